Background: an optimization exercise with open tools, aiming at a short achievable clock period and few clock cycles. Do not read the settings as production practice.
RTL that was checked went through simulation tests only; none was proved equivalent to the original.
Order is by start time. A run may have started before the one above it ended, and the first run may already hold edits.
Not every run is shown, and edits may drop behaviour that the tests do not exercise.
Only the layout flow was run in runs 2 to 4 and 6; the RTL was not checked for function there.
Power is estimated from default activity; no workload was simulated.

--- flow/run.sh ---
#!/bin/bash
# synth_recipe.tcl (not shown) runs the flow's synth.tcl, then flattens the netlist and writes it again
# the make line also repeats each setting of config.mk as NAME=value (left out here)
make -C /OpenROAD-flow-scripts/flow DESIGN_CONFIG=/design/flow/config.mk WORK_HOME=/design/flow/orfs CLKGATE_MAP_FILE= SYNTH_SCRIPT=/design/flow/synth_recipe.tcl finish
--- flow/design.v ---
`timescale 1ns/1ps
module mux2 #(parameter WIDTH = 32) (
  input logic sel,
  input logic [WIDTH-1:0] in0,
  input logic [WIDTH-1:0] in1,
  output logic [WIDTH-1:0] out
);
  assign out = (sel == 1'b0) ? in0 : in1;
endmodule 
`timescale 1ns/1ps
module mux3 #(parameter WIDTH = 32) (
  input logic [1:0] sel,
  input logic [WIDTH-1:0] in0,
  input logic [WIDTH-1:0] in1,
  input logic [WIDTH-1:0] in2,
  output logic [WIDTH-1:0] out
);
  assign out = (sel == 2'b00) ? in0 :
               (sel == 2'b01) ? in1 : in2;
endmodule
`timescale 1ns/1ps
module alu (
  input  logic [3:0]  alu_op,
  input  logic [31:0] num1,
  input  logic [31:0] num2,
  input  logic        store_op,  
  output logic [31:0] result,
  output logic        zero
);
  always_comb begin
    if (store_op) begin
      result = num1 + num2;  
    end else begin
      case (alu_op)
        4'b0000: result = num1 + num2;                                           
        4'b0001: result = num1 - num2;                                           
        4'b0010: result = num1 << num2[4:0];                                     
        4'b0011: result = $signed(num1) < $signed(num2) ? 32'h1 : 32'h0;         
        4'b0100: result = num1 ^ num2;                                           
        4'b0101: result = num1 >> num2[4:0];                                     
        4'b0110: result = $signed(num1) >>> num2[4:0];                           
        4'b0111: result = num1 | num2;                                           
        4'b1000: result = num1 & num2;                                           
        4'b1001: result = (num1 < num2) ? 32'h1 : 32'h0;                         
        default: result = 32'h0;
      endcase
    end
  end
  assign zero = (result == 32'h0) ? 1'b1 : 1'b0;
endmodule
module branch_unit (  
  input  logic [31:0] val1,
  input  logic [31:0] val2,
  input  logic [2:0]  funct3,
  output logic        branch_taken
);
  always_comb begin
    case (funct3)
      3'b000: branch_taken = (val1 == val2);                    
      3'b001: branch_taken = (val1 != val2);                    
      3'b100: branch_taken = ($signed(val1) < $signed(val2));   
      3'b101: branch_taken = ($signed(val1) >= $signed(val2));  
      3'b110: branch_taken = (val1 < val2);                     
      3'b111: branch_taken = (val1 >= val2);                    
      default: branch_taken = 1'b0;
    endcase
  end
endmodule
`timescale 1ns/1ps
module controller (
  input logic [6:0] opcode,
  input logic [2:0] funct3,
  input logic [6:0] funct7,
  output logic       branch,
  output logic       mem_read,
  output logic       mem_write,
  output logic       reg_write,
  output logic [2:0] alu_src,     
  output logic [1:0] result_src,  
  output logic       jal,
  output logic       jalr,
  output logic [3:0] alu_op       
);
  always_comb begin
    case (opcode)
      7'b0110011: begin  
        branch     = 1'b0;
        mem_read   = 1'b0;
        alu_src    = 3'b000;
        mem_write  = 1'b0;
        result_src = 2'b00;
        reg_write  = 1'b1;
        jal        = 1'b0;
        jalr       = 1'b0;
      end
      7'b0010011: begin  
        branch     = 1'b0;
        mem_read   = 1'b0;
        alu_src    = 3'b001;
        mem_write  = 1'b0;
        result_src = 2'b00;
        reg_write  = 1'b1;
        jal        = 1'b0;
        jalr       = 1'b0;
      end
      7'b0000011: begin  
        branch     = 1'b0;
        mem_read   = 1'b1;
        alu_src    = 3'b001;
        mem_write  = 1'b0;
        result_src = 2'b01;
        reg_write  = 1'b1;
        jal        = 1'b0;
        jalr       = 1'b0;
      end
      7'b0100011: begin  
        branch     = 1'b0;
        mem_read   = 1'b0;
        alu_src    = 1'b1;
        mem_write  = 1'b1;
        result_src = 2'b00;
        reg_write  = 1'b0;
        jal        = 1'b0;
        jalr       = 1'b0;
      end
      7'b1100011: begin  
        branch     = 1'b1;
        mem_read   = 1'b0;
        alu_src    = 1'b0;
        mem_write  = 1'b0;
        result_src = 1'b0;
        reg_write  = 1'b0;
        jal        = 1'b0;
        jalr       = 1'b0;
      end
      7'b0110111: begin  
        branch     = 1'b0;
        mem_read   = 1'b0;
        alu_src    = 3'b101; 
        mem_write  = 1'b0;
        result_src = 2'b00; 
        reg_write  = 1'b1;
        jal        = 1'b0;
        jalr       = 1'b0;
      end
      7'b0010111: begin  
        branch     = 1'b0;
        mem_read   = 1'b0;
        alu_src    = 3'b011; 
        mem_write  = 1'b0;
        result_src = 2'b00; 
        reg_write  = 1'b1;
        jal        = 1'b0;
        jalr       = 1'b0;
      end
      7'b1101111: begin  
        branch     = 1'b0;
        mem_read   = 1'b0;
        alu_src    = 3'b000;
        mem_write  = 1'b0;
        result_src = 2'b10;
        reg_write  = 1'b1;
        jal        = 1'b1;
        jalr       = 1'b0;
      end
      7'b1100111: begin  
        branch     = 1'b0;
        mem_read   = 1'b0;
        alu_src    = 3'b001;
        mem_write  = 1'b0;
        result_src = 2'b10;
        reg_write  = 1'b1;
        jal        = 1'b0;
        jalr       = 1'b1;
      end
      default: begin
        branch     = 1'b0;
        mem_read   = 1'b0;
        alu_src    = 3'b000;
        mem_write  = 1'b0;
        result_src = 2'b00;
        reg_write  = 1'b0;
        jal        = 1'b0;
        jalr       = 1'b0;
      end
    endcase
  end
  always_comb begin
    alu_op = 4'b0000;  
    case (opcode)
      7'b0110011: begin  
        case ({funct7, funct3})
          10'b0000000_000: alu_op = 4'b0000;  
          10'b0100000_000: alu_op = 4'b0001;  
          10'b0000000_001: alu_op = 4'b0010;  
          10'b0000000_010: alu_op = 4'b0011;  
          10'b0000000_011: alu_op = 4'b1001;  
          10'b0000000_100: alu_op = 4'b0100;  
          10'b0000000_101: alu_op = 4'b0101;  
          10'b0100000_101: alu_op = 4'b0110;  
          10'b0000000_110: alu_op = 4'b0111;  
          10'b0000000_111: alu_op = 4'b1000;  
          default:         alu_op = 4'b0000;
        endcase
      end
      7'b0010011: begin  
        case (funct3)
          3'b000: alu_op = 4'b0000;                                    
          3'b010: alu_op = 4'b0011;                                    
          3'b011: alu_op = 4'b1001;                                    
          3'b100: alu_op = 4'b0100;                                    
          3'b110: alu_op = 4'b0111;                                    
          3'b111: alu_op = 4'b1000;                                    
          3'b001: alu_op = 4'b0010;                                    
          3'b101: alu_op = (funct7[5]) ? 4'b0110 : 4'b0101;            
          default: alu_op = 4'b0000;
        endcase
      end
      default: alu_op = 4'b0000;  
    endcase
  end
endmodule
`timescale 1ns/1ps
module instruction_decoder (
  input logic [31:0] instruction,
  output logic [6:0] opcode,
  output logic [4:0] rd,
  output logic [2:0] funct3,
  output logic [4:0] rs1,
  output logic [4:0] rs2,
  output logic [6:0] funct7
);
  assign opcode = instruction[6:0];
  assign rd     = instruction[11:7];
  assign funct3 = instruction[14:12];
  assign rs1    = instruction[19:15];
  assign rs2    = instruction[24:20];
  assign funct7 = instruction[31:25];
endmodule
`timescale 1ns/1ps
module program_counter (
  input  logic        clk,
  input  logic        reset,
  input  logic [31:0] pc_in,
  output logic [31:0] pc_out
);
  always_ff @(posedge clk) begin
    if (reset) pc_out <= 32'h00000000;
    else pc_out <= pc_in;
  end
endmodule
`timescale 1ns/1ps
module register_file (
  input logic         clk,
  input logic         reset,
  input logic         reg_write,
  input logic [4:0]   rs1,
  input logic [4:0]   rs2,
  input logic [4:0]   rd,
  input logic [31:0]  write_data,
  output logic [31:0] read_data1,
  output logic [31:0] read_data2
);
  logic [31:0] registers [31:0];
  assign read_data1 = registers[rs1];
  assign read_data2 = registers[rs2];
  always_ff @(posedge clk) begin
    if (reset) begin
      for (int i = 0; i < 32; i++) registers[i] <= 32'h0;
    end else if (reg_write && rd != 5'd0) begin
      registers[rd] <= write_data;
    end
  end
endmodule
`timescale 1ns/1ps
module sign_extender (
  input  logic [31:0] instruction,
  output logic [31:0] imm_ex
);
  always_comb begin
    case (instruction[6:0])
      7'b0010011,  
      7'b0000011,  
      7'b1100111:  
        imm_ex = {{20{instruction[31]}}, instruction[31:20]};
      7'b0100011:  
        imm_ex = {{20{instruction[31]}}, instruction[31:25], instruction[11:7]};
      7'b1100011:  
        imm_ex = {{19{instruction[31]}}, instruction[31], instruction[7], instruction[30:25], instruction[11:8], 1'b0};
      7'b0110111,  
      7'b0010111:  
        imm_ex = {instruction[31:12], 12'b0};
      7'b1101111:  
        imm_ex = {{11{instruction[31]}}, instruction[31], instruction[19:12], instruction[20], instruction[30:21], 1'b0};
      default:
        imm_ex = 32'h0;
    endcase
  end
endmodule
`timescale 1ns/1ps
module load_store_unit (
  input  logic        mem_write,
  input  logic        mem_read,
  input  logic [2:0]  width,
  input  logic [31:0] address,
  input  logic [31:0] write_data,
  input  logic [31:0] bus_rdata,
  output logic [31:0] bus_addr,
  output logic [31:0] bus_wdata,
  output logic [3:0]  bus_wstrb,
  output logic [31:0] read_data
);
  logic [7:0]  rd_byte;
  logic [15:0] rd_half;
  assign bus_addr = address;
  always_comb begin
    bus_wstrb = 4'b0000;
    bus_wdata = write_data;
    if (mem_write) begin
      case (width[1:0])
        2'b00: begin  
          bus_wstrb = 4'b0001 << address[1:0];
          bus_wdata = {4{write_data[7:0]}};
        end
        2'b01: begin  
          bus_wstrb = address[1] ? 4'b1100 : 4'b0011;
          bus_wdata = {2{write_data[15:0]}};
        end
        default: begin  
          bus_wstrb = 4'b1111;
          bus_wdata = write_data;
        end
      endcase
    end
  end
  always_comb begin
    case (address[1:0])
      2'b00:   rd_byte = bus_rdata[7:0];
      2'b01:   rd_byte = bus_rdata[15:8];
      2'b10:   rd_byte = bus_rdata[23:16];
      default: rd_byte = bus_rdata[31:24];
    endcase
  end
  assign rd_half = address[1] ? bus_rdata[31:16] : bus_rdata[15:0];
  always_comb begin
    if (!mem_read) read_data = 32'h00000000;
    else begin
      case (width)
        3'b000:  read_data = {{24{rd_byte[7]}}, rd_byte};   
        3'b001:  read_data = {{16{rd_half[15]}}, rd_half};  
        3'b100:  read_data = {24'h0, rd_byte};              
        3'b101:  read_data = {16'h0, rd_half};              
        default: read_data = bus_rdata;                     
      endcase
    end
  end
endmodule
`timescale 1ns/1ps
module cpu (
  input  logic        clk,
  input  logic        reset,
  output logic [31:0] imem_addr,
  input  logic [31:0] imem_rdata,
  output logic [31:0] dmem_addr,
  output logic [31:0] dmem_wdata,
  output logic [3:0]  dmem_wstrb,
  input  logic [31:0] dmem_rdata
);
  logic [31:0] instruction_a,
               instruction_out,
               read_data1,
               read_data2,
               num1,
               num2,
               data_memory_read_data,
               alu_result,
               write_data,
               imm_ex,
               pc_next,
               pc_plus4;
  logic        branch, 
               mem_read, 
               mem_write,
               reg_write,
               branch_taken,
               jal,
               jalr,
               link;
  logic [2:0]  alu_src;
  logic [1:0]  result_src;
  logic [3:0]  alu_op;
  logic [6:0]  opcode;
  logic [4:0]  rd, rs1, rs2;
  logic [2:0]  funct3;
  logic [6:0]  funct7;
  assign pc_plus4 = instruction_a + 4;
  assign pc_next  = (jal) ? (instruction_a + imm_ex) :                     
                    (jalr) ? ((read_data1 + imm_ex) & ~32'b1) :            
                    (branch && branch_taken) ? (instruction_a + imm_ex) :  
                     pc_plus4;                                             
   program_counter program_counter(
    .clk(clk),
    .reset(reset),
    .pc_in(pc_next),
    .pc_out(instruction_a)
  );
  assign imem_addr       = instruction_a;
  assign instruction_out = imem_rdata;
  instruction_decoder instruction_decoder(
    .instruction(instruction_out),
    .opcode(opcode),
    .rd(rd),
    .funct3(funct3),
    .rs1(rs1),
    .rs2(rs2),
    .funct7(funct7)
  );
  register_file register_file(
    .clk(clk),
    .reset(reset),
    .reg_write(reg_write),
    .rs1(rs1),
    .rs2(rs2),
    .rd(rd),
    .write_data(write_data),
    .read_data1(read_data1),
    .read_data2(read_data2)
  );
  controller controller(
    .opcode(opcode),
    .funct3(funct3),
    .funct7(funct7),
    .branch(branch),
    .mem_read(mem_read),
    .alu_src(alu_src),
    .mem_write(mem_write),
    .result_src(result_src),
    .jal(jal),
    .jalr(jalr),
    .reg_write(reg_write),
    .alu_op(alu_op)
  );
  alu alu(
    .alu_op(alu_op),
    .num1(num1),
    .num2(num2),
    .store_op(mem_write),
    .result(alu_result),
    .zero()
  );
  branch_unit branch_unit(
    .val1(read_data1),
    .val2(read_data2),
    .funct3(funct3),
    .branch_taken(branch_taken)
  );
  sign_extender sign_extender(
    .instruction(instruction_out),
    .imm_ex(imm_ex)
  );
  mux3 src1_mux(  
    .sel(alu_src[2:1]),
    .in0(read_data1),
    .in1(instruction_a), 
    .in2(32'b0), 
    .out(num1)
  );
  mux2 src2_mux(  
    .sel(alu_src[0]),
    .in0(read_data2),
    .in1(imm_ex),
    .out(num2)
  );
  load_store_unit load_store_unit(  
    .mem_write(mem_write),
    .mem_read(mem_read),
    .width(funct3),
    .address(alu_result),
    .write_data(read_data2),
    .bus_rdata(dmem_rdata),
    .bus_addr(dmem_addr),
    .bus_wdata(dmem_wdata),
    .bus_wstrb(dmem_wstrb),
    .read_data(data_memory_read_data)
  );
  mux3 data_mux(  
    .sel(result_src),
    .in0(alu_result),
    .in1(data_memory_read_data),
    .in2(pc_plus4),  
    .out(write_data)
  );
endmodule
--- flow/constraint.sdc ---
create_clock -name core_clock -period 12.0 [get_ports {clk}]
set_input_delay 2.4000 -clock core_clock [delete_from_list [all_inputs] [get_ports {clk}]]
set_output_delay 2.4000 -clock core_clock [all_outputs]
set_load 0.01 [all_outputs]
--- flow/config.mk ---
export PLATFORM = sky130hd
export DESIGN_NAME = cpu
export DESIGN_NICKNAME = cpu
export VERILOG_FILES = /design/flow/design.v
export SDC_FILE = /design/flow/constraint.sdc
export NUM_CORES = 4
export LEC_CHECK = 0
export CAP_MARGIN = 20
export CORE_MARGIN = 2
export CORE_UTILIZATION = 40
export SETUP_SLACK_MARGIN = 0.5
export SLEW_MARGIN = 20
==> out/summary.md, run 1 <==
The run finished with no timing, DRC or antenna violations. Fraction of final layout cells sized beyond drive strength 1: 0.171. The type of the setup path with the least slack was in -> out.

edfxtp_1 takes more of the synthesized area than any other cell. Clock-pin slew was measured on the worst setup and hold paths at 0.05 ns. From bottom edge to top edge, the die measures 421 um. The count of buffers added on input and output ports is 165.

Met2 layer usage reported by global route: 0.515. The hold violation count in the final report was 0. The HPWL after detailed placement is 208000 um. After synthesis, the netlist uses 94 different library cells. The dominant cell by count in the synthesized netlist is nor2_1. The total setup violations reported at the end of the flow is 0. The initialized floorplan defines 153 standard-cell rows. The first global-routing pass estimated 425000 um of wire. The via density per instance works out to 6.64. The worst register-to-register path begins at register_file.registers[0][0]. VDD sags by at most 0.117 mV. In this run, the number of DRC markers left after iteration 0 of detailed routing was 8754. The most instantiated flip-flop cell in the synthesis netlist is edfxtp_1.

The post-layout utilization of the core is 0.458. The Yosys step of the flow raised 7 warnings. The reg-to-reg setup timing slack was 4.01 ns; the pin count of the biggest net entering global routing was 103.

The logs give 0.450 for the sequential area share after synthesis and 31400 um^2 for the total area of sequential cells. The tools report the quantity of hold-fixing buffers added after cts as 0. The async set-or-reset flop fraction in the synthesized netlist is 0. The worst register-to-register path ends at register_file.registers[28][14].

Sorting the synthesized cells by area gives the leading types as edfxtp_1, mux4_2, mux2i_1. The logs give 0.0713 for the met3 demand-to-capacity share in global routing and 6371 for the post-synthesis instance total. After detailed routing, the number of remaining DRC violations is 0. The run gives 1.07 as the final weighted congestion in routability-driven placement.

The remaining max-slew budget at the tightest pin is 0.181. For the deepest level of the CTS H-tree, the log shows 3. The worst hold path begins at program_counter.pc_out[0]. Counting every sink on the clock net gives 1056.

TritonCTS built the clock tree. Based on the critical path, the design can be clocked at up to 0.0879 GHz. For the count of antenna-violating nets left after detailed routing, the log shows 0. The number of nets in the layout is 6765, and the cell depth of the worst min-delay path is 2. The cell area that synthesis handed to floorplanning was 69700 um^2. Share of the clock period used by the worst path after layout: 0.948. Max-cap violations in this run came to 0. The class of the most critical hold timing path was reg -> reg.

The end of the worst hold path was program_counter.pc_out[0]. The largest fanout on the critical path was 13; the met1 layer usage reported by global route was 0.413. After synthesis, the most frequently instantiated cells are nor2_1, edfxtp_1, mux2i_1. The final layout contains routed wiring with a total length of 303000 um. After detailed routing, the average wire length per cell comes to 34.0 um.

From left edge to right edge, the die measures 421 um. For the worst setup path, the data required time is 9.60 ns. Setup repair after global routing could not meet its margin everywhere. In this run the standard cell core region covers 173000 um^2. At the later pin of the worst-skew pair, clock insertion delay measures 0.75 ns.

The shortest period the worst path allows was 11.38 ns; the via total after detailed routing was 59200. The run gives 178000 um^2 as the area of the die. Clock tree synthesis inserted a total of 112 buffers. The layout-stage area growth over the synthesis result was 14.1%. The number of cells on the worst reg-to-reg path is 24.

For the via count of the first global-routing pass, the log shows 56800. A synthesized cell averages 10.9 um^2. The starting utilization of the core area is 0.402. The area share of the leading cell type in the synthesized netlist was 0.441; the fill cell total of the finished layout was 16100. The maximum clock path buffer count was 3; the number of flops mapped to enable cells by yosys was 1024. The actual slew at the worst max-slew pin is 1.22 ns, and the total global-route track usage is 0.330. The logs give 0 ns for the setup TNS after final layout and 36200 um^2 for the area of combinational cells with multiple inputs.

The worst setup path is captured at an output port. STA classifies the critical path startpoint as an input pin. Pin placement for this block handled 166 I/O pins.

The tools report the sum of overflow across all layers after global routing as 0. The peak-usage layer in the global routing report is met2. For the detailed-router iteration count before antenna repair, the log shows 6. The worst setup skew after layout was 0.0536 ns; the arrival time reported for the critical path endpoint was 8.98 ns. The synthesized design contains 1056 register bits. The run gives 0 as the number of max-slew violations in the final report. For this design the static power due to leakage is 30.6 nW.

Dividing total power by cell area gives a power density of 150 nW/um^2. The library cell used as clock root buffer is clkbuf_16. The number of antenna violations at the first check in global routing came out at 9.
[stage by stage]
step           power (mW)  setup WS, ns  instances  cell area, um^2  hold WS, ns
2_1_floorplan        6.60         0.518       6402            69800        0.509
3_3_place_gp         8.35        -0.613       8704            75600        0.576
3_5_place_dp         8.36        -0.583       8704            75600        0.567
4_1_cts              11.8         0.489       8912            79300        0.576
5_1_grt              12.2         0.485       8919            79500        0.606
6_report             11.9         0.623       8921            79500        0.591
[power breakdown]
part / leakage (nW) / internal (mW) / switching (mW)
clock network: 1.70 / 1.93 / 1.51
registers: 10.8 / 4.17 / 0.0766
logic: 18.0 / 1.39 / 2.85
total: 30.6 / 7.48 / 4.43
[critical path: stages]
cell	delay [ns]
clkdlybuf4s50_1	0.67
buf_4	0.31
or2_4	0.39
a21oi_1	0.10
nor4_1	0.37
buf_4	0.24
a22oi_1	0.11
buf_4	0.21
fa_1	0.43
nor2b_1	0.18
o31a_1	0.19
o221ai_1	0.18
and3b_1	0.25
nor4b_2	0.42
o21ai_0	0.27
a21oi_2	0.27
a21oi_1	0.12
buf_4	0.16
o41ai_4	0.42
buf_4	0.30
a31o_2	0.21
a21oi_1	0.09
nor2_1	0.12
clkdlybuf4s50_1	0.55
[registers in the layout, indices dropped and copies added (netlist names)]
name / count
register_file.registers: 1024
program_counter.pc_out: 32
[routing by layer]
layer	vias to the layer above	routed length [um]
met3	874	34700
met1	29800	109000
met5	-	31
met4	4	23300
met2	4155	136000
li1	24400	-
[area by class of cell]
cell class                 count  area share
multi-input combinational   4638       0.455
sequential                  1056       0.395
timing repair buffer         553      0.0621
tap                         2325      0.0366
clock buffer                 138      0.0365
clock inverter                65     0.00778
inverter                     143     0.00678
antenna                        3   0.0000944
[cells by family (layout without fill, tap and decap cells)]
family / after synthesis / after routing / share of synthesized area
DFF: 1056 / 1056 / 0.450
xor gates and xnor gates: 97 / 97 / 0.0122
buffers and inverters: 710 / 899 / 0.0430
muxes: 989 / 989 / 0.205
and+or+nand+nor: 1968 / 1970 / 0.122
other: 1 / 35 / 0.0000538
adders and majority gates: 195 / 195 / 0.0354
AOI/OAI and AO/OA: 1355 / 1355 / 0.132
[timing repair]
action                                  4_1_cts  5_1_grt
resized for setup                            30       31
buffers inserted                              2        2
cloned                                        3        2
endpoints found under the setup margin       14        9
pin swaps                                     2        3
[worst max path at each step]
stage	startpoint	end
2_1_floorplan	imem_rdata[20]	dmem_wstrb[2]
6_report	imem_rdata[18]	dmem_wstrb[0]
4_1_cts	imem_rdata[20]	dmem_wstrb[0]
3_3_place_gp	imem_rdata[19]	dmem_wstrb[0]
5_1_grt	imem_rdata[18]	dmem_wstrb[0]
3_5_place_dp	imem_rdata[19]	dmem_wstrb[0]
[placed cells by master (no fill, tap or decap), types with 150 or more instances in the layout]
master           synthesis  final
edfxtp_1              1024   1024
a21oi_1                362    355
mux2i_1                616    612
buf_4                   39    362
clkdlybuf4s50_1          0    151
a22oi_1                264    264
ha_1                   191    191
mux4_2                 346    346
o21ai_0                152    150
nor2_1                1251   1244
nand2_1                267    237
Testbench counts, summed over its fixed seeds: cycles 51,712.
==> run 2: changes to the inputs <==
--- a/flow/design.v
+++ b/flow/design.v
@@ -366,128 +366,225 @@
   output logic [3:0]  dmem_wstrb,
   input  logic [31:0] dmem_rdata
 );
-  logic [31:0] instruction_a,
-               instruction_out,
-               read_data1,
-               read_data2,
-               num1,
-               num2,
-               data_memory_read_data,
-               alu_result,
-               write_data,
-               imm_ex,
-               pc_next,
-               pc_plus4;
-  logic        branch, 
-               mem_read, 
-               mem_write,
-               reg_write,
-               branch_taken,
-               jal,
-               jalr,
-               link;
-  logic [2:0]  alu_src;
-  logic [1:0]  result_src;
-  logic [3:0]  alu_op;
-  logic [6:0]  opcode;
-  logic [4:0]  rd, rs1, rs2;
-  logic [2:0]  funct3;
-  logic [6:0]  funct7;
-  assign pc_plus4 = instruction_a + 4;
-  assign pc_next  = (jal) ? (instruction_a + imm_ex) :                     
-                    (jalr) ? ((read_data1 + imm_ex) & ~32'b1) :            
-                    (branch && branch_taken) ? (instruction_a + imm_ex) :  
-                     pc_plus4;                                             
-   program_counter program_counter(
-    .clk(clk),
-    .reset(reset),
-    .pc_in(pc_next),
-    .pc_out(instruction_a)
-  );
-  assign imem_addr       = instruction_a;
-  assign instruction_out = imem_rdata;
-  instruction_decoder instruction_decoder(
-    .instruction(instruction_out),
-    .opcode(opcode),
-    .rd(rd),
-    .funct3(funct3),
-    .rs1(rs1),
-    .rs2(rs2),
-    .funct7(funct7)
-  );
-  register_file register_file(
-    .clk(clk),
-    .reset(reset),
-    .reg_write(reg_write),
-    .rs1(rs1),
-    .rs2(rs2),
-    .rd(rd),
-    .write_data(write_data),
-    .read_data1(read_data1),
-    .read_data2(read_data2)
-  );
-  controller controller(
-    .opcode(opcode),
-    .funct3(funct3),
-    .funct7(funct7),
-    .branch(branch),
-    .mem_read(mem_read),
-    .alu_src(alu_src),
-    .mem_write(mem_write),
-    .result_src(result_src),
-    .jal(jal),
-    .jalr(jalr),
-    .reg_write(reg_write),
-    .alu_op(alu_op)
-  );
-  alu alu(
-    .alu_op(alu_op),
-    .num1(num1),
-    .num2(num2),
-    .store_op(mem_write),
-    .result(alu_result),
-    .zero()
-  );
-  branch_unit branch_unit(
-    .val1(read_data1),
-    .val2(read_data2),
-    .funct3(funct3),
-    .branch_taken(branch_taken)
-  );
-  sign_extender sign_extender(
-    .instruction(instruction_out),
-    .imm_ex(imm_ex)
-  );
-  mux3 src1_mux(  
-    .sel(alu_src[2:1]),
-    .in0(read_data1),
-    .in1(instruction_a), 
-    .in2(32'b0), 
-    .out(num1)
-  );
-  mux2 src2_mux(  
-    .sel(alu_src[0]),
-    .in0(read_data2),
-    .in1(imm_ex),
-    .out(num2)
-  );
-  load_store_unit load_store_unit(  
-    .mem_write(mem_write),
-    .mem_read(mem_read),
-    .width(funct3),
-    .address(alu_result),
-    .write_data(read_data2),
-    .bus_rdata(dmem_rdata),
-    .bus_addr(dmem_addr),
-    .bus_wdata(dmem_wdata),
-    .bus_wstrb(dmem_wstrb),
-    .read_data(data_memory_read_data)
-  );
-  mux3 data_mux(  
-    .sel(result_src),
-    .in0(alu_result),
-    .in1(data_memory_read_data),
-    .in2(pc_plus4),  
-    .out(write_data)
-  );
+  logic [31:0] pc_f;
+  logic        v_d;
+  logic [31:0] ir_d, pc_d;
+  logic        v_e, wr_e, ld_e, st_e, br_e, jalr_e, link_e;
+  logic [4:0]  rd_e;
+  logic [2:0]  f3_e;
+  logic [31:0] a_e, b_e, r2_e, imm_e, tgt_e, lnk_e;
+  logic        op_add_e, op_sub_e, op_sll_e, op_slt_e, op_sltu_e, op_xor_e,
+               op_srl_e, op_sra_e, op_or_e, op_and_e;
+  logic        v_m, wr_m, ld_m;
+  logic [4:0]  rd_m;
+  logic [2:0]  f3_m;
+  logic [31:0] res_m, addr_m, wdata_m;
+  logic [3:0]  wstrb_m;
+  logic        v_w, wr_w, ld_w;
+  logic [4:0]  rd_w;
+  logic [2:0]  f3_w;
+  logic [1:0]  lo_w;
+  logic [31:0] res_w, rdata_w;
+  logic [31:0] rf [1:31];
+  logic [7:0]  w_byte;
+  logic [15:0] w_half;
+  logic [31:0] ld_val_w, wb_val;
+  always_comb begin
+    case (lo_w)
+      2'b00:   w_byte = rdata_w[7:0];
+      2'b01:   w_byte = rdata_w[15:8];
+      2'b10:   w_byte = rdata_w[23:16];
+      default: w_byte = rdata_w[31:24];
+    endcase
+    w_half = lo_w[1] ? rdata_w[31:16] : rdata_w[15:0];
+    case (f3_w)
+      3'b000:  ld_val_w = {{24{w_byte[7]}}, w_byte};
+      3'b001:  ld_val_w = {{16{w_half[15]}}, w_half};
+      3'b100:  ld_val_w = {24'h0, w_byte};
+      3'b101:  ld_val_w = {16'h0, w_half};
+      default: ld_val_w = rdata_w;
+    endcase
+  end
+  assign wb_val = ld_w ? ld_val_w : res_w;
+  always_ff @(posedge clk) begin
+    if (reset) begin
+      for (int i = 1; i < 32; i++) rf[i] <= 32'h0;
+    end else if (v_w && wr_w) begin
+      rf[rd_w] <= wb_val;
+    end
+  end
+  logic [31:0] bx_e, sum_e, sll_e, srl_e, sra_e, alu_e, agu_e;
+  logic        c_e, slt_e, sltu_e, eq_e, lt_e, ltu_e, taken_e, redir_e;
+  logic [31:0] redir_pc_e;
+  assign bx_e = b_e ^ {32{op_sub_e | op_slt_e | op_sltu_e}};
+  assign {c_e, sum_e} = {1'b0, a_e} + {1'b0, bx_e} + {32'h0, (op_sub_e | op_slt_e | op_sltu_e)};
+  assign slt_e  = (a_e[31] ^ b_e[31]) ? a_e[31] : sum_e[31];
+  assign sltu_e = ~c_e;
+  assign sll_e  = a_e << b_e[4:0];
+  assign srl_e  = a_e >> b_e[4:0];
+  assign sra_e  = $signed(a_e) >>> b_e[4:0];
+  assign alu_e = ({32{op_add_e | op_sub_e}} & sum_e)
+               | ({32{op_slt_e}}  & {31'h0, slt_e})
+               | ({32{op_sltu_e}} & {31'h0, sltu_e})
+               | ({32{op_xor_e}}  & (a_e ^ b_e))
+               | ({32{op_or_e}}   & (a_e | b_e))
+               | ({32{op_and_e}}  & (a_e & b_e))
+               | ({32{op_sll_e}}  & sll_e)
+               | ({32{op_srl_e}}  & srl_e)
+               | ({32{op_sra_e}}  & sra_e)
+               | ({32{link_e}}    & lnk_e);
+  assign agu_e = a_e + imm_e;
+  assign eq_e  = (a_e == r2_e);
+  assign lt_e  = $signed(a_e) < $signed(r2_e);
+  assign ltu_e = a_e < r2_e;
+  always_comb begin
+    case (f3_e)
+      3'b000:  taken_e = eq_e;
+      3'b001:  taken_e = ~eq_e;
+      3'b100:  taken_e = lt_e;
+      3'b101:  taken_e = ~lt_e;
+      3'b110:  taken_e = ltu_e;
+      3'b111:  taken_e = ~ltu_e;
+      default: taken_e = 1'b0;
+    endcase
+  end
+  assign redir_e    = v_e & ((br_e & taken_e) | jalr_e);
+  assign redir_pc_e = jalr_e ? {agu_e[31:1], 1'b0} : tgt_e;
+  logic [6:0]  opc_d;
+  logic [4:0]  rs1_d, rs2_d, rd_d;
+  logic [2:0]  f3_d;
+  logic        is_lui, is_auipc, is_jal, is_jalr, is_br, is_ld, is_st, is_opi, is_op;
+  logic        use1_d, use2_d, wr_d;
+  logic [31:0] imm_i, imm_s, imm_b, imm_u, imm_j;
+  logic [31:0] rf1, rf2, v1_nE, v2_nE, a_nE, b_nE;
+  logic        fe1, fe2, hz1, hz2, stall_d, jal_d;
+  logic [31:0] jal_tgt_d;
+  assign opc_d = ir_d[6:0];
+  assign rd_d  = ir_d[11:7];
+  assign f3_d  = ir_d[14:12];
+  assign rs1_d = ir_d[19:15];
+  assign rs2_d = ir_d[24:20];
+  assign is_lui   = opc_d == 7'b0110111;
+  assign is_auipc = opc_d == 7'b0010111;
+  assign is_jal   = opc_d == 7'b1101111;
+  assign is_jalr  = opc_d == 7'b1100111;
+  assign is_br    = opc_d == 7'b1100011;
+  assign is_ld    = opc_d == 7'b0000011;
+  assign is_st    = opc_d == 7'b0100011;
+  assign is_opi   = opc_d == 7'b0010011;
+  assign is_op    = opc_d == 7'b0110011;
+  assign use1_d = (is_jalr | is_br | is_ld | is_st | is_opi | is_op) & (rs1_d != 5'd0);
+  assign use2_d = (is_br | is_st | is_op) & (rs2_d != 5'd0);
+  assign wr_d   = (is_lui | is_auipc | is_jal | is_jalr | is_ld | is_opi | is_op) & (rd_d != 5'd0);
+  assign imm_i = {{20{ir_d[31]}}, ir_d[31:20]};
+  assign imm_s = {{20{ir_d[31]}}, ir_d[31:25], ir_d[11:7]};
+  assign imm_b = {{19{ir_d[31]}}, ir_d[31], ir_d[7], ir_d[30:25], ir_d[11:8], 1'b0};
+  assign imm_u = {ir_d[31:12], 12'b0};
+  assign imm_j = {{11{ir_d[31]}}, ir_d[31], ir_d[19:12], ir_d[20], ir_d[30:21], 1'b0};
+  assign rf1 = (rs1_d == 5'd0) ? 32'h0 : rf[rs1_d];
+  assign rf2 = (rs2_d == 5'd0) ? 32'h0 : rf[rs2_d];
+  always_comb begin
+    if (v_m && wr_m && rd_m == rs1_d)      v1_nE = res_m;
+    else if (v_w && wr_w && rd_w == rs1_d) v1_nE = wb_val;
+    else                                   v1_nE = rf1;
+    if (v_m && wr_m && rd_m == rs2_d)      v2_nE = res_m;
+    else if (v_w && wr_w && rd_w == rs2_d) v2_nE = wb_val;
+    else                                   v2_nE = rf2;
+  end
+  assign fe1 = v_e && wr_e && rd_e == rs1_d && use1_d;
+  assign fe2 = v_e && wr_e && rd_e == rs2_d && use2_d;
+  assign hz1 = use1_d && ((v_e && ld_e && wr_e && rd_e == rs1_d) || (v_m && ld_m && wr_m && rd_m == rs1_d));
+  assign hz2 = use2_d && ((v_e && ld_e && wr_e && rd_e == rs2_d) || (v_m && ld_m && wr_m && rd_m == rs2_d));
+  assign stall_d = v_d && (hz1 || hz2);
+  assign a_nE = is_lui ? 32'h0 : is_auipc ? pc_d : v1_nE;
+  assign b_nE = (is_op || is_br) ? v2_nE : (is_lui || is_auipc) ? imm_u : imm_i;
+  assign jal_d     = v_d && is_jal && !redir_e;
+  assign jal_tgt_d = pc_d + imm_j;
+  always_ff @(posedge clk) begin
+    if (reset) begin
+      pc_f    <= 32'h0;
+      v_d     <= 1'b0;
+      v_e     <= 1'b0;
+      v_m     <= 1'b0;
+      v_w     <= 1'b0;
+      wstrb_m <= 4'h0;
+    end else begin
+      if (redir_e) begin
+        pc_f <= redir_pc_e;
+        v_d  <= 1'b0;
+      end else if (stall_d) begin
+        pc_f <= pc_f;
+      end else if (jal_d) begin
+        pc_f <= jal_tgt_d;
+        v_d  <= 1'b0;
+      end else begin
+        pc_f <= pc_f + 32'd4;
+        v_d  <= 1'b1;
+      end
+      v_e <= v_d && !stall_d && !redir_e;
+      v_m <= v_e;
+      if (v_e && st_e) begin
+        case (f3_e[1:0])
+          2'b00:   wstrb_m <= 4'b0001 << agu_e[1:0];
+          2'b01:   wstrb_m <= agu_e[1] ? 4'b1100 : 4'b0011;
+          default: wstrb_m <= 4'b1111;
+        endcase
+      end else begin
+        wstrb_m <= 4'h0;
+      end
+      v_w <= v_m;
+    end
+  end
+  always_ff @(posedge clk) begin
+    if (!stall_d || redir_e) begin
+      ir_d <= imem_rdata;
+      pc_d <= pc_f;
+    end
+    rd_e     <= rd_d;
+    wr_e     <= wr_d;
+    ld_e     <= is_ld;
+    st_e     <= is_st;
+    br_e     <= is_br;
+    jalr_e   <= is_jalr;
+    link_e   <= is_jal | is_jalr;
+    f3_e     <= f3_d;
+    a_e      <= fe1 ? alu_e : a_nE;
+    b_e      <= (fe2 && (is_op || is_br)) ? alu_e : b_nE;
+    r2_e     <= fe2 ? alu_e : v2_nE;
+    imm_e    <= is_st ? imm_s : imm_i;
+    tgt_e    <= pc_d + imm_b;
+    lnk_e    <= pc_d + 32'd4;
+    op_add_e  <= is_lui | is_auipc | ((is_op | is_opi) & f3_d == 3'b000 & !(is_op & ir_d[30]));
+    op_sub_e  <= is_op & f3_d == 3'b000 & ir_d[30];
+    op_sll_e  <= (is_op | is_opi) & f3_d == 3'b001;
+    op_slt_e  <= (is_op | is_opi) & f3_d == 3'b010;
+    op_sltu_e <= (is_op | is_opi) & f3_d == 3'b011;
+    op_xor_e  <= (is_op | is_opi) & f3_d == 3'b100;
+    op_srl_e  <= (is_op | is_opi) & f3_d == 3'b101 & !ir_d[30];
+    op_sra_e  <= (is_op | is_opi) & f3_d == 3'b101 & ir_d[30];
+    op_or_e   <= (is_op | is_opi) & f3_d == 3'b110;
+    op_and_e  <= (is_op | is_opi) & f3_d == 3'b111;
+    rd_m    <= rd_e;
+    wr_m    <= wr_e;
+    ld_m    <= ld_e;
+    f3_m    <= f3_e;
+    res_m   <= alu_e;
+    addr_m  <= agu_e;
+    case (f3_e[1:0])
+      2'b00:   wdata_m <= {4{r2_e[7:0]}};
+      2'b01:   wdata_m <= {2{r2_e[15:0]}};
+      default: wdata_m <= r2_e;
+    endcase
+    rd_w    <= rd_m;
+    wr_w    <= wr_m;
+    ld_w    <= ld_m;
+    f3_w    <= f3_m;
+    lo_w    <= addr_m[1:0];
+    res_w   <= res_m;
+    rdata_w <= dmem_rdata;
+  end
+  assign imem_addr  = pc_f;
+  assign dmem_addr  = addr_m;
+  assign dmem_wdata = wdata_m;
+  assign dmem_wstrb = wstrb_m;
 endmodule
--- a/flow/config.mk
+++ b/flow/config.mk
@@ -5,6 +5,7 @@
 export SDC_FILE = /design/flow/constraint.sdc
 export NUM_CORES = 4
 export LEC_CHECK = 0
+export ABC_CLOCK_PERIOD_IN_PS = 2500
 export CAP_MARGIN = 20
 export CORE_MARGIN = 2
 export CORE_UTILIZATION = 40
==> run 2 against run 1 <==
Maximum frequency increased by 110%. Combinational power decreased by 48%. Setup slack improved by 6.0 ns. First-iteration DRC count increased by 4.6%. Synthesized cell count increased by 3.6%. Sequential power increased by 45%. Sequential share of layout area increased by 5.6 points. Total power increased by 14%. Register-to-register slack improved by 2.6 ns. Clock skew decreased by 0.015 ns. Largest power group unchanged. Highest routed layer unchanged.
==> out/summary.md, run 2 <==
The flow ran to the end and the layout has no timing, DRC or antenna violations. Counting instances, the worst hold path has a depth of 0. TritonCTS built the clock tree. The startpoint identified for the worst hold timing path is f3_m[0]. The area share of the leading cell type in the synthesized netlist is 0.401, and the worst-case vdd ir drop is 0.147 mV. The floorplan has 165 rows.

The I/O pin total was 166. The post-synthesis cell type count was 89. The post-CTS setup buffer count is 0. The tools report the sequential area share after synthesis as 0.505. Summing every instance area after synthesis gives 81600 um^2. The synthesized area per cell was 12.4 um^2. The compound-gate portion of the synthesized area came out at 0.0922.

After the first detailed-routing iteration, the DRC count stood at 9157. The logs give 0.0991 for the remaining max-slew budget at the tightest pin and 0 ns for the setup TNS after final layout. For this run, the top clock speed supported by timing is 0.185 GHz. The setup path with the least slack is of type in -> reg. The tools report the library cell used as clock root buffer as clkbuf_16.

Ranked by total cell area, the synthesized netlist is headed by edfxtp_1, mux4_2, dfxtp_1. The simple-gate portion of the synthesized area is 0.100, and the shortest period the worst path allows is 5.41 ns. Kind of capture point of the worst setup path: a register. Hold timing on the final database bottoms out at a slack of 0.327 ns. Data arrives at the worst endpoint at 5.85 ns.

Via count of the first global-routing pass: 57400. The run gives 6.59 ns as the worst-case setup margin in the final layout. For the number of synthesis warnings, the log shows 1. The most frequent cell on the critical path was nand2_2. Input and output buffers added on the ports amount to 165. The tools report the kind of start point of the critical path as an input pin. In this run the power density over the cells is 148 nW/um^2. Main combinational cell family by area after synthesis: multiplexers. The number of buffers inserted during clock tree synthesis came out at 167. Delay of the slowest cell on the worst path: 0.96 ns. For the count of antenna-violating nets left after detailed routing, the log shows 0. The required time at the endpoint of the critical path was 12.44 ns; the largest fanout on the critical path was 33. The most instantiated flip-flop cell in the synthesis netlist was edfxtp_1. After detailed routing, the number of remaining DRC violations is 0. The starting utilization of the core area was 0.403. Clock latency on the worst-skew pair, taken at its later pin, is 0.84 ns.

After detailed routing, the number of vias per cell comes to 6.49. Clock-pin slew was measured on the worst setup and hold paths at 0.06 ns. The total core area was 203000 um^2.

The mux contribution to synthesized area works out to 0.212. The path with the worst hold slack has its endpoint at f3_w[0]. The endpoint identified for the worst register-to-register timing path is a_e[26]. The worst setup skew after layout is 0.0386 ns, and the clock net sink count is 1515.

On the critical path, the stage with the largest delay is an instance of nand2_2. Summed over all layers, the routed wires come to 307000 um. Measured along the y axis, the die boundary spans 456 um.

The number of nets in the layout is 6783. The count of max-cap constraint violations is 0. The largest total area in the synthesized netlist belongs to edfxtp_1. The arithmetic-cell share of the synthesized area counting full adders, half adders and majority gates was 0.0323. Counting along the longest clock path gives a buffer depth of 3. The number of flip-flops in the largest register was 1024. Setup violations remaining at the end of the flow were counted as 0. Quantity of hold-fixing buffers added after cts: 0.

The count of instances resized after the clock tree is built is 0. Register ranked first by flip-flop count: rf. The hold violation count in the final report is 0, and the share of the clock period used by the worst path after layout is 0.451.

The tools report the HPWL after detailed placement as 215000 um. By instance count, the leading cell after synthesis is nor2_1. The critical path goes through clkdlybuf4s50_1 -> buf_4 -> nor4_4 -> nand2_2 -> nand2_2.

The run gives 0.289 as the total global-route track usage. From synthesis to final layout, the design area changed by 12.1%. After global routing the overflow that remains totals 0. The routed layout has 60500 vias. Reg-to-reg setup timing slack: 6.63 ns. The run gives 0 as the number of max-slew violations in the final report. The async set-or-reset flop fraction in the synthesized netlist is 0. The routed wirelength normalized by instance count is 32.9 um, and the area of the die is 208000 um^2. The number of antenna violations at the first check in global routing is 24, and the number of flops mapped to enable cells by yosys is 1088. For this design the static power due to leakage is 32.3 nW. The library cells used most frequently in the layout, excluding fill and tap cells, are nor2_1, edfxtp_1, mux4_2, dfxtp_1, o21ai_0. The post-synthesis share of cell area spent on xor and xnor gates works out to 0.0216. The congestion estimate from routability-driven global placement came to 0.985.

The run gives 4 as the deepest level of the CTS H-tree. The run gives 6602 as the post-synthesis instance total. By count the netlist is led by nor2_1, edfxtp_1, mux4_2.

Class of the most critical hold timing path: reg -> reg. The pin count of the biggest net entering global routing came out at 116. At the pin with the least slew margin, the transition time is 1.34 ns. Setup repair after global routing left no endpoint under its margin. Fraction of final layout cells sized beyond drive strength 1: 0.192. After synthesis the netlist holds a flip-flop and latch count of 1515. The first global-routing pass estimated 431000 um of wire. The length in cells of the worst reg-to-reg path came out at 9. The horizontal die dimension was 456 um; the detailed-router iteration count before antenna repair was 6. Leaving out fill and tap cells, the most frequent cell in the layout is nor2_1.

OpenSTA, run right after detailed placement, puts the worst setup slack at 5.84 ns.
[run 2: logic make-up (layout without fill, tap and decap cells)]
group	Yosys count	in the layout
compound gates	1115	1115
flops	1515	1515
simple gates	1936	1936
other cells	0	9
buf+inv	774	816
xor+xnor	201	201
mux	853	853
fa+ha+maj	208	208
[run 2: how the worst max path moves through the flow]
stage	from	to	slack [ns]
3_3_place_gp	reset	rf[16][22]	5.80
4_1_cts	a_e[14]	ir_d[6]	6.71
5_1_grt	register	a_e[26]	6.36
2_1_floorplan	a_e[10]	ir_d[0]	6.72
6_report	reset	rf[16][20]	6.59
3_5_place_dp	reset	rf[16][13]	5.84
[run 2: final cells by class]
type	count	area, um^2
Fill cell	18100	111000
Sequential cell	1515	41300
Multi-Input combinational cell	4313	37900
Clock buffer	217	4640
Tap cell	2672	3340
Timing Repair Buffer	296	2730
Inverter	216	812
Clock inverter	87	803
Antenna cell	9	22.5
[run 2: critical path, delay by kind of cell]
kind / cells / cell delay, ns
AND/OR/NAND/NOR: 3 / 2.67
buffers and inverters: 2 / 0.71
[run 2: per-layer routing]
| layer | vias to the layer above | track usage | routed length, um | part of all wire |
|---|---|---|---|---|
| met5 | - | 0 | 77 | 0.00025 |
| met4 | 10 | 0.154 | 19200 | 0.063 |
| met3 | 797 | 0.0662 | 36200 | 0.12 |
| met2 | 4157 | 0.451 | 140000 | 0.46 |
| met1 | 30700 | 0.374 | 111000 | 0.36 |
| li1 | 24900 | - | - | - |
[run 2: where the power goes]
group | internal, mW | switching, mW
Combinational | 0.904 | 1.31
Clock | 2.92 | 2.25
Sequential | 5.85 | 0.289
Total | 9.68 | 3.85
[run 2: per-stage QoR]
| step | instance area [um^2] | utilization | instances | total power [mW] |
|---|---|---|---|---|
| 2_1_floorplan | 81600 | - | 6602 | 7.41 |
| 3_3_place_gp | 85900 | 0.424 | 9008 | 8.36 |
| 3_5_place_dp | 86000 | 0.424 | 9009 | 8.39 |
| 4_1_cts | 91400 | 0.451 | 9313 | 13.5 |
| 5_1_grt | 91500 | 0.452 | 9318 | 13.9 |
| 6_report | 91500 | 0.452 | 9325 | 13.5 |
==> run 3: changes to the inputs <==
--- a/flow/design.v
+++ b/flow/design.v
@@ -536,7 +536,7 @@
     end
   end
   always_ff @(posedge clk) begin
-    if (!stall_d || redir_e) begin
+    if (!stall_d) begin
       ir_d <= imem_rdata;
       pc_d <= pc_f;
     end
==> flow/flow/run.sh (new file) <==
#!/bin/bash
# Standard layout, with timing repair aimed well below the 12 ns constraint:
# the repair steps treat any path with less than SETUP_SLACK_MARGIN ns of slack
# as failing, so they size and buffer the design for a shorter period.
set -euo pipefail
bash standard.sh SETUP_SLACK_MARGIN=8.5 finish > standard.log 2>&1
==> flow/standard.sh (new file) <==
#!/bin/bash
# synth_recipe.tcl (not shown) runs the flow's synth.tcl, then flattens the netlist and writes it again
# the make line also repeats each setting of config.mk as NAME=value (left out here)
make -C /OpenROAD-flow-scripts/flow DESIGN_CONFIG=/design/flow/config.mk WORK_HOME=/design/flow/orfs CLKGATE_MAP_FILE= SYNTH_SCRIPT=/design/flow/synth_recipe.tcl "${@:-finish}"
--- a/flow/config.mk
+++ b/flow/config.mk
@@ -9,5 +9,5 @@
 export CAP_MARGIN = 20
 export CORE_MARGIN = 2
 export CORE_UTILIZATION = 40
-export SETUP_SLACK_MARGIN = 0.5
 export SLEW_MARGIN = 20
+export TNS_END_PERCENT = 5
removed: flow/run.sh
==> run 3 against run 2 <==
Design area grew 3.7%. First-iteration DRC count grew 3.9%. Flip-flop and latch count is the same. Worst hold slack lost 0.028 ns. Area after synthesis shrank 0.27%. Combinational power grew 9%. Non-clock buffer count grew 167. Die area shrank 0.27%. Largest cell class unchanged. Largest power group unchanged.
==> out/summary.md, run 3 <==
The number of synthesis warnings is 1, and the quantity of hold-fixing buffers added after cts is 0. The floorplan has 165 rows. Fill cells in the final layout number 17800. The highest layer touched by signal routing is met5. By instance count, the leading cell after synthesis is nor2_1. The tools report the post-detailed-route DRC marker count as 0. The final cell area excluding filler cells is 94900 um^2.

The library cell used most frequently in the layout, excluding fill and tap cells, is nor2_1. Timing analysis after detailed placement gives a worst setup slack of 6.69 ns. The synthesized area per cell is 12.4 um^2. The reg-to-reg setup timing slack was 8.09 ns. The smallest hold slack is 0.299 ns, and the deepest level of the CTS H-tree is 4.

Of all nets on the critical path, the largest fanout is 34. The share of the clock period used by the worst path after layout came out at 0.331. The worst hold path passes through 0 cells.

The wire length on met2 is 141000 um. The class of the most critical hold timing path is reg -> reg. The floorplan step set the die width to 455 um.

The run gives 9518 as the violation count after the first detailed-routing iteration. The detailed-route wire length is 320000 um. After detailed routing, the number of vias per cell comes to 6.47. At the pin with the least slew margin, the transition time is 1.36 ns.

The run gives 106 as the post-synthesis cell type count. In the synthesized netlist, the number of instances is 6573. The maximum operating frequency is 0.252 GHz. The area of the die is 207000 um^2, and the via total after detailed routing is 61300. The critical path is of the in -> reg type. For the final database, setup skew stands at 0.0785 ns. The commonest cells after synthesis are nor2_1, edfxtp_1, mux4_2.

The via count of the first global-routing pass was 58400. The logs give 12.50 ns for the required time at the endpoint of the critical path and 41400 um for the sum of met3 wire segment lengths after detailed routing. Dividing total power by cell area gives a power density of 146 nW/um^2.

During placement, the flow inserted port buffers numbering 165. The number of antenna violations at the first check in global routing is 28, and the length in cells of the worst reg-to-reg path is 15. The synthesized netlist occupies a cell area of 81400 um^2. The flow ran to the end and the layout has no timing, DRC or antenna violations.

The routed wirelength normalized by instance count is 33.7 um. STA classifies the critical path endpoint as a register. The tools report the sum of overflow across all layers after global routing as 0. The tools report the sequential area share after synthesis as 0.507. The first global-routing pass estimated 446000 um of wire.

For the number of max-slew violations in the final report, the log shows 0. Yosys mapped a number of flops with a built-in enable equal to 1088. The count of nets left with antenna violations once routing finished came out at 0. Entering global routing, the biggest net connects 66 pins. The shortest period the worst path allows is 3.97 ns. The placed cell area was 85800 um^2; the fraction of final layout cells sized beyond drive strength 1 was 0.240. The design draws 13.9 mW. The cell type with the largest total area after synthesis is edfxtp_1. The library cells used most frequently in the layout, excluding fill and tap cells, are nor2_1, edfxtp_1, mux4_2, dfxtp_1, nand2_1. For the non-filler instance count after layout, the log shows 9486. For the worst setup path, the data arrival time is 4.47 ns. The register with the most flip-flops in the layout has 1024 of them. Across the VDD grid, the largest voltage drop is 0.165 mV. The async set-or-reset flop fraction in the synthesized netlist was 0. The logs give 0.403 for the starting utilization of the core area and 202000 um^2 for the total core area. No sink is reached through more buffers than the 3 on the longest clock path. Worst-case setup margin in the final layout: 8.03 ns. Relative to the synthesized area, the layout overhead comes to 16.6%.

For the hold violation count in the final report, the log shows 0. The analysis attributes to cell leakage a power of 34.3 nW. The number of placed instances, taps included, is 8982. The register with the most flip-flops in the final layout is rf.

TritonCTS built the clock tree. The clock slew at the register clock pins of the worst setup and hold paths was 0.07 ns. The run gives 0.304 as the total global-route track usage. After synthesis the netlist holds a flip-flop and latch count of 1515. Ranked by total cell area, the synthesized netlist is headed by edfxtp_1, mux4_2, dfxtp_1. HPWL after detailed placement: 211000 um. The kind of start point of the critical path was an input pin. Remaining max-slew budget at the tightest pin: 0.0907. Adding up every negative setup slack in the final design gives 0 ns.

Setup repair after global routing could not meet its margin everywhere. Routability-driven placement finished with a final weighted congestion of 1.01. The tools report the count of max-cap constraint violations as 0. The met1 routed wirelength after detailed routing was 119000 um; the clock net sink count was 1515.

The logs give 0.469 for the post-layout utilization of the core and 166 for the I/O pin total. For the number of nets in the layout, the log shows 6938. Clock tree synthesis inserted a total of 166 buffers. The most instantiated flip-flop cell in the synthesis netlist is edfxtp_1. The height of the chip works out to 455 um. Setup violations remaining at the end of the flow were counted as 0. The area share of the leading cell type in the synthesized netlist was 0.402; the worst-skew pair later-pin latency was 0.86 ns. Before antenna repair, the detailed router went through 7 iterations. Library cell used as clock root buffer: clkbuf_16.
-- run 3: worst max-delay path: stages --
cell	delay (ns)
buf_4	0.22
nor4b_4	0.41
buf_4	0.28
nand2_2	0.53
nand2b_4	0.58
-- run 3: path summary, 6_finish.rpt --
kind / startpoint / end
worst max-delay path: reset / rf[18][11]
worst min-delay path: f3_m[0] / f3_w[0]
worst max register to register: op_slt_e / b_e[9]
worst min register to register: f3_m[0] / f3_w[0]
-- run 3: cells by family after synthesis --
group	share of synthesized area
xor+xnor	0.0223
mux	0.211
simple gates	0.105
compound gates	0.0859
buf+inv	0.0374
fa+ha+maj	0.0324
flops	0.507
-- run 3: layer usage --
layer / vias to the layer above / track usage
met5: - / 0
met4: 18 / 0.140
met3: 791 / 0.0966
met2: 4230 / 0.453
met1: 31200 / 0.404
li1: 25100 / -
-- run 3: what timing repair did --
action,CTS,global route
buffers inserted,117,33
pin swaps,56,22
setup endpoints to repair,1719,1341
gates cloned,34,2
gates resized for setup,512,32
-- run 3: where the power goes --
group          leakage (nW)  total, mW  internal, mW  switching (mW)
combinational          16.8       2.40         0.961            1.44
sequential             14.8       6.10          5.85           0.252
clock                  2.77       5.36          3.07            2.30
-- run 3: layout make-up --
type | count | area (um^2) | share of cell area
well taps | 2672 | 3340 | 0.0352
clock inverters | 93 | 1070 | 0.0112
repair buffers | 463 | 4810 | 0.0507
flip-flops and latches | 1515 | 41400 | 0.437
repair inverters | 1 | 16.3 | 0.000171
inverters | 194 | 758 | 0.00799
clock buffers | 215 | 4620 | 0.0487
multi-input cells | 4323 | 38800 | 0.409
diodes | 10 | 25.0 | 0.000264
==> run 4: changes to the inputs <==
--- a/flow/design.v
+++ b/flow/design.v
@@ -19,34 +19,38 @@
                (sel == 2'b01) ? in1 : in2;
 endmodule
 `timescale 1ns/1ps
-module alu (
-  input  logic [3:0]  alu_op,
-  input  logic [31:0] num1,
-  input  logic [31:0] num2,
-  input  logic        store_op,  
-  output logic [31:0] result,
-  output logic        zero
+module ks_add #(parameter int W = 32) (
+  input  logic [W-1:0] a,
+  input  logic [W-1:0] b,
+  input  logic         cin,
+  output logic [W-1:0] s,
+  output logic         cout
 );
-  always_comb begin
-    if (store_op) begin
-      result = num1 + num2;  
-    end else begin
-      case (alu_op)
-        4'b0000: result = num1 + num2;                                           
-        4'b0001: result = num1 - num2;                                           
-        4'b0010: result = num1 << num2[4:0];                                     
-        4'b0011: result = $signed(num1) < $signed(num2) ? 32'h1 : 32'h0;         
-        4'b0100: result = num1 ^ num2;                                           
-        4'b0101: result = num1 >> num2[4:0];                                     
-        4'b0110: result = $signed(num1) >>> num2[4:0];                           
-        4'b0111: result = num1 | num2;                                           
-        4'b1000: result = num1 & num2;                                           
-        4'b1001: result = (num1 < num2) ? 32'h1 : 32'h0;                         
-        default: result = 32'h0;
-      endcase
+  localparam int L = $clog2(W);
+  logic [W-1:0] p, g;
+  logic [W-1:0] gl [0:L];
+  logic [W-1:0] pl [0:L];
+  always_comb begin
+    p = a ^ b;
+    g = a & b;
+    gl[0] = g;
+    pl[0] = p;
+    gl[0][0] = g[0] | (p[0] & cin);
+    for (int k = 0; k < L; k++) begin
+      for (int i = 0; i < W; i++) begin
+        if (i >= (1 << k)) begin
+          gl[k+1][i] = gl[k][i] | (pl[k][i] & gl[k][i - (1 << k)]);
+          pl[k+1][i] = pl[k][i] & pl[k][i - (1 << k)];
+        end else begin
+          gl[k+1][i] = gl[k][i];
+          pl[k+1][i] = pl[k][i];
+        end
+      end
     end
+    s[0] = p[0] ^ cin;
+    for (int i = 1; i < W; i++) s[i] = p[i] ^ gl[L][i-1];
+    cout = gl[L][W-1];
   end
-  assign zero = (result == 32'h0) ? 1'b1 : 1'b0;
 endmodule
 module branch_unit (  
   input  logic [31:0] val1,
@@ -366,58 +370,79 @@
   output logic [3:0]  dmem_wstrb,
   input  logic [31:0] dmem_rdata
 );
+  localparam int HI = 6;             
+  localparam int HN = 1 << HI;
   logic [31:0] pc_f;
-  logic        v_d;
-  logic [31:0] ir_d, pc_d;
-  logic        v_e, wr_e, ld_e, st_e, br_e, jalr_e, link_e;
+  logic        rst_r, rst_any;
+  assign rst_any = reset | rst_r;
+  logic        v_e, wr_e, ld_e, st_e, br_e, jalr_e, link_e, pred_e;
   logic [4:0]  rd_e;
   logic [2:0]  f3_e;
   logic [31:0] a_e, b_e, r2_e, imm_e, tgt_e, lnk_e;
+  logic [HI-1:0] hidx_e;
   logic        op_add_e, op_sub_e, op_sll_e, op_slt_e, op_sltu_e, op_xor_e,
                op_srl_e, op_sra_e, op_or_e, op_and_e;
-  logic        v_m, wr_m, ld_m;
+  logic        wr_m, ld_m;
   logic [4:0]  rd_m;
   logic [2:0]  f3_m;
   logic [31:0] res_m, addr_m, wdata_m;
   logic [3:0]  wstrb_m;
-  logic        v_w, wr_w, ld_w;
-  logic [4:0]  rd_w;
-  logic [2:0]  f3_w;
-  logic [1:0]  lo_w;
-  logic [31:0] res_w, rdata_w;
+  logic [HN-1:0] bh_v, bh_t;
+  logic          hu_v, hu_t;
+  logic [HI-1:0] hu_idx;
   logic [31:0] rf [1:31];
-  logic [7:0]  w_byte;
-  logic [15:0] w_half;
-  logic [31:0] ld_val_w, wb_val;
-  always_comb begin
-    case (lo_w)
-      2'b00:   w_byte = rdata_w[7:0];
-      2'b01:   w_byte = rdata_w[15:8];
-      2'b10:   w_byte = rdata_w[23:16];
-      default: w_byte = rdata_w[31:24];
+  logic [31:1] zf;                   
+  logic        ez_ok_e, jp_e, up_e;  
+  logic [31:0] up_val_e;             
+  logic        zres_m, zok_m;        
+  logic [7:0]  m_byte;
+  logic [15:0] m_half;
+  logic [31:0] ld_val_m, m_val;
+  always_comb begin
+    case (addr_m[1:0])
+      2'b00:   m_byte = dmem_rdata[7:0];
+      2'b01:   m_byte = dmem_rdata[15:8];
+      2'b10:   m_byte = dmem_rdata[23:16];
+      default: m_byte = dmem_rdata[31:24];
     endcase
-    w_half = lo_w[1] ? rdata_w[31:16] : rdata_w[15:0];
-    case (f3_w)
-      3'b000:  ld_val_w = {{24{w_byte[7]}}, w_byte};
-      3'b001:  ld_val_w = {{16{w_half[15]}}, w_half};
-      3'b100:  ld_val_w = {24'h0, w_byte};
-      3'b101:  ld_val_w = {16'h0, w_half};
-      default: ld_val_w = rdata_w;
+    m_half = addr_m[1] ? dmem_rdata[31:16] : dmem_rdata[15:0];
+    case (f3_m)
+      3'b000:  ld_val_m = {{24{m_byte[7]}}, m_byte};
+      3'b001:  ld_val_m = {{16{m_half[15]}}, m_half};
+      3'b100:  ld_val_m = {24'h0, m_byte};
+      3'b101:  ld_val_m = {16'h0, m_half};
+      default: ld_val_m = dmem_rdata;
     endcase
   end
-  assign wb_val = ld_w ? ld_val_w : res_w;
+  assign m_val = ld_m ? ld_val_m : res_m;
+  logic [3:0] lz;
+  logic       ld_zero_m;
+  always_comb begin
+    for (int k = 0; k < 4; k++) lz[k] = (dmem_rdata[8*k +: 8] == 8'h0);
+    case (f3_m[1:0])
+      2'b00:   ld_zero_m = lz[addr_m[1:0]];
+      2'b01:   ld_zero_m = addr_m[1] ? (lz[2] & lz[3]) : (lz[0] & lz[1]);
+      default: ld_zero_m = &lz;
+    endcase
+  end
+  always_ff @(posedge clk) rst_r <= reset;
   always_ff @(posedge clk) begin
-    if (reset) begin
+    if (rst_r) begin
       for (int i = 1; i < 32; i++) rf[i] <= 32'h0;
-    end else if (v_w && wr_w) begin
-      rf[rd_w] <= wb_val;
+    end else if (wr_m) begin
+      rf[rd_m] <= m_val;
     end
   end
+  always_ff @(posedge clk) begin
+    if (rst_r) zf <= '1;
+    else if (wr_m) zf[rd_m] <= ld_m ? ld_zero_m : (res_m == 32'h0);
+  end
   logic [31:0] bx_e, sum_e, sll_e, srl_e, sra_e, alu_e, agu_e;
-  logic        c_e, slt_e, sltu_e, eq_e, lt_e, ltu_e, taken_e, redir_e;
+  logic        c_e, slt_e, sltu_e, eq_e, lt_e, ltu_e, taken_e, redir_e, sub_e;
   logic [31:0] redir_pc_e;
-  assign bx_e = b_e ^ {32{op_sub_e | op_slt_e | op_sltu_e}};
-  assign {c_e, sum_e} = {1'b0, a_e} + {1'b0, bx_e} + {32'h0, (op_sub_e | op_slt_e | op_sltu_e)};
+  assign sub_e  = op_sub_e | op_slt_e | op_sltu_e;
+  assign bx_e   = b_e ^ {32{sub_e}};
+  ks_add #(32) u_sum (.a(a_e), .b(bx_e), .cin(sub_e), .s(sum_e), .cout(c_e));
   assign slt_e  = (a_e[31] ^ b_e[31]) ? a_e[31] : sum_e[31];
   assign sltu_e = ~c_e;
   assign sll_e  = a_e << b_e[4:0];
@@ -433,7 +458,28 @@
                | ({32{op_srl_e}}  & srl_e)
                | ({32{op_sra_e}}  & sra_e)
                | ({32{link_e}}    & lnk_e);
-  assign agu_e = a_e + imm_e;
+  logic agu_c;
+  ks_add #(32) u_agu (.a(a_e), .b(imm_e), .cin(1'b0), .s(agu_e), .cout(agu_c));
+  logic [31:0] ax_e, ao_e;
+  logic        addz_e, ezero_e;
+  assign ax_e   = a_e ^ bx_e;
+  assign ao_e   = a_e | bx_e;
+  assign addz_e = (ax_e[0] == sub_e) && (ax_e[31:1] == ao_e[30:0]);
+  assign ezero_e = ((op_add_e | op_sub_e) & addz_e)
+                 | (op_xor_e & (a_e == b_e))
+                 | (op_or_e  & ((a_e | b_e) == 32'h0))
+                 | (op_and_e & ((a_e & b_e) == 32'h0))
+                 | (link_e   & (lnk_e == 32'h0));
+  logic [31:0] jh_e, jc_e;
+  logic        jok_e;
+  always_comb begin
+    jh_e = a_e ^ imm_e ^ tgt_e;
+    jc_e[0] = 1'b0;
+    jc_e[1] = a_e[0] & imm_e[0];
+    for (int i = 2; i < 32; i++)
+      jc_e[i] = (a_e[i-1] & imm_e[i-1]) | (a_e[i-1] & jh_e[i-1]) | (imm_e[i-1] & jh_e[i-1]);
+  end
+  assign jok_e = (jh_e[31:1] == jc_e[31:1]);
   assign eq_e  = (a_e == r2_e);
   assign lt_e  = $signed(a_e) < $signed(r2_e);
   assign ltu_e = a_e < r2_e;
@@ -448,81 +494,136 @@
       default: taken_e = 1'b0;
     endcase
   end
-  assign redir_e    = v_e & ((br_e & taken_e) | jalr_e);
-  assign redir_pc_e = jalr_e ? {agu_e[31:1], 1'b0} : tgt_e;
-  logic [6:0]  opc_d;
-  logic [4:0]  rs1_d, rs2_d, rd_d;
-  logic [2:0]  f3_d;
+  assign redir_e    = v_e & ((br_e & (taken_e ^ pred_e)) | (jalr_e & !(jp_e & jok_e)));
+  assign redir_pc_e = jalr_e ? {agu_e[31:1], 1'b0} : pred_e ? lnk_e : tgt_e;
+  logic [31:0] ins;
+  logic [6:0]  opc;
+  logic [4:0]  rs1, rs2, rd;
+  logic [2:0]  f3;
   logic        is_lui, is_auipc, is_jal, is_jalr, is_br, is_ld, is_st, is_opi, is_op;
-  logic        use1_d, use2_d, wr_d;
+  logic        use1, use2, wr_d;
   logic [31:0] imm_i, imm_s, imm_b, imm_u, imm_j;
-  logic [31:0] rf1, rf2, v1_nE, v2_nE, a_nE, b_nE;
-  logic        fe1, fe2, hz1, hz2, stall_d, jal_d;
-  logic [31:0] jal_tgt_d;
-  assign opc_d = ir_d[6:0];
-  assign rd_d  = ir_d[11:7];
-  assign f3_d  = ir_d[14:12];
-  assign rs1_d = ir_d[19:15];
-  assign rs2_d = ir_d[24:20];
-  assign is_lui   = opc_d == 7'b0110111;
-  assign is_auipc = opc_d == 7'b0010111;
-  assign is_jal   = opc_d == 7'b1101111;
-  assign is_jalr  = opc_d == 7'b1100111;
-  assign is_br    = opc_d == 7'b1100011;
-  assign is_ld    = opc_d == 7'b0000011;
-  assign is_st    = opc_d == 7'b0100011;
-  assign is_opi   = opc_d == 7'b0010011;
-  assign is_op    = opc_d == 7'b0110011;
-  assign use1_d = (is_jalr | is_br | is_ld | is_st | is_opi | is_op) & (rs1_d != 5'd0);
-  assign use2_d = (is_br | is_st | is_op) & (rs2_d != 5'd0);
-  assign wr_d   = (is_lui | is_auipc | is_jal | is_jalr | is_ld | is_opi | is_op) & (rd_d != 5'd0);
-  assign imm_i = {{20{ir_d[31]}}, ir_d[31:20]};
-  assign imm_s = {{20{ir_d[31]}}, ir_d[31:25], ir_d[11:7]};
-  assign imm_b = {{19{ir_d[31]}}, ir_d[31], ir_d[7], ir_d[30:25], ir_d[11:8], 1'b0};
-  assign imm_u = {ir_d[31:12], 12'b0};
-  assign imm_j = {{11{ir_d[31]}}, ir_d[31], ir_d[19:12], ir_d[20], ir_d[30:21], 1'b0};
-  assign rf1 = (rs1_d == 5'd0) ? 32'h0 : rf[rs1_d];
-  assign rf2 = (rs2_d == 5'd0) ? 32'h0 : rf[rs2_d];
-  always_comb begin
-    if (v_m && wr_m && rd_m == rs1_d)      v1_nE = res_m;
-    else if (v_w && wr_w && rd_w == rs1_d) v1_nE = wb_val;
-    else                                   v1_nE = rf1;
-    if (v_m && wr_m && rd_m == rs2_d)      v2_nE = res_m;
-    else if (v_w && wr_w && rd_w == rs2_d) v2_nE = wb_val;
-    else                                   v2_nE = rf2;
-  end
-  assign fe1 = v_e && wr_e && rd_e == rs1_d && use1_d;
-  assign fe2 = v_e && wr_e && rd_e == rs2_d && use2_d;
-  assign hz1 = use1_d && ((v_e && ld_e && wr_e && rd_e == rs1_d) || (v_m && ld_m && wr_m && rd_m == rs1_d));
-  assign hz2 = use2_d && ((v_e && ld_e && wr_e && rd_e == rs2_d) || (v_m && ld_m && wr_m && rd_m == rs2_d));
-  assign stall_d = v_d && (hz1 || hz2);
-  assign a_nE = is_lui ? 32'h0 : is_auipc ? pc_d : v1_nE;
-  assign b_nE = (is_op || is_br) ? v2_nE : (is_lui || is_auipc) ? imm_u : imm_i;
-  assign jal_d     = v_d && is_jal && !redir_e;
-  assign jal_tgt_d = pc_d + imm_j;
+  logic [31:0] rf1, rf2;
+  logic        fe1, fe2, stall, pred_t;
+  logic [HI-1:0] hidx;
+  logic [31:0] pc4, br_tgt, jal_tgt;
+  assign ins = imem_rdata;
+  assign opc = ins[6:0];
+  assign rd  = ins[11:7];
+  assign f3  = ins[14:12];
+  assign rs1 = ins[19:15];
+  assign rs2 = ins[24:20];
+  assign is_lui   = opc == 7'b0110111;
+  assign is_auipc = opc == 7'b0010111;
+  assign is_jal   = opc == 7'b1101111;
+  assign is_jalr  = opc == 7'b1100111;
+  assign is_br    = opc == 7'b1100011;
+  assign is_ld    = opc == 7'b0000011;
+  assign is_st    = opc == 7'b0100011;
+  assign is_opi   = opc == 7'b0010011;
+  assign is_op    = opc == 7'b0110011;
+  assign use1 = (is_jalr | is_br | is_ld | is_st | is_opi | is_op) & (rs1 != 5'd0);
+  assign use2 = (is_br | is_st | is_op) & (rs2 != 5'd0);
+  assign wr_d = (is_lui | is_auipc | is_jal | is_jalr | is_ld | is_opi | is_op) & (rd != 5'd0);
+  assign imm_i = {{20{ins[31]}}, ins[31:20]};
+  assign imm_s = {{20{ins[31]}}, ins[31:25], ins[11:7]};
+  assign imm_b = {{19{ins[31]}}, ins[31], ins[7], ins[30:25], ins[11:8], 1'b0};
+  assign imm_u = {ins[31:12], 12'b0};
+  assign imm_j = {{11{ins[31]}}, ins[31], ins[19:12], ins[20], ins[30:21], 1'b0};
+  assign rf1 = (rs1 == 5'd0) ? 32'h0 : rf[rs1];
+  assign rf2 = (rs2 == 5'd0) ? 32'h0 : rf[rs2];
+  assign fe1 = v_e && wr_e && rd_e == rs1;
+  assign fe2 = v_e && wr_e && rd_e == rs2;
+  logic fm1, fm2;
+  assign fm1 = wr_m && rd_m == rs1;
+  assign fm2 = wr_m && rd_m == rs2;
+  assign stall = v_e && ld_e && wr_e &&
+                 ((use1 && rd_e == rs1) || (use2 && rd_e == rs2));
+  logic        sa_e, sa_m, sa_pc, sa_rf, sb_e, sb_m, sb_imm, sb_rf, s2_e, s2_m, s2_rf;
+  logic [31:0] imm_b_sel, a_next, b_next, r2_next;
+  assign sa_e  = fe1 && use1;
+  assign sa_pc = is_auipc;
+  assign sa_m  = !sa_e && !is_lui && !is_auipc && fm1;
+  assign sa_rf = !sa_e && !is_lui && !is_auipc && !fm1;
+  assign sb_imm = !(is_op || is_br);
+  assign sb_e  = !sb_imm && fe2;
+  assign sb_m  = !sb_imm && !fe2 && fm2;
+  assign sb_rf = !sb_imm && !fe2 && !fm2;
+  assign s2_e  = fe2;
+  assign s2_m  = !fe2 && fm2;
+  assign s2_rf = !fe2 && !fm2;
+  assign imm_b_sel = (is_lui || is_auipc) ? imm_u : is_st ? imm_s : imm_i;
+  assign a_next  = ({32{sa_e}} & alu_e) | ({32{sa_m}} & m_val) | ({32{sa_pc}} & pc_f) | ({32{sa_rf}} & rf1);
+  assign b_next  = ({32{sb_e}} & alu_e) | ({32{sb_m}} & m_val) | ({32{sb_imm}} & imm_b_sel) | ({32{sb_rf}} & rf2);
+  assign r2_next = ({32{s2_e}} & alu_e) | ({32{s2_m}} & m_val) | ({32{s2_rf}} & rf2);
+  logic [31:0] zn, okn;
+  always_comb begin
+    zn  = {zf, 1'b1};
+    okn = '1;
+    for (int i = 1; i < 32; i++) begin
+      if (v_e && wr_e && rd_e == 5'(i)) begin
+        zn[i]  = ezero_e;
+        okn[i] = ez_ok_e;
+      end else if (wr_m && rd_m == 5'(i)) begin
+        zn[i]  = zres_m;
+        okn[i] = zok_m;
+      end
+    end
+  end
+  logic        z1, z2, ok1, ok2, same, early, early_t, hist_t, jfol;
+  logic [31:0] jtgt;
+  assign z1   = zn[rs1];
+  assign z2   = zn[rs2];
+  assign ok1  = okn[rs1];
+  assign ok2  = okn[rs2];
+  assign same = rs1 == rs2;
+  assign early = is_br && f3[2:1] == 2'b00 &&
+                 (same || (rs2 == 5'd0 && ok1) || (rs1 == 5'd0 && ok2));
+  assign early_t = f3[0] ^ (same || (rs2 == 5'd0 ? z1 : z2));
+  assign hidx    = pc_f[HI+1:2];
+  assign hist_t  = bh_v[hidx] ? bh_t[hidx] : ins[31];
+  assign pred_t  = early ? early_t : hist_t;
+  assign jfol = is_jalr && fe1 && up_e;
+  logic [13:0] bt_lo;
+  logic [21:0] jt_lo;
+  logic [12:0] rt_lo;
+  logic [31:13] pc_hi_p, pc_hi_m;
+  logic [31:21] pc_hj_p, pc_hj_m;
+  logic [31:12] up_hi_p, up_hi_m;
+  logic [4:0] inc_c;
+  ks_add #(19) u_bp (.a(pc_f[31:13]),     .b('0), .cin(1'b1), .s(pc_hi_p), .cout(inc_c[0]));
+  ks_add #(19) u_bm (.a(pc_f[31:13]),     .b('1), .cin(1'b0), .s(pc_hi_m), .cout(inc_c[1]));
+  ks_add #(11) u_jp (.a(pc_f[31:21]),     .b('0), .cin(1'b1), .s(pc_hj_p), .cout(inc_c[2]));
+  ks_add #(11) u_jm (.a(pc_f[31:21]),     .b('1), .cin(1'b0), .s(pc_hj_m), .cout(inc_c[3]));
+  ks_add #(20) u_up (.a(up_val_e[31:12]), .b('0), .cin(1'b1), .s(up_hi_p), .cout(inc_c[4]));
+  logic up_mc;
+  ks_add #(20) u_um (.a(up_val_e[31:12]), .b('1), .cin(1'b0), .s(up_hi_m), .cout(up_mc));
+  ks_add #(13) u_bt (.a(pc_f[12:0]), .b(imm_b[12:0]), .cin(1'b0), .s(bt_lo[12:0]), .cout(bt_lo[13]));
+  ks_add #(21) u_jt (.a(pc_f[20:0]), .b(imm_j[20:0]), .cin(1'b0), .s(jt_lo[20:0]), .cout(jt_lo[21]));
+  ks_add #(12) u_rt (.a(up_val_e[11:0]), .b(imm_i[11:0]), .cin(1'b0), .s(rt_lo[11:0]), .cout(rt_lo[12]));
+  assign br_tgt  = {(bt_lo[13] == imm_b[12]) ? pc_f[31:13] : bt_lo[13] ? pc_hi_p : pc_hi_m, bt_lo[12:0]};
+  assign jal_tgt = {(jt_lo[21] == imm_j[20]) ? pc_f[31:21] : jt_lo[21] ? pc_hj_p : pc_hj_m, jt_lo[20:0]};
+  assign jtgt    = {(rt_lo[12] == imm_i[11]) ? up_val_e[31:12] : rt_lo[12] ? up_hi_p : up_hi_m, rt_lo[11:1], 1'b0};
+  assign pc4     = pc_f + 32'd4;
+  logic        take, n_redir, n_hold, n_tgt, n_seq;
+  logic [31:0] tgt, pc_next;
+  assign take    = is_jal || (is_br && pred_t) || jfol;
+  assign tgt     = ins[3] ? jal_tgt : ins[2] ? jtgt : br_tgt;
+  assign n_redir = redir_e;
+  assign n_hold  = !redir_e && stall;
+  assign n_tgt   = !redir_e && !stall && take;
+  assign n_seq   = !redir_e && !stall && !take;
+  assign pc_next = ({32{n_redir}} & redir_pc_e) | ({32{n_hold}} & pc_f) |
+                   ({32{n_tgt}} & tgt) | ({32{n_seq}} & pc4);
   always_ff @(posedge clk) begin
+    if (rst_any) pc_f <= 32'h0;
+    else         pc_f <= pc_next;
+    v_e <= !rst_any && !redir_e && !stall;
     if (reset) begin
-      pc_f    <= 32'h0;
-      v_d     <= 1'b0;
-      v_e     <= 1'b0;
-      v_m     <= 1'b0;
-      v_w     <= 1'b0;
+      wr_m    <= 1'b0;
       wstrb_m <= 4'h0;
     end else begin
-      if (redir_e) begin
-        pc_f <= redir_pc_e;
-        v_d  <= 1'b0;
-      end else if (stall_d) begin
-        pc_f <= pc_f;
-      end else if (jal_d) begin
-        pc_f <= jal_tgt_d;
-        v_d  <= 1'b0;
-      end else begin
-        pc_f <= pc_f + 32'd4;
-        v_d  <= 1'b1;
-      end
-      v_e <= v_d && !stall_d && !redir_e;
-      v_m <= v_e;
+      wr_m <= v_e && wr_e;
       if (v_e && st_e) begin
         case (f3_e[1:0])
           2'b00:   wstrb_m <= 4'b0001 << agu_e[1:0];
@@ -532,56 +633,62 @@
       end else begin
         wstrb_m <= 4'h0;
       end
-      v_w <= v_m;
+    end
+    if (reset) hu_v <= 1'b0;
+    else       hu_v <= v_e && br_e;
+    if (rst_r) begin
+      bh_v <= '0;
+    end else if (hu_v) begin
+      bh_v[hu_idx] <= 1'b1;
+      bh_t[hu_idx] <= hu_t;
     end
   end
   always_ff @(posedge clk) begin
-    if (!stall_d) begin
-      ir_d <= imem_rdata;
-      pc_d <= pc_f;
-    end
-    rd_e     <= rd_d;
+    hu_idx <= hidx_e;
+    hu_t   <= taken_e;
+    rd_e     <= rd;
     wr_e     <= wr_d;
     ld_e     <= is_ld;
     st_e     <= is_st;
     br_e     <= is_br;
     jalr_e   <= is_jalr;
     link_e   <= is_jal | is_jalr;
-    f3_e     <= f3_d;
-    a_e      <= fe1 ? alu_e : a_nE;
-    b_e      <= (fe2 && (is_op || is_br)) ? alu_e : b_nE;
-    r2_e     <= fe2 ? alu_e : v2_nE;
+    pred_e   <= pred_t;
+    hidx_e   <= hidx;
+    f3_e     <= f3;
+    a_e      <= a_next;
+    b_e      <= b_next;
+    r2_e     <= r2_next;
     imm_e    <= is_st ? imm_s : imm_i;
-    tgt_e    <= pc_d + imm_b;
-    lnk_e    <= pc_d + 32'd4;
-    op_add_e  <= is_lui | is_auipc | ((is_op | is_opi) & f3_d == 3'b000 & !(is_op & ir_d[30]));
-    op_sub_e  <= is_op & f3_d == 3'b000 & ir_d[30];
-    op_sll_e  <= (is_op | is_opi) & f3_d == 3'b001;
-    op_slt_e  <= (is_op | is_opi) & f3_d == 3'b010;
-    op_sltu_e <= (is_op | is_opi) & f3_d == 3'b011;
-    op_xor_e  <= (is_op | is_opi) & f3_d == 3'b100;
-    op_srl_e  <= (is_op | is_opi) & f3_d == 3'b101 & !ir_d[30];
-    op_sra_e  <= (is_op | is_opi) & f3_d == 3'b101 & ir_d[30];
-    op_or_e   <= (is_op | is_opi) & f3_d == 3'b110;
-    op_and_e  <= (is_op | is_opi) & f3_d == 3'b111;
+    tgt_e    <= is_jalr ? jtgt : br_tgt;
+    jp_e     <= jfol;
+    up_e     <= is_lui | is_auipc;
+    up_val_e <= is_lui ? imm_u : pc_f + imm_u;
+    ez_ok_e  <= is_lui | is_auipc | is_jal | is_jalr | is_ld | is_st |
+                ((is_op | is_opi) & (f3 == 3'b000 | f3 == 3'b100 | f3 == 3'b110 | f3 == 3'b111));
+    lnk_e    <= pc4;
+    op_add_e  <= is_lui | is_auipc | is_ld | is_st | ((is_op | is_opi) & f3 == 3'b000 & !(is_op & ins[30]));
+    op_sub_e  <= is_op & f3 == 3'b000 & ins[30];
+    op_sll_e  <= (is_op | is_opi) & f3 == 3'b001;
+    op_slt_e  <= (is_op | is_opi) & f3 == 3'b010;
+    op_sltu_e <= (is_op | is_opi) & f3 == 3'b011;
+    op_xor_e  <= (is_op | is_opi) & f3 == 3'b100;
+    op_srl_e  <= (is_op | is_opi) & f3 == 3'b101 & !ins[30];
+    op_sra_e  <= (is_op | is_opi) & f3 == 3'b101 & ins[30];
+    op_or_e   <= (is_op | is_opi) & f3 == 3'b110;
+    op_and_e  <= (is_op | is_opi) & f3 == 3'b111;
     rd_m    <= rd_e;
-    wr_m    <= wr_e;
     ld_m    <= ld_e;
     f3_m    <= f3_e;
     res_m   <= alu_e;
+    zres_m  <= ezero_e;
+    zok_m   <= ez_ok_e && !ld_e;
     addr_m  <= agu_e;
     case (f3_e[1:0])
       2'b00:   wdata_m <= {4{r2_e[7:0]}};
       2'b01:   wdata_m <= {2{r2_e[15:0]}};
       default: wdata_m <= r2_e;
     endcase
-    rd_w    <= rd_m;
-    wr_w    <= wr_m;
-    ld_w    <= ld_m;
-    f3_w    <= f3_m;
-    lo_w    <= addr_m[1:0];
-    res_w   <= res_m;
-    rdata_w <= dmem_rdata;
   end
   assign imem_addr  = pc_f;
   assign dmem_addr  = addr_m;
==> run 4 against run 3 <==
Via count grew 28%. Largest cell class is now multi-input gates. Flip-flop and latch count grew 60. Design area grew 19%. Area after synthesis grew 14%. Clock skew grew 0.0071 ns.
==> out/summary.md, run 4 <==
Of all nets on the critical path, the largest fanout is 8. STA classifies the critical path startpoint as a register. The run gives 34 as the number of antenna violations at the first check in global routing. The area of the die is 237000 um^2.

Fraction of final layout cells sized beyond drive strength 1: 0.250. Leaving out fill and tap cells, the most frequent cell in the layout is nor2_1. Counting flops with a built-in enable in the synthesized netlist gives 1088. The combinational power share was 0.216; the async set-or-reset flop fraction in the synthesized netlist was 0. The clock reaches the later pin of the worst-skew pair after 0.90 ns. For this design the total switching power over the nets is 4.59 mW.

The tools report the number of buffers inserted during clock tree synthesis as 174. In the post-synthesis netlist, the biggest area contributors are edfxtp_1, mux4_2, dfxtp_1. The detailed router placed 78300 vias in this run. The synthesized area per cell works out to 11.0 um^2.

By instance count, the cell type seen most on the critical path is buf_12. Setup violations remaining at the end of the flow were counted as 0. After technology mapping, the gate count stands at 8426. The switching share of power was 0.306. The number of flip-flops in the largest register came out at 1024. The cell type with the largest total area after synthesis is edfxtp_1. The total core area came out at 232000 um^2. The run finished with no timing, DRC or antenna violations.

Number of max-slew violations in the final report: 0. The post-synth design cell area came out at 93100 um^2. Dominant cell by count in the synthesized netlist: nor2_1. The worst-case vdd ir drop is 0.124 mV. The most instantiated flip-flop cell in the synthesis netlist was edfxtp_1. In this run the deepest clock path goes through 3 buffers. The path class of the tightest hold or removal check is reg -> reg. The kind of capture point of the worst setup path was a register. The logs give 166 for the I/O pin total and 11200 for the violation count after the first detailed-routing iteration. Remaining max-slew budget at the tightest pin: 0.169. In the layout the commonest cells are nor2_1, edfxtp_1, mux4_2, nand2_1, dfxtp_1. The required time at the endpoint of the critical path was 12.79 ns. On the critical path the largest part of the delay comes from compound AO/OA/AOI/OAI gates.

The via density per instance is 6.60, and the area share of the leading cell type in the synthesized netlist is 0.351. The layout-stage area growth over the synthesis result is 20.8%. By count the netlist is led by nor2_1, edfxtp_1, mux4_2.

Clock-pin slew was measured on the worst setup and hold paths at 0.06 ns. The maximum operating frequency was 0.202 GHz. The largest registers in the layout are rf x1024, bh_t x64, bh_v x64. The sequential share of power was 0.415; the deepest level of the CTS H-tree was 4. In this design, the stage delay of the slowest critical-path cell is 0.42 ns. The initialized floorplan defines 177 standard-cell rows.

The worst path in the final design needs a cycle of 4.96 ns, including I/O delays and setup. The congestion estimate from routability-driven global placement came to 1.02. After detailed routing, the number of remaining DRC violations is 0.

The total power density per cell area is 133 nW/um^2. In the final routed layout, each cell accounts on average for 36.1 um. Setup repair after global routing could not meet its margin everywhere. STA puts the critical path data arrival time at 5.75 ns.

The internal power of the cells totals 10.4 mW. From left edge to right edge, the die measures 486 um. Across the routed clock network, the largest skew measured is 0.0856 ns. The count of antenna-violating nets left after detailed routing was 0; the number of synthesis warnings was 22. Entering global routing, the biggest net connects 84 pins. The logs give 8 for the detailed-router iteration count before antenna repair and 0.353 for the total global-route track usage. The count of state elements after synthesis was 1575. For the sequential area share after synthesis, the log shows 0.456. The number of buffers and inverters on the critical path is 5. Among all stages on the critical path, the largest delay is contributed by o31a_4. After filler insertion, the fill cell instance count of the layout stands at 20400. The smallest hold slack is 0.315 ns, and the setup TNS after final layout is 0 ns.

The signal on the critical path passes through nor3_4 -> buf_6 -> buf_12 -> xnor2_2 -> inv_1 -> ha_4 -> xnor2_2 -> nor4_4 -> nand4_1 -> or3_4 -> and2_4 -> a31oi_1 -> or3b_1 -> o31a_4 -> a21o_1 -> a211oi_4 -> buf_12 -> buf_12 -> a211oi_2 -> a21o_1 -> a221o_1. The first-pass GRT wire length was 589000 um; the number of buffer cells added on primary ports was 165. The logs give 0 for the hold violation count in the final report and 429000 um for the detailed-route wire length.

In this run the static leakage power is 40.9 nW. The sum of overflow across all layers after global routing came out at 0. After legalization and detailed placement, the total HPWL measured 272000 um. TritonCTS built the clock tree.

For the via count of the first global-routing pass, the log shows 75000. Share of the clock period used by the worst path after layout: 0.413. At the pin with the least slew margin, the transition time is 1.25 ns. In this run the clock root is driven by a clkbuf_16.

Register ranked first by flip-flop count: rf. The run gives 0.485 as the post-layout utilization of the core. The tool flagged a number of max-cap violations equal to 0. The type of the setup path with the least slack is reg -> reg.

The post-synthesis cell type count was 97. The area of combinational cells with multiple inputs was 50200 um^2. Starting utilization of the core area: 0.401. In the final layout, flip-flops and latches occupy 42500 um^2.

The tree built by TritonCTS fans out to 1575 sinks. The die is 486 um tall. The net count of the finished layout is 9019.

The run gives 0.368 as the share of power burned in the clock network.
## run 4: changes by cell type after synthesis, moves of 68 or more
cell	delta
o21ai_0	+255
nand2_1	+239
nor2_1	+154
inv_1	+152
clkbuf_1	+141
a21oi_1	+108
o22ai_1	+82
nor4_1	+74
buf_1	+71
xor2_1	+68
## run 4: worst paths after layout
kind                   from  cells past startpoint  slack, ns        end
hold / removal    hidx_e[5]                      0       0.32  hu_idx[5]
hold reg to reg   hidx_e[5]                      0       0.32  hu_idx[5]
setup / recovery   op_slt_e                     21       7.04   pc_f[27]
setup reg to reg   op_slt_e                     21       7.04   pc_f[27]
## run 4: per-stage QoR
stage                     instances  setup slack (ns)  power, mW  instance area (um^2)
after floorplan                8426              6.53       7.87                 93800
final                         11900              7.04       15.0                112000
after global routing          11900              6.96       15.4                112000
after global placement        11200              4.25       9.03                 98400
after CTS                     11700              7.13       14.8                110000
after detailed placement      11200              4.21       9.05                 98500
## run 4: repair_timing
item,in CTS,in global routing
pin swaps,128,116
setup buffers,166,96
hold buffers,0,0
endpoints found under the hold margin,0,0
resized for setup,640,283
gates cloned,61,5
setup endpoints to repair,1404,1357
## run 4: cell families after synthesis
logic type | synth area share
simple gates | 0.127
flops | 0.456
compound gates | 0.106
buf+inv | 0.0432
mux | 0.197
xor+xnor | 0.0294
fa+ha+maj | 0.0419
## run 4: final cells by class
class / count / area share
Clock buffer: 212 / 0.0410
Tap cell: 3043 / 0.0339
Clock inverter: 108 / 0.0107
Timing Repair Buffer: 760 / 0.0787
Antenna cell: 16 / 0.000356
Multi-Input combinational cell: 5804 / 0.446
Sequential cell: 1575 / 0.378
Inverter: 348 / 0.0117
## run 4: routing by layer
layer	track usage	wire length, um
met1	0.443	155000
met2	0.551	194000
met3	0.0769	45900
met4	0.231	33900
met5	0	142
## run 4: power groups by stage
stage	logic [mW]	registers (mW)	clock network, mW
after floorplan	1.58	6.29	0
after global placement	2.71	6.33	0
after detailed placement	2.71	6.34	0
after CTS	3.04	6.22	5.55
after global routing	3.35	6.25	5.75
final	3.25	6.23	5.53
==> run 5: changes to the inputs <==
--- a/flow/design.v
+++ b/flow/design.v
@@ -26,7 +26,7 @@
   output logic [W-1:0] s,
   output logic         cout
 );
-  localparam int L = $clog2(W);
+  localparam int L = 5;              
   logic [W-1:0] p, g;
   logic [W-1:0] gl [0:L];
   logic [W-1:0] pl [0:L];
==> run 5 against run 4 <==
Still clean on timing, DRC and antenna. Final cell count did not move. Sequential share of layout area stayed put. First-iteration DRC count did not move. Largest cell class unchanged. Largest power group unchanged.
==> out/summary.md, run 5 <==
The run finished with no timing, DRC or antenna violations. The leakage power of the design is 40.9 nW. For the sequential area share after synthesis, the log shows 0.456. The post-synth design cell area was 93100 um^2.

The die is 486 um tall. Data on the critical path arrives at its endpoint at 5.75 ns. The register ranked first by flip-flop count is rf. For the worst setup path, the data required time is 12.79 ns.

The total global-route track usage was 0.353. The most critical setup path has its startpoint at op_slt_e. After floorplanning, the core was divided into 177 placement rows. The post-synthesis instance total is 8426.

In this run the power density over the cells is 133 nW/um^2. Adding up every negative setup slack in the final design gives 0 ns. Clock skew on the completed layout was measured at 0.0856 ns.

The die covers 237000 um^2. The compound-gate portion of the synthesized area works out to 0.106. The worst path meets setup with 7.04 ns of slack.

The fraction of final layout cells sized beyond drive strength 1 is 0.250. Clock tree synthesis found a total of 1575 sinks. At the end of routability-driven placement, the weighted congestion stood at 1.02. After layout, the design draws a total of 15.0 mW. The worst-case IR drop observed on VDD is 0.124 mV. In the post-synthesis netlist, the cell with the most instances is nor2_1. The via count of the first global-routing pass was 75000. Type of the setup path with the least slack: reg -> reg.

The worst-skew pair later-pin latency is 0.90 ns, and the via density per instance is 6.60. The tools report the number of max-slew violations in the final report as 0. By area the synthesized netlist is led by edfxtp_1, mux4_2, dfxtp_1. Entering global routing, the biggest net connects 84 pins.

The post-detailed-route DRC marker count is 0, and the number of nets in the layout is 9019. The first-pass GRT wire length was 589000 um; the area share of the leading cell type in the synthesized netlist was 0.351. The startpoint identified for the worst hold timing path is hidx_e[5]. The horizontal die dimension works out to 486 um. The register with the most flip-flops in the layout has 1024 of them. The actual slew at the worst max-slew pin works out to 1.25 ns.

For the detailed-route wire length, the log shows 429000 um. The most instantiated flip-flop cell in the synthesis netlist was edfxtp_1. The arithmetic-cell share of the synthesized area counting full adders, half adders and majority gates is 0.0419. By area, the combinational part of the netlist is dominated by multiplexers.

By count the netlist is led by nor2_1, edfxtp_1, mux4_2. The starting utilization of the core area is 0.401. For the I/O pin total, the log shows 166. The synthesized design contains 1088 enable-type register cells.

The worst register-to-register path begins at op_slt_e. Kind of start point of the critical path: a register. Setup violations remaining at the end of the flow were counted as 0.

Kind of capture point of the worst setup path: a register. The layout-stage area growth over the synthesis result came out at 20.8%. Peak-usage layer in the global routing report: met2. Hold timing on the final database bottoms out at a slack of 0.315 ns. The met3 demand-to-capacity share in global routing was 0.0769. The routed wirelength normalized by instance count is 36.1 um.

The fill cell total of the finished layout is 20400, and the number of synthesis warnings is 22. In the final layout, the registers with the most flip-flops are rf x1024, bh_t x64, bh_v x64. Port buffering added 165 buffers. Timing analysis after detailed placement gives a worst setup slack of 4.21 ns. The tools report the hold violation count in the final report as 0. The clock slew at the register clock pins of the worst setup and hold paths is 0.06 ns, and the remaining max-slew budget at the tightest pin is 0.169.

Counting the buffers created by CTS gives 174. The tightest min-delay check is of the reg -> reg type. The mux contribution to synthesized area is 0.197. Share of the clock period used by the worst path after layout: 0.413. Total core area: 232000 um^2. The post-synthesis cell type count came out at 97.

Setup repair after global routing could not meet its margin everywhere. The synthesized area per cell is 11.0 um^2. The async set-or-reset flop fraction in the synthesized netlist was 0; the count of max-cap constraint violations was 0.

The clock period could shrink to 4.96 ns. The library cell used most frequently in the layout, excluding fill and tap cells, is nor2_1. For the number of antenna violations at the first check in global routing, the log shows 34.

After synthesis the netlist holds a flip-flop and latch count of 1575. The largest total area in the synthesized netlist belongs to edfxtp_1. The met2 layer usage reported by global route is 0.551. The library cells used most frequently in the layout, excluding fill and tap cells, are nor2_1, edfxtp_1, mux4_2, nand2_1, dfxtp_1.

The routed layout has 78300 vias. The HPWL after detailed placement came out at 272000 um. The simple-gate portion of the synthesized area was 0.127; the met1 layer usage reported by global route was 0.443. TritonCTS built the clock tree.

The count of antenna-violating nets left after detailed routing is 0, and the sum of overflow across all layers after global routing is 0. In this run the number of H-tree levels came out at 4. The violation count after the first detailed-routing iteration is 11200, and the maximum clock path buffer count is 3. The detailed-router iteration count before antenna repair came out at 8.

The post-synthesis share of cell area spent on xor and xnor gates was 0.0294. Timing would allow up to 0.202 GHz. CTS placed an instance of clkbuf_16 at the clock tree root.

The largest fanout on the critical path works out to 8.
-- run 5: cell counts in the layout (fill, tap and decap cells not counted) --
Identical to the previous run, type by type.
-- run 5: per-stage QoR --
| step | cells | utilization | instance area, um^2 |
|---|---|---|---|
| final | 11900 | 0.485 | 112000 |
| after global routing | 11900 | 0.485 | 112000 |
| after CTS | 11700 | 0.475 | 110000 |
| after detailed placement | 11200 | 0.425 | 98500 |
| after global placement | 11200 | 0.425 | 98400 |
| after floorplan | 8426 | - | 93800 |
-- run 5: what timing repair did --
action,in CTS,in global routing
gates cloned,61,5
hold buffers,0,0
setup buffers,166,96
gates resized for setup,640,283
pin swaps,128,116
endpoints found under the setup margin,1404,1357
-- run 5: cell families after synthesis --
logic type / after synthesis
and+or+nand+nor: 2693
DFF: 1575
AOI/OAI and AO/OA: 1537
buffers and inverters: 1053
muxes: 966
xor gates and xnor gates: 312
adders and majority gates: 290
-- run 5: final cells by class --
cell class	count	area, um^2	area share
tap	3043	3810	0.0339
timing repair buffer	760	8850	0.0787
sequential	1575	42500	0.378
clock buffer	212	4610	0.0410
clock inverter	108	1210	0.0107
multi-input combinational	5804	50200	0.446
antenna	16	40.0	0.000356
inverter	348	1310	0.0117
-- run 5: final timing paths --
path / cells after the start / slack, ns / endpoint
setup reg to reg: 21 / 7.04 / pc_f[27]
hold / removal: 0 / 0.32 / hu_idx[5]
setup / recovery: 21 / 7.04 / pc_f[27]
hold reg to reg: 0 / 0.32 / hu_idx[5]
-- run 5: layer usage --
layer | wire [um] | vias to the layer above
met5 | 142 | -
met4 | 33900 | 24
met3 | 45900 | 1321
met2 | 194000 | 5485
met1 | 155000 | 39600
li1 | - | 31900
-- run 5: critical path, stage by stage (launching register included) --
cell and delay, ns:
dfxtp_4 0.36, nor3_4 0.22, buf_6 0.17, buf_12 0.19, xnor2_2 0.20, inv_1 0.13, ha_4 0.28, xnor2_2 0.31
nor4_4 0.06, nand4_1 0.10, or3_4 0.30, and2_4 0.25, a31oi_1 0.09, or3b_1 0.41, o31a_4 0.42, a21o_1 0.24
a211oi_4 0.28, buf_12 0.18, buf_12 0.13, a211oi_2 0.04, a21o_1 0.17, a221o_1 0.28
-- run 5: power by group --
| group | switching [mW] | internal [mW] | leakage (nW) | total [mW] |
|---|---|---|---|---|
| Clock | 2.42 | 3.11 | 2.83 | 5.53 |
| Sequential | 0.204 | 6.03 | 15.1 | 6.23 |
| Combinational | 1.97 | 1.28 | 22.9 | 3.25 |
Testbench counts for the RTL of run 5, summed over its fixed seeds: cycles 52,919.
==> run 6: changes to the inputs <==
--- a/flow/design.v
+++ b/flow/design.v
@@ -461,13 +461,14 @@
   logic agu_c;
   ks_add #(32) u_agu (.a(a_e), .b(imm_e), .cin(1'b0), .s(agu_e), .cout(agu_c));
   logic [31:0] ax_e, ao_e;
-  logic        addz_e, ezero_e;
-  assign ax_e   = a_e ^ bx_e;
-  assign ao_e   = a_e | bx_e;
-  assign addz_e = (ax_e[0] == sub_e) && (ax_e[31:1] == ao_e[30:0]);
-  assign ezero_e = ((op_add_e | op_sub_e) & addz_e)
-                 | (op_xor_e & (a_e == b_e))
-                 | (op_or_e  & ((a_e | b_e) == 32'h0))
+  logic        addz_e, eqz_e, ezero_e;
+  assign ax_e   = a_e ^ b_e;
+  assign ao_e   = a_e | b_e;
+  assign addz_e = !ax_e[0] && (ax_e[31:1] == ao_e[30:0]);
+  assign eqz_e  = (ax_e == 32'h0);
+  assign ezero_e = (op_add_e & addz_e)
+                 | ((op_sub_e | op_xor_e) & eqz_e)
+                 | (op_or_e  & (ao_e == 32'h0))
                  | (op_and_e & ((a_e & b_e) == 32'h0))
                  | (link_e   & (lnk_e == 32'h0));
   logic [31:0] jh_e, jc_e;
@@ -561,25 +562,24 @@
     zn  = {zf, 1'b1};
     okn = '1;
     for (int i = 1; i < 32; i++) begin
-      if (v_e && wr_e && rd_e == 5'(i)) begin
-        zn[i]  = ezero_e;
-        okn[i] = ez_ok_e;
-      end else if (wr_m && rd_m == 5'(i)) begin
+      if (wr_m && rd_m == 5'(i)) begin
         zn[i]  = zres_m;
         okn[i] = zok_m;
       end
     end
   end
-  logic        z1, z2, ok1, ok2, same, early, early_t, hist_t, jfol;
+  logic        zx, okx, same, anyz, early, early_t, hist_t, jfol;
+  logic [4:0]  rsx;
   logic [31:0] jtgt;
-  assign z1   = zn[rs1];
-  assign z2   = zn[rs2];
-  assign ok1  = okn[rs1];
-  assign ok2  = okn[rs2];
+  assign rsx  = rs1 | rs2;
+  logic fex;
+  assign fex  = v_e && wr_e && rd_e == rsx;
+  assign zx   = fex ? ezero_e : zn[rsx];
+  assign okx  = fex ? ez_ok_e : okn[rsx];
   assign same = rs1 == rs2;
-  assign early = is_br && f3[2:1] == 2'b00 &&
-                 (same || (rs2 == 5'd0 && ok1) || (rs1 == 5'd0 && ok2));
-  assign early_t = f3[0] ^ (same || (rs2 == 5'd0 ? z1 : z2));
+  assign anyz = (rs1 == 5'd0) || (rs2 == 5'd0);
+  assign early = is_br && f3[2:1] == 2'b00 && (same || (anyz && okx));
+  assign early_t = f3[0] ^ (same || zx);
   assign hidx    = pc_f[HI+1:2];
   assign hist_t  = bh_v[hidx] ? bh_t[hidx] : ins[31];
   assign pred_t  = early ? early_t : hist_t;
==> flow/flow/run.sh (replaced) <==
#!/bin/bash
# Standard layout, with timing repair aimed well below the 12 ns constraint:
# the repair steps treat any path with less than SETUP_SLACK_MARGIN ns of slack
# as failing, so they size and buffer the design for a shorter period.
set -euo pipefail
bash standard.sh SETUP_SLACK_MARGIN=7.6 finish > standard.log 2>&1
--- a/flow/config.mk
+++ b/flow/config.mk
@@ -10,4 +10,4 @@
 export CORE_MARGIN = 2
 export CORE_UTILIZATION = 40
 export SLEW_MARGIN = 20
-export TNS_END_PERCENT = 5
+export TNS_END_PERCENT = 100
==> run 6 against run 5 <==
Register-to-register slack better by 0.12 ns. Final cell count shrank 3.4%. Clock skew rose by 0.0032 ns. Flip-flop and latch count did not move. Clock-buffer cell count decreased by 3. Largest cell class unchanged. Highest routed layer unchanged.
==> out/summary.md, run 6 <==
Across the routed clock network, the largest skew measured is 0.0888 ns. Kind of capture point of the worst setup path: a register. Fill cells in the final layout number 20100. In this run, synthesis inferred 1088 flip-flops with an integrated enable.

The peak-usage layer in the global routing report is met2. Setup repair after global routing could not meet its margin everywhere. The first global-routing pass estimated 563000 um of wire.

For this run, design rule violations remaining after detail routing come to 0. Dividing the detail-routed via count by the number of cells gives 6.57. The final layout contains routed wiring with a total length of 409000 um. The die covers 231000 um^2. For the met2 layer usage reported by global route, the log shows 0.527. The flow ran to the end and the layout has no timing, DRC or antenna violations. After floorplanning, the core was divided into 175 placement rows. Following the worst setup path forward leads to its endpoint at pc_f[7]. The cell type with the largest total area after synthesis was edfxtp_1. In this run the power density over the cells is 133 nW/um^2. The area share of the leading cell type in the synthesized netlist was 0.359.

The capture instance of the worst register-to-register path is pc_f[7]. From bottom edge to top edge, the die measures 481 um. The logs give 0 for the sum of overflow across all layers after global routing and 0.327 ns for the smallest hold slack. The remaining max-slew budget at the tightest pin is 0.175. The largest registers in the layout are rf x1024, bh_t x64, bh_v x64. The logs give 75300 for the via total after detailed routing and 8108 for the post-synthesis instance total. Counting flops and latches in the post-synthesis netlist gives 1575. The run gives 72700 as the via count of the first global-routing pass.

The setup TNS after final layout is 0 ns. From left edge to right edge, the die measures 481 um. After clock tree synthesis, the clock-pin slew on the worst setup and hold paths is 0.06 ns. The count of max-cap constraint violations is 0. Cell internal power was estimated by the tool at 10.2 mW.

The tools report the maximum operating frequency as 0.201 GHz. The post-synth design cell area came out at 91000 um^2. After synthesis, the mean cell area works out to 11.2 um^2. The I/O pin total is 166. For the worst-case vdd ir drop, the log shows 0.168 mV. The reg-to-reg setup timing slack was 7.16 ns; the count of antenna-violating nets left after detailed routing was 0.

The switching share of power works out to 0.299. The number of nets in the layout is 8640. The run gives 0 as the hold violation count in the final report. The class of the most critical hold timing path was reg -> reg. TritonCTS built the clock tree. For the share of power burned in the clock network, the log shows 0.374.

The share of the clock period used by the worst path after layout is 0.415, and the routed wirelength normalized by instance count is 35.7 um. By instance count, the leading cell after synthesis is nor2_1. After floorplanning, the core was sized to cover 227000 um^2.

The HPWL after detailed placement is 254000 um, and the total global-route track usage is 0.346. The kind of start point of the critical path was an input pin. Routability-driven placement finished with a final weighted congestion of 1.03. The type of the setup path with the least slack is in -> reg. Required time at the endpoint of the critical path: 12.71 ns. After layout, the minimum clock period comes to 4.98 ns. The run gives 0.414 as the met1 layer usage reported by global route. The number of antenna violations at the first check in global routing is 28, and the number of buffer cells added on primary ports is 165. The largest fanout on the critical path was 8. In this run, the number of DRC markers left after iteration 0 of detailed routing was 11500. The starting utilization of the core area was 0.401.

The sequential share of power was 0.426; the met3 demand-to-capacity share in global routing was 0.0987. At the pin with the least slew margin, the transition time is 1.22 ns. The clock net in this run drives a total of 1575 sinks.

The maximum clock path buffer count was 3. The arrival time reported for the critical path endpoint is 5.69 ns, and the quantity of hold-fixing buffers added after cts is 0. The total setup violations reported at the end of the flow is 0. The fraction of final layout cells sized beyond drive strength 1 was 0.244. For this run, the leading register cell type out of synthesis is edfxtp_1. Leaving out fill and tap cells, the most frequent cell in the layout is nor2_1. The number of synthesis warnings was 22; the layout-stage area growth over the synthesis result was 20.2%. The library cells used most frequently in the layout, excluding fill and tap cells, are nor2_1, edfxtp_1, mux4_2, nand2_1, dfxtp_1.

The run gives 0.91 ns as the worst-skew pair later-pin latency. The register ranked first by flip-flop count is rf. The first TritonRoute pass finished after 9 iterations.

For the number of max-slew violations in the final report, the log shows 0. Library cell used as clock root buffer: clkbuf_16. Number of buffers inserted during clock tree synthesis: 170.

Worst setup path startpoint: imem_rdata[20]. The analysis attributes to net switching a power of 4.37 mW. The number of flip-flops in the largest register is 1024, and the sequential area share after synthesis is 0.466. For the deepest level of the CTS H-tree, the log shows 4. By count the netlist is led by nor2_1, edfxtp_1, mux4_2. By area the synthesized netlist is led by edfxtp_1, mux4_2, dfxtp_1. Post-synthesis cell type count: 92. The pin count of the biggest net entering global routing is 76.

The async set-or-reset flop fraction in the synthesized netlist was 0; the leakage power of the design was 39.0 nW. In this run the critical register-to-register path is launched from b_e[4]. For the combinational power share, the log shows 0.200. The post-layout utilization of the core was 0.482; the length in cells of the worst reg-to-reg path was 17.
run 6: area by class of cell:
class                      count  area [um^2]  share of cell area
antenna                        9         22.5            0.000206
clock buffer                 209         4500              0.0412
clock inverter               101         1240              0.0113
inverter                     316         1260              0.0115
multi-input combinational   5554        47900               0.438
sequential                  1575        42500               0.389
tap                         3009         3760              0.0344
timing repair buffer         690         8130              0.0743
timing repair inverter         2         17.5            0.000160
run 6: power by group through the flow:
stage / clock network, mW / logic (mW) / registers (mW)
6_report: 5.45 / 2.93 / 6.22
5_1_grt: 5.68 / 3.02 / 6.23
4_1_cts: 5.47 / 2.77 / 6.20
3_5_place_dp: 0 / 2.56 / 6.32
3_3_place_gp: 0 / 2.55 / 6.30
2_1_floorplan: 0 / 1.51 / 6.29
run 6: layer usage:
layer	up-vias	wire length [um]
li1	30700	-
met1	37600	141000
met2	5554	183000
met3	1454	47800
met4	20	37300
met5	-	131
run 6: cells by family after synthesis:
family,synth area share
compound gates,0.103
xor+xnor,0.0297
fa+ha+maj,0.0394
buf+inv,0.0411
flops,0.466
mux,0.196
simple gates,0.124
run 6: how the worst min path moves through the flow:
| stage | startpoint | end | cells past startpoint |
|---|---|---|---|
| 6_report | hidx_e[5] | hu_idx[5] | 0 |
| 5_1_grt | hidx_e[5] | hu_idx[5] | 0 |
| 4_1_cts | hidx_e[5] | hu_idx[5] | 0 |
| 3_5_place_dp | hidx_e[5] | hu_idx[5] | 0 |
| 3_3_place_gp | hidx_e[3] | hu_idx[3] | 0 |
| 2_1_floorplan | hidx_e[0] | hu_idx[0] | 0 |
run 6: critical path, cell delays in order:
cell and delay, ns:
buf_16 0.13, inv_8 0.07, ha_4 0.23, buf_8 0.17
mux4_2 0.53, nand3b_1 0.12, nand2_2 0.07, a31oi_4 0.18
o2111ai_4 0.18, buf_4 0.19, nor4_2 0.25, a211o_4 0.21
buf_4 0.14, nor4_4 0.03, buf_4 0.18, clkbuf_16 0.17
a221oi_1 0.30, o22ai_1 0.12
run 6: per-stage QoR:
stage               std cells  power [mW]  instance area (um^2)  setup WS, ns
floorplan                8108        7.80                 92200          5.99
global placement        10900        8.85                 96900          3.80
detailed placement      10900        8.88                 96900          3.77
CTS                     11400        14.4                108000          7.16
global route            11500        14.9                109000          6.98
finish                  11500        14.6                109000          7.02
run 6: what timing repair did:
action | 4_1_cts | 5_1_grt
pin swaps | 113 | 67
setup endpoints to repair | 874 | 368
buffers inserted | 159 | 57
gates resized for setup | 578 | 188
gates cloned | 49 | 13

[what the ideal ports hide]
How much do the figures lean on ideal ports? The routed layouts below were timed once more, with nothing changed but the port constraints.
Step 1 sets driving cells, clkbuf_16 on the clock port and buf_2 on the other inputs (assumed; they add their load-dependent delay and slew).
Step 2 times the ports against the registers' clock, not the clock port: input delays grow and output delays shrink by t, the midpoint of the rising clock arrivals with the driver on.
Slacks: no drivers / after step 1 / after step 2; pairs: no drivers / after step 1.
run | t (ns) | setup slack, ns | worst slew at a driven data input, ns
run 1 | 0.798 | 0.623 / 0.522 / 0.522 | 0.23
run 2 | 0.910 | 6.588 / 6.635 / 5.740 | 0.06
run 3 | 0.909 | 8.026 / 8.068 / 7.177 | 0.14
run 4 | 0.947 | 7.038 / 6.733 / 5.786 | 0.55
run 5 | 0.947 | 7.038 / 6.733 / 5.786 | 0.55
run 6 | 0.955 | 7.018 / 6.957 / 6.002 | 0.32
After both steps every run listed still meets setup and hold.
